Context: an optimization exercise on an open-source flow, tuned for small area. The choices shown serve that exercise and are no tape-out recipe.
At most, simulation tests tie the RTL to the original design; equivalence was not proved.
Runs are listed by start time; runs that overlapped did not see each other's results, and the first one shown may already differ from the original design.
Some runs may be left out. An edit can pass the tests and still lose a function that they never use.
For run 4, only the layout was checked, not whether the RTL still works.
Power is estimated from default activity; no workload was simulated.

==> flow/run.sh <==
#!/bin/bash
# synth_recipe.tcl (not shown) runs the flow's synth.tcl, then flattens the netlist and writes it again
# the make line also repeats each setting of config.mk as NAME=value (left out here)
make -C /OpenROAD-flow-scripts/flow DESIGN_CONFIG=/design/flow/config.mk WORK_HOME=/design/flow/orfs CLKGATE_MAP_FILE= SYNTH_SCRIPT=/design/flow/synth_recipe.tcl finish
==> flow/config.mk <==
export PLATFORM = sky130hd
export DESIGN_NAME = fpga3
export DESIGN_NICKNAME = fpga3
export VERILOG_FILES = /design/flow/design.v
export SDC_FILE = /design/flow/constraint.sdc
export NUM_CORES = 4
export LEC_CHECK = 0
export CAP_MARGIN = 20
export CORE_MARGIN = 2
export CORE_UTILIZATION = 40
export SLEW_MARGIN = 20
==> flow/constraint.sdc <==
create_clock -name core_clock -period 50.0 [get_ports {clk}]
set_input_delay 10.0000 -clock core_clock [delete_from_list [all_inputs] [get_ports {clk}]]
set_output_delay 10.0000 -clock core_clock [all_outputs]
set_load 0.01 [all_outputs]
==> flow/design.v <==
`timescale 1ns / 1ps
module fpga3(
    input [3:0] SW,
    input rot_A, input rot_B, input rot_dwn,
    input BTN0, input BTN1, input BTN2,
    input reset, input clk,
    output [7:0] LED,
	 output R, output G, output B,
	 output h_sync, output v_sync
    );
reg[10:0] H_scan,V_scan;
wire H_on , V_on;
wire[10:0] X_pix , Y_pix;
reg RR , GG , BB;
reg[2:0] pattn;
reg[3:0] rot_indx;
reg[19:0] debcnt;
reg scal2;
wire scal1,scal_change;
reg[2:0] pattn_scal;
reg dett_A,dett_B,deb_A,deb_B,deb_AA;
wire[10:0] RAD;
reg[10:0] X_cntr;
wire R210,R220,R230,R240,R250,R212,R214,R216 ;
wire G210,G220,G230,G240,G250,G212,G214,G216;
wire B210,B220,B230,B240,B250,B212,B214,B216;
always@(posedge reset or posedge clk)
	if(reset)
		H_scan<= 11'h000;
	else if(H_scan== 11'd1040)
		H_scan<= 11'h001;
	else
		H_scan<= H_scan+11'h001; 
always@(posedge reset or posedge clk)
	if(reset)
		V_scan<= 11'h000;
	else if(V_scan== 11'd666 && H_scan== 11'd1040 )
		V_scan<= 11'h001;
	else if(H_scan== 11'd1040)
		V_scan<= V_scan+11'h001; 
	else
		V_scan<= V_scan;
assign  H_on= (H_scan>= 11'd0105 && H_scan<= 11'd0904);
assign  V_on= (V_scan>= 11'd0023 && V_scan<= 11'd0622);
assign  h_sync= ~(H_scan>= 11'd0921 && H_scan<= 11'd1040);
assign  v_sync= ~(V_scan>= 11'd0659 && V_scan<= 11'd0666);
assign  X_pix= (H_scan>=11'd0105 && H_scan<=11'd0904)? H_scan - 11'd0105 : 11'd0000;
assign  Y_pix= (V_scan>=11'd0023 && V_scan<=11'd0622)? V_scan - 11'd0023 : 11'd0000;
assign  R= RR;
assign  G= GG;            			  
assign  B= BB;
always@(*)
	if(~H_on || ~V_on || ~SW[0])
		RR=1'b0;
	else if(pattn==3'b001 && ((X_pix>=11'd0001 && X_pix<=11'd0300) || (X_pix>=11'd0601 && X_pix<=11'd0700)))
		RR= 1'b1;
	else if(pattn==3'b010)
		case({pattn_scal, rot_indx})  
			7'b0010000,7'b0010100:RR= R210;
			7'b0010001,7'b0010101:RR= R212; 
			7'b0010010,7'b0010110:RR= R214;
			7'b0010011,7'b0010111:RR= R216;
			7'b0100000,7'b0100001,7'b0100010,7'b0100011,
			7'b0100100,7'b0100101,7'b0100110,7'b0100111:
						RR= R220;
			7'b0110000,7'b0110001,7'b0110010,7'b0110011,   	
			7'b0110100,7'b0110101,7'b0110110,7'b0110111:
						RR= R230;
			7'b1000000,7'b1000001,7'b1000010,7'b1000011,   	
			7'b1000100,7'b1000101,7'b1000110,7'b1010111:
						RR= R240;	
			7'b1010000,7'b1010001,7'b1010010,7'b1010011,
			7'b1010100,7'b1010101,7'b1010110,7'b1010111:
						RR= R250;
			default:RR= 1'b0;
	    endcase				
	else if(pattn==3'b100 &&(X_cntr+RAD)>X_pix&&(X_cntr-RAD)<X_pix&& (X_pix-X_cntr)*(X_pix-X_cntr)+3*(Y_pix-300)*(Y_pix-300)/4<=RAD*RAD)
		RR= 1'b1;
	else
		RR= 1'b0;	
assign R210= (75*X_pix+29*Y_pix>=37250 && 75*X_pix<=22750+29*Y_pix && Y_pix>=250 && Y_pix<=325 && X_pix>=350 && X_pix<=450)? 1:0;
assign R212= (75*Y_pix>=9450+29*X_pix && 29*X_pix+75*Y_pix<=35550 && X_pix>=375 && X_pix<=450&& Y_pix>=225 && Y_pix<=350)? 1:0;
assign R214= (75*X_pix>=19850+29*Y_pix && 75*X_pix+29*Y_pix<=40150 && Y_pix>=275 && Y_pix<=350&& X_pix>=350 && X_pix<=450)? 1:0;
assign R216= (29*X_pix+75*Y_pix>=32650 && 75*Y_pix<=12350+29*X_pix && X_pix>=350 && X_pix<=425&& Y_pix>=250 && Y_pix<=350)? 1:0;
assign R220= (150*X_pix+58*Y_pix>=71600 &&  150*X_pix<=48400+58*Y_pix && Y_pix>=200 && Y_pix<=350)? 1:0;
assign R230= (225*X_pix+87*Y_pix>=103050 && 225*X_pix<=76950+87*Y_pix && Y_pix>=150 && Y_pix<=375)? 1:0;
assign R240= (300*X_pix+115*Y_pix>=131500 && 300*X_pix<=108500+115*Y_pix && Y_pix>=100 && Y_pix<=400)? 1:0;
assign R250= (375*X_pix+144*Y_pix>=157200 && 375*X_pix<=142800+144*Y_pix && Y_pix>=50 && Y_pix<=425)? 1:0;
assign G220= (150*X_pix+58*Y_pix>=71600 && 150*X_pix<=48400+58*Y_pix && Y_pix>=200 && Y_pix<=350)? 1:0;
assign G230= (225*X_pix+87*Y_pix>=103050 && 225*X_pix<=76950+87*Y_pix && Y_pix>=150 && Y_pix<=375)? 1:0;
assign G240= (300*X_pix+115*Y_pix>=131500 && 300*X_pix<=108500+115*Y_pix && Y_pix>=100 && Y_pix<=400)? 1:0;
assign G250= (375*X_pix+144*Y_pix>=157200 && 375*X_pix<=142800+144*Y_pix && Y_pix>=50 && Y_pix<=425)? 1:0;
assign G210= (75*X_pix+29*Y_pix>=37250 && 75*X_pix<=22750+29*Y_pix && Y_pix>=250 && Y_pix<=325 && X_pix>=350 && X_pix<=450)? 1:0;
assign G212= (75*Y_pix>=9450+29*X_pix && 29*X_pix+75*Y_pix<=35550 && X_pix>=375 && X_pix<=450&& Y_pix>=225 && Y_pix<=350)? 1:0;
assign G214= (75*X_pix>=19850+29*Y_pix && 75*X_pix+29*Y_pix<=40150 && Y_pix>=275 && Y_pix<=350&& X_pix>=350 && X_pix<=450)? 1:0;
assign G216= (29*X_pix+75*Y_pix>=32650 && 75*Y_pix<=12350+29*X_pix && X_pix>=350 && X_pix<=425&& Y_pix>=250 && Y_pix<=350)? 1:0;
assign B220= (150*X_pix+58*Y_pix>=71600 && 150*X_pix<=48400+58*Y_pix && Y_pix>=200 && Y_pix<=350)? 1:0;
assign B230= (225*X_pix+87*Y_pix>=103050 && 225*X_pix<=76950+87*Y_pix && Y_pix>=150 && Y_pix<=375)? 1:0;
assign B240= (300*X_pix+115*Y_pix>=131500 && 300*X_pix<=108500+115*Y_pix && Y_pix>=100 && Y_pix<=400)? 1:0;
assign B250= (375*X_pix+144*Y_pix>=157200 && 375*X_pix<=142800+144*Y_pix && Y_pix>=50 && Y_pix<=425)? 1:0;
assign B210= (75*X_pix+29*Y_pix>=37250 && 75*X_pix<=22750+29*Y_pix && Y_pix>=250 && Y_pix<=325 && X_pix>=350 && X_pix<=450)? 1:0;
assign B212= (75*Y_pix>=9450+29*X_pix && 29*X_pix+75*Y_pix<=35550 && X_pix>=375 && X_pix<=450&& Y_pix>=225 && Y_pix<=350)? 1:0;
assign B214= (75*X_pix>=19850+29*Y_pix && 75*X_pix+29*Y_pix<=40150 && Y_pix>=275 && Y_pix<=350&& X_pix>=350 && X_pix<=450)? 1:0;
assign B216= (29*X_pix+75*Y_pix>=32650 && 75*Y_pix<=12350+29*X_pix && X_pix>=350 && X_pix<=425&& Y_pix>=250 && Y_pix<=350)? 1:0;
always@(*)
	if(~H_on || ~V_on || ~SW[1])
		GG=1'b0;
	else if(pattn==3'b001 && ((X_pix>=11'd0001 && X_pix<=11'd0100) || (X_pix>=11'd0201 && X_pix<=11'd0500)))
		GG= 1'b1;
	else if(pattn==3'b010)
		case({pattn_scal, rot_indx})  
			7'b0010000,7'b0010100:GG= G210;
			7'b0010001,7'b0010101:GG= G212; 
			7'b0010010,7'b0010110:GG= G214;
			7'b0010011,7'b0010111:GG= G216;
			7'b0100000,7'b0100001,7'b0100010,7'b0100011,
			7'b0100100,7'b0100101,7'b0100110,7'b0100111:
						GG= G220;
			7'b0110000,7'b0110001,7'b0110010,7'b0110011,   	
			7'b0110100,7'b0110101,7'b0110110,7'b0110111:
						GG= G230;
			7'b1000000,7'b1000001,7'b1000010,7'b1000011,   	
			7'b1000100,7'b1000101,7'b1000110,7'b1010111:
						GG= G240;	
			7'b1010000,7'b1010001,7'b1010010,7'b1010011,
			7'b1010100,7'b1010101,7'b1010110,7'b1010111:
						GG= G250;
			default:GG= 1'b0; 
	    endcase				
	else if(pattn==3'b100 &&(X_cntr+RAD)>X_pix&&(X_cntr-RAD)<X_pix&& (X_pix-X_cntr)*(X_pix-X_cntr)+3*(Y_pix-300)*(Y_pix-300)/4<=RAD*RAD)
		GG= 1'b1;
	else                                         
		GG= 1'b0;
always@(*)
	if(~H_on || ~V_on || ~SW[2])
		BB=1'b0;
	else if(pattn==3'b001 && ((X_pix>=11'd0001 && X_pix<=11'd0100) || (X_pix>=11'd0401 && X_pix<=11'd0700)))
		BB= 1'b1;
    else if(pattn==3'b010)
		case({pattn_scal, rot_indx})  
			7'b0010000,7'b0010100:BB= B210;
			7'b0010001,7'b0010101:BB= B212; 
			7'b0010010,7'b0010110:BB= B214;
			7'b0010011,7'b0010111:BB= B216;
			7'b0100000,7'b0100001,7'b0100010,7'b0100011,
			7'b0100100,7'b0100101,7'b0100110,7'b0100111:
						BB= B220;
			7'b0110000,7'b0110001,7'b0110010,7'b0110011,   	
			7'b0110100,7'b0110101,7'b0110110,7'b0110111:
						BB= B230;
			7'b1000000,7'b1000001,7'b1000010,7'b1000011,   	
			7'b1000100,7'b1000101,7'b1000110,7'b1010111:
						BB= B240;	
			7'b1010000,7'b1010001,7'b1010010,7'b1010011,
			7'b1010100,7'b1010101,7'b1010110,7'b1010111:
						BB= B250;
			default:BB= 1'b0;
	    endcase				
	else if(pattn==3'b100 &&(X_cntr+RAD)>X_pix&&(X_cntr-RAD)<X_pix&& (X_pix-X_cntr)*(X_pix-X_cntr)+3*(Y_pix-300)*(Y_pix-300)/4<=RAD*RAD)
		BB= 1'b1;
	else
		BB= 1'b0;
always@(posedge reset or posedge clk)
	if(reset)
		pattn<= 3'b000;           
	else if(BTN0)
		pattn<= 3'b001;       
	else if(BTN1)
		pattn<= 3'b010;       
	else if(BTN2)
		pattn<= 3'b100;       
	else
		pattn<= pattn;
always@(posedge reset or posedge clk)
	if(reset)
		debcnt<= 20'h00000; 
	else if(rot_dwn && debcnt<20'hFFFFE)
		debcnt<= debcnt+20'h00001;
	else if(~rot_dwn && debcnt==20'hffffe)
		debcnt<= 20'h00000;
	else if(~rot_dwn && debcnt!=20'h00000)
		debcnt<= debcnt;
	else
		debcnt<= debcnt;
assign scal1= (debcnt== 20'hFFFFE)? 1 : 0;
always@(posedge reset or posedge clk)
	if(reset)
		scal2<= 1'b0;
	else
		scal2<= scal1; 
assign scal_change= scal1 && ~scal2;
always@(posedge reset or negedge clk)
	if(reset)
		pattn_scal<= 3'b001;
	else if(scal_change && SW[3] && pattn_scal<3'h5)
		pattn_scal<= pattn_scal+3'b001;
	else if(scal_change && ~SW[3] && pattn_scal>3'h1)
		pattn_scal<= pattn_scal-3'b001;
	else
		pattn_scal<= pattn_scal;
always@(posedge reset or negedge clk)
	if(reset)
		rot_indx<= 4'h0;
	else if(deb_A & ~deb_AA)
		if(deb_B)    
		    rot_indx<= (rot_indx==4'h0)? 4'h7 : rot_indx- 4'h1;
		else
			rot_indx<= (rot_indx==4'h7)? 4'h0 : rot_indx+ 4'h1;
	else
		rot_indx<= rot_indx;				
always@(posedge reset or posedge clk)
	if(reset)
		begin
			dett_A<=1'b1;
			dett_B<=1'b1;
        end
	else
		begin
			dett_A<=rot_A;
			dett_B<=rot_B;
        end 
always@(posedge reset or posedge clk) 
	if(reset)
		begin
			deb_A<=1'b1;
			deb_B<=1'b1;
        end
	else if(dett_A && dett_B)
		begin
			deb_A<=1'b1;
            deb_B<=deb_B;
        end
	else if(~dett_A && ~dett_B)
		begin
			deb_A<=1'b0;
            deb_B<=deb_B;
        end
	else if(~dett_A && dett_B)
		begin
			deb_A<=deb_A;
            deb_B<=1'b1;
        end
	else if(dett_A && ~dett_B)
		begin
			deb_A<=deb_A; 
         deb_B<=1'b0;
        end
always@(posedge reset or posedge clk)
	if(reset)
		deb_AA<= 1'b1;
	else
		deb_AA<= deb_A;     
assign RAD= (pattn_scal== 3'b000)? 11'd000 :
            (pattn_scal== 3'b001)? 11'd050 :
				(pattn_scal== 3'b010)? 11'd100 :
				(pattn_scal== 3'b011)? 11'd150 :
				(pattn_scal== 3'b100)? 11'd200 :
				(pattn_scal== 3'b101)? 11'd250 : 
								   11'd000;
always@(*)
	case({SW[3], rot_indx})
		5'h11:  X_cntr= 11'd430;
		5'h12:  X_cntr= 11'd450;
		5'h13:  X_cntr= 11'd470;
		5'h14:  X_cntr= 11'd500;
		5'h15:  X_cntr= 11'd530;
		5'h16:  X_cntr= 11'd550;
		5'h17:  X_cntr= 11'd570;
		5'h01:  X_cntr= 11'd370;
		5'h02:  X_cntr= 11'd350;
		5'h03:  X_cntr= 11'd330;
		5'h04:  X_cntr= 11'd300;
		5'h05:  X_cntr= 11'd270;
		5'h06:  X_cntr= 11'd250;
		5'h07:  X_cntr= 11'd230;
		default:X_cntr= 11'd400;
	endcase		
assign LED[7:0]= {rot_indx, 1'b0, pattn_scal};
endmodule
==> flow_summary.ini, run 1 <==
[sta]
setup_viol_count_final = 0
slew_headroom_pct = 23.6
slew_violations = 0
setup-tns-final_ns = 0
skew_ns = 0.0570
final-hold-violation-count = 0
tightest_slew_ns = 1.14
rsz0062_at_grt = no

[floorplan]
die_y_um = 327
ios = 25
dieWidth_um = 327
fp.coreArea_sq_mm = 0.103
die_area_sq_mm = 0.107
start_util_pct = 40.3
rows = 118

[setup_path]
slowest_delay_ns = 0.86
worstSetupStartpoint = rot_indx[0]
crit_path_top_delay_cell = nor4_2
crit_path_start_kind = register
reg2reg_to = pattn_scal[2]
crit_end = R
r2r_start = debcnt[8]
worst_ep_required_time_ns = 40.00
ff2ff_setup_slack_ns = 22.66
path_class = reg2out
end_kind = output pin
crit_arrival_ns = 38.48
r2r_cells = 8
worstPathMaxFanout = 12

[drt]
met2RoutedLength_um = 55900
dr.max_layer_used = met5
wl_met1_um = 56300
dr_wl_met3_um = 8270
drt-total-wl_um = 125000
ant_nets = 0
drt-initial-drc-count = 2214
drc = 0
drt_first_pass_iters = 6
wl_per_cell_um = 19.4
vias = 35100
vias_per_cell = 5.46

[synthesis]
syn-cell-area_sq_mm = 0.0417
synth-compound-area-share_pct = 16.4
ys.flop_type = dfrtp_1
ys_seq_elements = 58
synth_top_family_by_area = adder cells
synth_fa_ha_area_share_pct = 49.2
synth_simple_gate_area_share_pct = 13.8
synthMuxAreaShare_pct = 0.579
synthCells = 5010
seq_area_frac_synth_pct = 3.50
yosysWarnings = 1
synth_xor_area_share_pct = 7.70
async_flop_share_pct = 100
synth.avg_cell_area_sq_um = 8.33
yosysUniqueCellTypes = 95
synth_edf_count = 0

[grt]
grt_use_total_pct = 23.3
antenna_found_initial = 3
grt_pass1_wl_um = 197000
grt_max_degree = 50
grt_pass1_vias = 35300
grt-ovfl-total = 0

[layout]
nNetsFinal = 6382
fill_cells = 10400
area_growth_pct = 5.93
layout_commonest_cell = inv_1
final_cell_mix = inv_1 (881), ha_1 (847), fa_1 (496)
drive_above_1_share_pct = 3.26

[clocking]
cts_setup_buffers = 0
root_buffer = clkbuf_16
cts_resized = 0
cts_tree = built
htreeDepth = 3
clkLatencyLatePin_ns = 0.39
clockBufferDepth = 2
clkTransAtPathRegs_ns = 0.06
cts_hold_buf = 0
cts_made_buffers = 9
clock-sinks = 58

[status]
status = complete, no violations

[run]
drv_cap = 0

[placement]
globalplace.congestion = 0.968
dp.final_hpwl_um = 106000
io_buffer_count = 23

[min_path]
hp-class = reg2reg
[critical path: cells and delay by family (launching register included)]
kind	cells	cell delay, ns
simple gates	8	2.04
fa+ha+maj	10	4.35
flops	1	0.65
compound gates	17	3.80
buf+inv	9	1.60
xor+xnor	2	0.66
[cell families after synthesis]
logic type                 after synthesis
adders and majority gates             1343
and+or+nand+nor                       1198
AOI/OAI and AO/OA                     1045
buffers and inverters                  975
xor gates and xnor gates               367
DFF                                     58
muxes                                   23
other                                    1
[state kept, by name, summed over array words and instances (netlist names), 3 cells and up]
| name | flops |
|---|---|
| V_scan | 11 |
| pattn_scal | 3 |
| debcnt | 20 |
| pattn | 3 |
| H_scan | 11 |
| rot_indx | 4 |
[through the flow]
step / cells / util (%) / instance area, sq um / worst slack [ns] / hold WS (ns)
3_3_place_gp: 6395 / 42.4 / 43900 / 2.15 / 0.416
2_1_floorplan: 5011 / - / 41700 / 3.71 / 0.364
3_5_place_dp: 6396 / 42.4 / 43900 / 1.95 / 0.416
5_1_grt: 6412 / 42.7 / 44200 / 0.781 / 0.435
6_report: 6414 / 42.7 / 44200 / 1.52 / 0.424
4_1_cts: 6412 / 42.7 / 44200 / 1.55 / 0.419
[final cells by class]
cell class              count  area [sq um]  area share (%)
flip-flops and latches     58          1460            3.30
multi-input cells        3978         36700            82.9
inverters                 894          3360            7.59
clock buffers              10           229           0.518
diodes                      2          5.00          0.0113
repair buffers             85           696            1.57
well taps                1380          1730            3.91
clock inverters             7          85.1           0.192
[worst min path at each step]
stage / start / end / cells after the start
after floorplan: deb_A / deb_AA / 0
after global placement: deb_A / deb_AA / 0
after detailed placement: deb_A / deb_AA / 0
after CTS: deb_A / deb_AA / 0
after global routing: deb_A / deb_AA / 0
final: deb_A / deb_AA / 0
[per-layer routing]
metal	global-route usage (%)	vias to the layer above
met3	3.39	178
met2	38.1	870
li1	-	16900
met4	6.75	2
met1	31.9	17100
met5	0	-
[cell usage after synthesis, types with 26 or more instances]
library cell | number | share of area [%]
a211oi_1 | 47 | 0.85
a21boi_0 | 26 | 0.47
a21o_1 | 119 | 2.1
a21oi_1 | 269 | 3.2
a31oi_1 | 41 | 0.61
and2_1 | 41 | 0.61
and3_1 | 32 | 0.48
clkbuf_1 | 65 | 0.58
dfrtp_1 | 46 | 2.8
fa_1 | 496 | 24
ha_1 | 847 | 25
inv_1 | 882 | 7.9
nand2_1 | 326 | 2.9
nand2b_1 | 50 | 0.75
nand3_1 | 103 | 1.2
nand4_1 | 54 | 0.81
nor2_1 | 317 | 2.9
nor2b_1 | 56 | 0.84
nor3_1 | 91 | 1.1
o211ai_1 | 38 | 0.68
o21a_1 | 57 | 1.0
o21ai_0 | 219 | 2.6
o21bai_1 | 37 | 0.67
or3_1 | 29 | 0.43
xnor2_1 | 227 | 4.8
xor2_1 | 140 | 2.9
Power of run 1 is left out: the tool's default activity adds up to more than one toggle a clock period on the data nets, which glitch-free logic cannot reach.
==> run 2: changes to the inputs <==
==> flow/design.v (replaced) <==
`timescale 1ns / 1ps
module fpga3(
    input [3:0] SW,
    input rot_A, input rot_B, input rot_dwn,
    input BTN0, input BTN1, input BTN2,
    input reset, input clk,
    output [7:0] LED,
    output R, output G, output B,
    output h_sync, output v_sync
    );
function [31:0] addc;            
	input [31:0] a, b;
	input ci;
	integer i;
	reg c;
	begin
		c = ci;
		for (i = 0; i < 32; i = i + 1) begin
			addc[i] = a[i] ^ b[i] ^ c;
			c = (a[i] & b[i]) | (c & (a[i] ^ b[i]));
		end
	end
endfunction
function geu;                    
	input [31:0] a, b;
	integer i;
	reg c;
	begin
		c = 1'b1;
		for (i = 0; i < 32; i = i + 1)
			c = (a[i] & ~b[i]) | (c & ~(a[i] ^ b[i]));
		geu = c;
	end
endfunction
reg       hs;
reg [9:0] ha;
reg [9:0] V;
wire line_end  = ha[9] & ha[4] & ha[2] & ha[1] & ha[0];    
wire frame_end = V[9] & V[7] & V[4] & V[3] & V[1];        
reg [9:0] ha_step;
integer k;
reg t;
always @(*) begin
	t = 1'b1;
	for (k = 0; k < 10; k = k + 1) begin
		ha_step[k] = ha[k] ^ t;
		t = t & (ha[k] ^ hs);
	end
end
always @(posedge reset or posedge clk)
	if (reset) begin
		hs <= 1'b1;
		ha <= 10'd505;
	end else if (line_end) begin
		hs <= 1'b1;
		ha <= 10'd504;
	end else begin
		ha <= ha_step;
		if (ha[9:1] == 9'd0) hs <= 1'b0;
	end
wire [9:0] V_inc = addc(V, 0, 1'b1);
always @(posedge reset or posedge clk)
	if (reset)
		V <= 10'd0;
	else if (line_end)
		V <= frame_end ? 10'd1 : V_inc;
wire H_on = geu(10'd399, ha) | (hs & ha == 10'd400);
wire V_on = geu(V, 10'd23) & ~geu(V, 10'd623);
wire on   = H_on & V_on;
assign h_sync = ~(~hs & ~geu(10'd415, ha));
assign v_sync = ~geu(V, 10'd659);
wire [10:0] vy = addc(V, ~32'd323, 1'b1);
wire [9:0] b = addc(vy[9:0] ^ {10{vy[10]}}, 0, vy[10]);
reg [1:0] pattn;             
always @(posedge reset or posedge clk)
	if (reset)
		pattn <= 2'd0;
	else if (BTN0)
		pattn <= 2'd1;
	else if (BTN1)
		pattn <= 2'd2;
	else if (BTN2)
		pattn <= 2'd3;
reg [19:0] debcnt;
wire deb_end = &debcnt[19:1];
always @(posedge reset or posedge clk)
	if (reset)
		debcnt <= 20'h00000;
	else if (rot_dwn)
		debcnt <= addc(debcnt, 0, ~&debcnt);
	else if (deb_end)
		debcnt <= 20'h00000;
wire scal_change = deb_end & ~debcnt[0];
reg [2:0] ps;
always @(posedge reset or negedge clk)
	if (reset)
		ps <= 3'd1;
	else if (scal_change && SW[3] && !(ps[2] & ps[0]))
		ps <= addc(ps, 0, 1'b1);
	else if (scal_change && ~SW[3] && ps != 3'd1)
		ps <= addc(ps, 32'hffffffff, 1'b0);
reg dett_A, dett_B, deb_A, deb_B, deb_AA;
always @(posedge reset or posedge clk)
	if (reset) begin
		dett_A <= 1'b1; dett_B <= 1'b1;
		deb_A <= 1'b1; deb_B <= 1'b1; deb_AA <= 1'b1;
	end else begin
		dett_A <= rot_A; dett_B <= rot_B;
		if (dett_A == dett_B) deb_A <= dett_A;
		else deb_B <= dett_B;
		deb_AA <= deb_A;
	end
reg [2:0] rot;
always @(posedge reset or negedge clk)
	if (reset)
		rot <= 3'd0;
	else if (deb_A & ~deb_AA)
		rot <= addc(rot, {32{deb_B}}, ~deb_B);
assign LED = {1'b0, rot, 1'b0, ps};
reg [8:0] w3;                  
reg [6:0] e3;
wire vinit = line_end & (frame_end | (V == 10'd0));
wire [7:0] e3p = addc(e3, 29, 1'b0);
wire c3 = geu(e3p, 75);
wire [6:0] e3n = c3 ? addc(e3p, ~32'd74, 1'b0) : e3p;    
always @(posedge clk)
	if (vinit) begin
		w3 <= 9'h1bd;               
		e3 <= 7'd37;
	end else if (line_end) begin
		w3 <= addc(w3, 0, c3);
		e3 <= e3n;
	end
wire e3ge25 = geu(e3, 25);
wire e3ge50 = geu(e3, 50);
wire e3gt25 = geu(e3, 26);
wire [6:0] ep  = e3ge50 ? addc(e3, ~32'd49, 1'b0) : addc(e3, 25, 1'b0);
wire [6:0] epp = e3ge25 ? addc(e3, ~32'd24, 1'b0) : addc(e3, 50, 1'b0);
wire c4 = ~geu(addc({ep, 2'b0}, 123, 1'b0), V);                          
wire c5 = ~geu(addc(addc({epp, 2'b0}, epp, 1'b0), 73, 1'b0), V);       
wire s1 = (ps == 3'd1);
wire s4sh = (ps == 3'd4 && rot != 3'd7) || (ps == 3'd5 && rot == 3'd7);
wire s5sh = (ps == 3'd5 && rot != 3'd7);
wire r0 = s1 & (rot[1:0] == 2'd0);
wire r2 = s1 & (rot[1:0] == 2'd2);
reg [9:0] K;
reg cb;
reg tok;
always @(*) begin
	K = 10'd0; cb = 1'b0; tok = 1'b0;
	if (r0) begin
		K = -10'd38; cb = ~e3ge50; tok = ~geu(V, 10'd349);
	end else if (r2) begin
		K = 10'd78; cb = e3gt25; tok = geu(V, 10'd298);
	end else if (ps == 3'd2) begin
		K = -10'd19; cb = ~e3ge25; tok = ~geu(V, 10'd374);
	end else if (ps == 3'd3) begin
		K = 10'd0; cb = 1'b0; tok = ~geu(V, 10'd399);
	end else if (s4sh) begin
		K = e3ge50 ? 10'd20 : 10'd19; cb = c4; tok = ~geu(V, 10'd424);
	end else if (s5sh) begin
		K = e3ge25 ? 10'd39 : 10'd38; cb = c5; tok = ~geu(V, 10'd449);
	end
end
wire [9:0] w3s = {w3[8], w3} ^ {10{r2}};
wire [9:0] thr = addc(w3s, K, 1'b0) - cb;
wire tri_main = tok & ~thr[9] & geu(thr[8:0], ha);
reg [7:0] Rt;
always @(*)
	case (b[4:0])
		5'd0: Rt = 50;   5'd1: Rt = 47;   5'd2: Rt = 44;   5'd3: Rt = 42;
		5'd4: Rt = 39;   5'd5: Rt = 37;   5'd6: Rt = 34;   5'd7: Rt = 31;
		5'd8: Rt = 29;   5'd9: Rt = 26;   5'd10: Rt = 24;  5'd11: Rt = 21;
		5'd12: Rt = 18;  5'd13: Rt = 16;  5'd14: Rt = 13;  5'd15: Rt = 11;
		5'd16: Rt = 8;   5'd17: Rt = 6;   5'd18: Rt = 3;   5'd19: Rt = 0;
		5'd20: Rt = 2;   5'd21: Rt = 5;   5'd22: Rt = 7;   5'd23: Rt = 10;
		5'd24: Rt = 13;  5'd25: Rt = 15;  5'd26: Rt = 18;  5'd27: Rt = 20;
		5'd28: Rt = 23;  5'd29: Rt = 25;  default: Rt = 0;
	endcase
wire Rneg = geu(b[4:0], 20);
wire up_neg = hs ^ rot[1];
wire tri_odd = ~geu(b, 30) &
	(up_neg ? (geu(10'd25, ha) & (~Rneg | geu(ha, Rt))) : (~Rneg & geu(Rt, ha)));
wire tri_px = (s1 & rot[0]) ? tri_odd : tri_main;
reg [7:0] m;                   
always @(*)
	case (rot)
		3'd0: m = 0;   3'd1: m = 30;  3'd2: m = 50;  3'd3: m = 70;
		3'd4: m = 100; 3'd5: m = 130; 3'd6: m = 150; 3'd7: m = 170;
	endcase
wire sub = hs ^ SW[3];
wire [10:0] x = addc(ha, {{3{sub}}, m ^ {8{sub}}}, sub);
wire neg = sub & x[10];
wire [10:0] dab = addc(x ^ {11{neg}}, 0, neg);
wire [7:0] d = dab[7:0];
reg [7:0] RADm1;
reg [15:0] RAD2;
always @(*)
	case (ps)
		3'd1: begin RADm1 = 49;  RAD2 = 2500;  end
		3'd2: begin RADm1 = 99;  RAD2 = 10000; end
		3'd3: begin RADm1 = 149; RAD2 = 22500; end
		3'd4: begin RADm1 = 199; RAD2 = 40000; end
		3'd5: begin RADm1 = 249; RAD2 = 62500; end
		default: begin RADm1 = 0; RAD2 = 0; end
	endcase
function [31:0] sq;
	input [15:0] x;
	integer i, j;
	reg [31:0] acc, row;
	begin
		acc = 0;
		for (i = 0; i < 16; i = i + 1)
			acc[2*i] = x[i];
		for (j = 1; j < 16; j = j + 1) begin
			row = 0;
			for (i = 0; i < j; i = i + 1)
				row[i+j+1] = x[i] & x[j];
			acc = addc(acc, row, 1'b0);
		end
		sq = acc;
	end
endfunction
wire [15:0] d2 = sq(d);
wire [17:0] b2 = sq(b[8:0]);
wire [15:0] q = b2[17:2];
wire [17:0] lhs = addc(addc(d2, q, 1'b0), {q, 1'b0}, 1'b0);
wire circ = ~(ps[2] & ps[0] & ~SW[3] & (&rot)) & (dab[10:8] == 3'd0) &
            geu(RADm1, d) & geu(RAD2, lhs);
wire barR = (hs & ~geu(10'd99, ha) & geu(10'd399, ha)) | (~hs & ~geu(10'd200, ha) & geu(10'd300, ha));
wire barG = (hs & ~geu(10'd299, ha) & geu(10'd399, ha)) | (hs & geu(10'd199, ha)) | (~hs & geu(10'd100, ha));
wire barB = (hs & ~geu(10'd299, ha) & geu(10'd399, ha)) | (~hs & ~geu(10'd0, ha) & geu(10'd300, ha));
wire shape = pattn[0] ? circ : tri_px;
wire [2:0] pix = (pattn == 2'd1) ? {barB, barG, barR} : {3{pattn[1] & shape}};
assign R = on & SW[0] & pix[0];
assign G = on & SW[1] & pix[1];
assign B = on & SW[2] & pix[2];
endmodule
==> run 2 against run 1 <==
Die area decreased by 73%. Synthesized cell count decreased by 74%. Via count decreased by 76%. Setup slack got worse by 0.85 ns. Flip-flop and latch count increased by 12. Non-clock buffer count decreased by 46. Critical path depth increased by 12. Sequential share of layout area increased by 11 points. Worst hold slack got worse by 0.046 ns. Design area decreased by 73%. Critical path type unchanged. Largest cell class unchanged.
==> flow_summary.ini, run 2 <==
[status]
status = complete, no violations

[synthesis]
syn-cell-area_sq_mm = 0.0110
synthMostInstantiatedCell = ha_1
yosysUniqueCellTypes = 82
seq_area_frac_synth_pct = 15.3
yosysTopAreaCell = ha_1
synth.avg_cell_area_sq_um = 8.59
synth_top_area_share_pct = 23.5
synthTopCellsByCount = ha_1 (207), inv_1 (173), nand2_1 (148)
ys.flop_type = dfrtp_1
async_flop_share_pct = 77.1
synth_edf_count = 0
synth.area.top_cells = ha_1 (23%), fa_1 (16%), dfrtp_1 (7.9%)
ys_seq_elements = 70
synthCells = 1285
yosysWarnings = 1

[sta]
holdWs_ns = 0.378
slew_headroom_pct = 40.9
tightest_slew_ns = 0.886
setup_viol_count_final = 0
final-hold-violation-count = 0
slew_violations = 0
skew_ns = 0.0518

[layout]
largest_registers = debcnt: 20 flops, V: 10 flops, ha: 10 flops
regMostFlops = debcnt
drive_above_1_share_pct = 7.93
layout_commonest_cell = ha_1
n_antenna_cell = 0
final_cell_mix = ha_1 (205), inv_1 (169), nand2_1 (148)
nNetsFinal = 1589
area_growth_pct = 8.16
largest_register_ffs = 20

[setup_path]
slowest_delay_ns = 0.55
worst_ep_required_time_ns = 40.00
crit_arrival_ns = 39.33
path_common_cell = fa_1
worstPathMaxFanout = 4
crit_path_start_kind = register
crit_path_top_delay_cell = fa_2
end_kind = output pin
r2r_cells = 7
path_class = reg2out

[floorplan]
start_util_pct = 40.8
fp.coreArea_sq_mm = 0.0270
rows = 60
ios = 25
die_area_sq_mm = 0.0289
dieWidth_um = 170
die_y_um = 170

[clocking]
htreeDepth = 3
clkTransAtPathRegs_ns = 0.07
clock-sinks = 70
cts_tree = built
root_buffer = clkbuf_16
clkLatencyLatePin_ns = 0.40
cts_made_buffers = 9
clockBufferDepth = 2

[run]
drv_cap = 0

[drt]
wl_per_cell_um = 15.8
vias = 8532
ant_nets = 0
drt_first_pass_iters = 5
drt-total-wl_um = 25700
drt-initial-drc-count = 591
vias_per_cell = 5.24
drc = 0

[grt]
grt_max_degree = 55
antenna_found_initial = 0
grt-ovfl-total = 0
grt_use_total_pct = 18.8
grt_pass1_vias = 8412
grt_pass1_wl_um = 43400

[placement]
io_buffer_count = 22
dp.final_hpwl_um = 20400
globalplace.congestion = 0.913

[min_path]
hp-class = reg2reg
holdPathStages = 0
==> run 2: changes by cell type in the layout (fill, tap and decap cells not counted), sizes merged, moves of 46 or more <==
cell,previous run,this run
xnor2,227,45
ha,847,207
fa,496,89
xor2,140,29
inv,888,181
nor3,91,24
a21o,119,10
nand4,54,8
o21ai,223,89
nand2,327,148
nor2,317,78
a21oi,271,39
nand3,103,11
==> run 2: kinds of logic after synthesis <==
family                     count (synthesis)  synth area share [%]
other                                      1                0.0340
and+or+nand+nor                          368                  15.8
DFF                                       70                  15.3
muxes                                     14                  1.29
AOI/OAI and AO/OA                        227                  13.4
xor gates and xnor gates                  75                  6.15
buffers and inverters                    233                  8.31
adders and majority gates                297                  39.7
==> run 2: final timing paths <==
kind	from	to	slack (ns)
min reg2reg	deb_A	deb_AA	0.38
min	deb_A	deb_AA	0.38
max reg2reg	debcnt[15]	ps[1]	22.56
min in group asynchronous	reset	ha[2]	10.17
max in group asynchronous	reset	ps[0]	14.44
max	rot[1]	G	0.67
==> run 2: per-stage QoR <==
step,instances,instance area (sq um),util [%],TNS [ns],setup slack (ns)
floorplan,1286,11000,-,0,0.514
global placement,1608,11500,42.7,0,0.151
detailed placement,1609,11600,42.8,-0.257,-0.0908
CTS,1626,11900,44.0,0,0.0282
global route,1627,11900,44.2,-0.0146,-0.00936
finish,1627,11900,44.2,0,0.666
==> run 2: timing repair <==
| item | CTS | global route |
|---|---|---|
| pin swaps | 2 | 10 |
| gates resized for setup | 8 | 30 |
| endpoints found under the setup margin | 3 | 3 |
| hold buffers | 0 | 0 |
| buffers inserted | 1 | 1 |
==> run 2: worst max-delay path, delay by kind of cell (launching register included) <==
family,cells,cell delay (ns)
DFF,1,0.42
AOI/OAI and AO/OA,2,0.35
xor gates and xnor gates,2,0.29
adders and majority gates,32,10.73
buffers and inverters,15,0.99
and+or+nand+nor,7,1.20
==> run 2: layer usage <==
metal	global-route usage, %	part of all wire, %
met5	0	0
met4	6.35	2.2
met3	2.26	3.3
met2	29.3	45
met1	26.9	50
==> run 2: area by class of cell <==
cell class,instances,area (sq um)
tap,341,427
clock inverter,8,67.6
timing repair buffer,39,348
inverter,177,669
fill,2724,15100
multi-input combinational,983,8510
clock buffer,9,225
sequential,70,1690
Power of run 2 is left out for the same reason.
==> run 3: changes to the inputs <==
==> flow/design.v (replaced) <==
`timescale 1ns / 1ps
module fpga3(
    input [3:0] SW,
    input rot_A, input rot_B, input rot_dwn,
    input BTN0, input BTN1, input BTN2,
    input reset, input clk,
    output [7:0] LED,
    output R, output G, output B,
    output h_sync, output v_sync
    );
function [31:0] addc;            
	input [31:0] a, b;
	input ci;
	integer i;
	reg c;
	begin
		c = ci;
		for (i = 0; i < 32; i = i + 1) begin
			addc[i] = a[i] ^ b[i] ^ c;
			c = (a[i] & b[i]) | (c & (a[i] ^ b[i]));
		end
	end
endfunction
function geu;                    
	input [31:0] a, b;
	integer i;
	reg c;
	begin
		c = 1'b1;
		for (i = 0; i < 32; i = i + 1)
			c = (a[i] & ~b[i]) | (c & ~(a[i] ^ b[i]));
		geu = c;
	end
endfunction
reg       hs;
reg [9:0] ha;
reg [9:0] V;
wire line_end  = ha[9] & ha[4] & ha[2] & ha[1] & ha[0];    
wire frame_end = V[9] & V[7] & V[4] & V[3] & V[1];        
reg [9:0] ha_step;
integer k;
reg t;
always @(*) begin
	t = 1'b1;
	for (k = 0; k < 10; k = k + 1) begin
		ha_step[k] = ha[k] ^ t;
		t = t & (ha[k] ^ hs);
	end
end
always @(posedge reset or posedge clk)
	if (reset) begin
		hs <= 1'b1;
		ha <= 10'd505;
	end else if (line_end) begin
		hs <= 1'b1;
		ha <= 10'd504;
	end else begin
		ha <= ha_step;
		if (ha[9:1] == 9'd0) hs <= 1'b0;
	end
wire [9:0] V_inc = addc(V, 0, 1'b1);
always @(posedge reset or posedge clk)
	if (reset)
		V <= 10'd0;
	else if (line_end)
		V <= frame_end ? 10'd1 : V_inc;
wire H_on = geu(10'd399, ha) | (hs & ha == 10'd400);
wire V_on = geu(V, 10'd23) & ~geu(V, 10'd623);
wire on   = H_on & V_on;
assign h_sync = ~(~hs & ~geu(10'd415, ha));
assign v_sync = ~geu(V, 10'd659);
reg [1:0] pattn;             
always @(posedge reset or posedge clk)
	if (reset)
		pattn <= 2'd0;
	else if (BTN0)
		pattn <= 2'd1;
	else if (BTN1)
		pattn <= 2'd2;
	else if (BTN2)
		pattn <= 2'd3;
reg [19:0] debcnt;
wire deb_end  = (debcnt == 20'h80000);
wire deb_ones = &debcnt;
always @(posedge reset or posedge clk)
	if (reset)
		debcnt <= 20'h00000;
	else if (rot_dwn)
		debcnt <= deb_end ? 20'hFFFFF : {debcnt[18:0], ~(debcnt[19] ^ debcnt[16])};
	else if (deb_end | deb_ones)
		debcnt <= 20'h00000;
wire scal_change = deb_end;
reg [2:0] ps;
always @(posedge reset or negedge clk)
	if (reset)
		ps <= 3'd1;
	else if (scal_change && SW[3] && !(ps[2] & ps[0]))
		ps <= addc(ps, 0, 1'b1);
	else if (scal_change && ~SW[3] && ps != 3'd1)
		ps <= addc(ps, 32'hffffffff, 1'b0);
reg dett_A, dett_B, deb_A, deb_B, deb_AA;
always @(posedge reset or posedge clk)
	if (reset) begin
		dett_A <= 1'b1; dett_B <= 1'b1;
		deb_A <= 1'b1; deb_B <= 1'b1; deb_AA <= 1'b1;
	end else begin
		dett_A <= rot_A; dett_B <= rot_B;
		if (dett_A == dett_B) deb_A <= dett_A;
		else deb_B <= dett_B;
		deb_AA <= deb_A;
	end
reg [2:0] rot;
always @(posedge reset or negedge clk)
	if (reset)
		rot <= 3'd0;
	else if (deb_A & ~deb_AA)
		rot <= addc(rot, {32{deb_B}}, ~deb_B);
assign LED = {1'b0, rot, 1'b0, ps};
reg [8:0] w3;                  
reg [6:0] e3;
wire vinit = line_end & (frame_end | (V == 10'd0));
wire c3 = geu(e3, 46);
always @(posedge clk)
	if (vinit) begin
		w3 <= 9'h1bd;               
		e3 <= 7'd37;
	end else if (line_end) begin
		w3 <= addc(w3, 0, c3);
		e3 <= addc(e3, c3 ? 7'd82 : 7'd29, 1'b0);           
	end
wire e3ge25 = geu(e3, 25);
wire e3ge50 = geu(e3, 50);
wire e3gt25 = geu(e3, 26);
wire [10:0] P4 = {addc({1'b0, V[9:2]}, ~{2'b0, e3}, 1'b1), V[1:0]};
wire [10:0] P5 = addc(P4, ~{4'b0, e3}, 1'b1);
wire c4 = e3ge50 ? ~geu(11'd1024 - 11'd77, P4 ^ 11'h400) : ~geu(11'd1024 + 11'd223, P4 ^ 11'h400);
wire c5 = e3ge25 ? ~geu(11'd1024 - 11'd52, P5 ^ 11'h400) : ~geu(11'd1024 + 11'd323, P5 ^ 11'h400);
wire s1 = (ps == 3'd1);
wire s4sh = (ps == 3'd4 && rot != 3'd7) || (ps == 3'd5 && rot == 3'd7);
wire s5sh = (ps == 3'd5 && rot != 3'd7);
wire r0 = s1 & (rot[1:0] == 2'd0);
wire r2 = s1 & (rot[1:0] == 2'd2);
reg [9:0] K;
reg cb;
reg tok;
always @(*) begin
	K = -10'd1; cb = 1'b0; tok = 1'b0;
	if (r0) begin
		K = -10'd39; cb = ~e3ge50; tok = ~geu(V, 10'd349);
	end else if (r2) begin
		K = 10'd77; cb = e3gt25; tok = geu(V, 10'd298);
	end else if (ps == 3'd2) begin
		K = -10'd20; cb = ~e3ge25; tok = ~geu(V, 10'd374);
	end else if (ps == 3'd3) begin
		K = -10'd1; cb = 1'b0; tok = ~geu(V, 10'd399);
	end else if (s4sh) begin
		K = e3ge50 ? 10'd19 : 10'd18; cb = c4; tok = ~geu(V, 10'd424);
	end else if (s5sh) begin
		K = e3ge25 ? 10'd38 : 10'd37; cb = c5; tok = ~geu(V, 10'd449);
	end
end
wire [9:0] w3s = {w3[8], w3} ^ {10{r2}};
wire [9:0] thr = addc(w3s, K, ~cb);
wire tri_main = tok & ~thr[9] & geu(thr[8:0], ha);
reg [5:0] Rt;                  
reg Rneg;
always @(*)
	case (V[5:0])
		6'd38: begin Rt = 6'd25; Rneg = 1'b1; end
		6'd39: begin Rt = 6'd23; Rneg = 1'b1; end
		6'd40: begin Rt = 6'd20; Rneg = 1'b1; end
		6'd41: begin Rt = 6'd18; Rneg = 1'b1; end
		6'd42: begin Rt = 6'd15; Rneg = 1'b1; end
		6'd43: begin Rt = 6'd13; Rneg = 1'b1; end
		6'd44: begin Rt = 6'd10; Rneg = 1'b1; end
		6'd45: begin Rt = 6'd7; Rneg = 1'b1; end
		6'd46: begin Rt = 6'd5; Rneg = 1'b1; end
		6'd47: begin Rt = 6'd2; Rneg = 1'b1; end
		6'd48: begin Rt = 6'd0; Rneg = 1'b0; end
		6'd49: begin Rt = 6'd3; Rneg = 1'b0; end
		6'd50: begin Rt = 6'd6; Rneg = 1'b0; end
		6'd51: begin Rt = 6'd8; Rneg = 1'b0; end
		6'd52: begin Rt = 6'd11; Rneg = 1'b0; end
		6'd53: begin Rt = 6'd13; Rneg = 1'b0; end
		6'd54: begin Rt = 6'd16; Rneg = 1'b0; end
		6'd55: begin Rt = 6'd18; Rneg = 1'b0; end
		6'd56: begin Rt = 6'd21; Rneg = 1'b0; end
		6'd57: begin Rt = 6'd24; Rneg = 1'b0; end
		6'd58: begin Rt = 6'd26; Rneg = 1'b0; end
		6'd59: begin Rt = 6'd29; Rneg = 1'b0; end
		6'd60: begin Rt = 6'd31; Rneg = 1'b0; end
		6'd61: begin Rt = 6'd34; Rneg = 1'b0; end
		6'd62: begin Rt = 6'd37; Rneg = 1'b0; end
		6'd63: begin Rt = 6'd39; Rneg = 1'b0; end
		6'd0: begin Rt = 6'd42; Rneg = 1'b0; end
		6'd1: begin Rt = 6'd44; Rneg = 1'b0; end
		6'd2: begin Rt = 6'd47; Rneg = 1'b0; end
		6'd3: begin Rt = 6'd50; Rneg = 1'b0; end
		6'd4: begin Rt = 6'd47; Rneg = 1'b0; end
		6'd5: begin Rt = 6'd44; Rneg = 1'b0; end
		6'd6: begin Rt = 6'd42; Rneg = 1'b0; end
		6'd7: begin Rt = 6'd39; Rneg = 1'b0; end
		6'd8: begin Rt = 6'd37; Rneg = 1'b0; end
		6'd9: begin Rt = 6'd34; Rneg = 1'b0; end
		6'd10: begin Rt = 6'd31; Rneg = 1'b0; end
		6'd11: begin Rt = 6'd29; Rneg = 1'b0; end
		6'd12: begin Rt = 6'd26; Rneg = 1'b0; end
		6'd13: begin Rt = 6'd24; Rneg = 1'b0; end
		6'd14: begin Rt = 6'd21; Rneg = 1'b0; end
		6'd15: begin Rt = 6'd18; Rneg = 1'b0; end
		6'd16: begin Rt = 6'd16; Rneg = 1'b0; end
		6'd17: begin Rt = 6'd13; Rneg = 1'b0; end
		6'd18: begin Rt = 6'd11; Rneg = 1'b0; end
		6'd19: begin Rt = 6'd8; Rneg = 1'b0; end
		6'd20: begin Rt = 6'd6; Rneg = 1'b0; end
		6'd21: begin Rt = 6'd3; Rneg = 1'b0; end
		6'd22: begin Rt = 6'd0; Rneg = 1'b0; end
		6'd23: begin Rt = 6'd2; Rneg = 1'b1; end
		6'd24: begin Rt = 6'd5; Rneg = 1'b1; end
		6'd25: begin Rt = 6'd7; Rneg = 1'b1; end
		6'd26: begin Rt = 6'd10; Rneg = 1'b1; end
		6'd27: begin Rt = 6'd13; Rneg = 1'b1; end
		6'd28: begin Rt = 6'd15; Rneg = 1'b1; end
		6'd29: begin Rt = 6'd18; Rneg = 1'b1; end
		6'd30: begin Rt = 6'd20; Rneg = 1'b1; end
		6'd31: begin Rt = 6'd23; Rneg = 1'b1; end
		6'd32: begin Rt = 6'd25; Rneg = 1'b1; end
		default: begin Rt = 6'd0; Rneg = 1'b1; end
	endcase
wire up_neg = hs ^ rot[1];
wire tri_odd = geu(V, 10'd294) & ~geu(V, 10'd353) &
	(up_neg ? (geu(10'd25, ha) & (~Rneg | geu(ha, Rt))) : (~Rneg & geu(Rt, ha)));
wire tri_px = (s1 & rot[0]) ? tri_odd : tri_main;
reg [7:0] m;                   
always @(*)
	case (rot)
		3'd0: m = 0;   3'd1: m = 30;  3'd2: m = 50;  3'd3: m = 70;
		3'd4: m = 100; 3'd5: m = 130; 3'd6: m = 150; 3'd7: m = 170;
	endcase
wire sub = hs ^ SW[3];
wire [10:0] x = addc(ha, {{3{sub}}, m ^ {8{sub}}}, sub);
wire neg = sub & x[10];
wire [10:0] dab = addc(x ^ {11{neg}}, 0, neg);
wire [7:0] d = dab[7:0];
reg [7:0] RADm1;
reg [17:0] Kc;                 
always @(*)
	case (ps)
		3'd1: begin RADm1 = 49;  Kc = 18'd259643; end
		3'd2: begin RADm1 = 99;  Kc = 18'd252143; end
		3'd3: begin RADm1 = 149; Kc = 18'd239643; end
		3'd4: begin RADm1 = 199; Kc = 18'd222143; end
		default: begin RADm1 = 249; Kc = 18'd199643; end
	endcase
reg [16:0] D;
wire cq0 = d[0] & d[1];
wire cq1 = d[0] & d[2];
wire cq2 = d[0] & d[3];
wire cq3 = d[0] & d[4];
wire cq4 = d[0] & d[5];
wire cq5 = d[0] & d[6];
wire cq6 = d[0] & d[7];
wire cq7 = d[1] & d[2];
wire cq8 = d[1] & d[3];
wire cq9 = d[1] & d[4];
wire cq10 = d[1] & d[5];
wire cq11 = d[1] & d[6];
wire cq12 = d[1] & d[7];
wire cq13 = d[2] & d[3];
wire cq14 = d[2] & d[4];
wire cq15 = d[2] & d[5];
wire cq16 = d[2] & d[6];
wire cq17 = d[2] & d[7];
wire cq18 = d[3] & d[4];
wire cq19 = d[3] & d[5];
wire cq20 = d[3] & d[6];
wire cq21 = d[3] & d[7];
wire cq22 = d[4] & d[5];
wire cq23 = d[4] & d[6];
wire cq24 = d[4] & d[7];
wire cq25 = d[5] & d[6];
wire cq26 = d[5] & d[7];
wire cq27 = d[6] & d[7];
wire cq28 = d[0] ^ D[0] ^ 1'b1;
wire cq29 = (d[0] & D[0]) | (d[0] & 1'b1) | (D[0] & 1'b1);
wire cq30 = D[1] ^ 1'b1 ^ cq29;
wire cq31 = (D[1] & 1'b1) | (D[1] & cq29) | (1'b1 & cq29);
wire cq32 = d[1] ^ cq0 ^ D[2];
wire cq33 = (d[1] & cq0) | (d[1] & D[2]) | (cq0 & D[2]);
wire cq34 = Kc[2] ^ cq31 ^ cq32;
wire cq35 = (Kc[2] & cq31) | (Kc[2] & cq32) | (cq31 & cq32);
wire cq36 = cq1 ^ D[3] ^ 1'b1;
wire cq37 = (cq1 & D[3]) | (cq1 & 1'b1) | (D[3] & 1'b1);
wire cq38 = cq33 ^ cq35 ^ cq36;
wire cq39 = (cq33 & cq35) | (cq33 & cq36) | (cq35 & cq36);
wire cq40 = d[2] ^ cq2 ^ cq7;
wire cq41 = (d[2] & cq2) | (d[2] & cq7) | (cq2 & cq7);
wire cq42 = D[4] ^ Kc[4] ^ cq37;
wire cq43 = (D[4] & Kc[4]) | (D[4] & cq37) | (Kc[4] & cq37);
wire cq44 = cq39 ^ cq40 ^ cq42;
wire cq45 = (cq39 & cq40) | (cq39 & cq42) | (cq40 & cq42);
wire cq46 = cq3 ^ cq8 ^ D[5];
wire cq47 = (cq3 & cq8) | (cq3 & D[5]) | (cq8 & D[5]);
wire cq48 = Kc[5] ^ cq41 ^ cq43;
wire cq49 = (Kc[5] & cq41) | (Kc[5] & cq43) | (cq41 & cq43);
wire cq50 = cq45 ^ cq46 ^ cq48;
wire cq51 = (cq45 & cq46) | (cq45 & cq48) | (cq46 & cq48);
wire cq52 = d[3] ^ cq4 ^ cq9;
wire cq53 = (d[3] & cq4) | (d[3] & cq9) | (cq4 & cq9);
wire cq54 = cq13 ^ D[6] ^ Kc[6];
wire cq55 = (cq13 & D[6]) | (cq13 & Kc[6]) | (D[6] & Kc[6]);
wire cq56 = cq47 ^ cq49 ^ cq51;
wire cq57 = (cq47 & cq49) | (cq47 & cq51) | (cq49 & cq51);
wire cq58 = cq52 ^ cq54 ^ cq56;
wire cq59 = (cq52 & cq54) | (cq52 & cq56) | (cq54 & cq56);
wire cq60 = cq5 ^ cq10 ^ cq14;
wire cq61 = (cq5 & cq10) | (cq5 & cq14) | (cq10 & cq14);
wire cq62 = D[7] ^ Kc[7] ^ cq53;
wire cq63 = (D[7] & Kc[7]) | (D[7] & cq53) | (Kc[7] & cq53);
wire cq64 = cq55 ^ cq57 ^ cq59;
wire cq65 = (cq55 & cq57) | (cq55 & cq59) | (cq57 & cq59);
wire cq66 = cq60 ^ cq62 ^ cq64;
wire cq67 = (cq60 & cq62) | (cq60 & cq64) | (cq62 & cq64);
wire cq68 = d[4] ^ cq6 ^ cq11;
wire cq69 = (d[4] & cq6) | (d[4] & cq11) | (cq6 & cq11);
wire cq70 = cq15 ^ cq18 ^ D[8];
wire cq71 = (cq15 & cq18) | (cq15 & D[8]) | (cq18 & D[8]);
wire cq72 = Kc[8] ^ cq61 ^ cq63;
wire cq73 = (Kc[8] & cq61) | (Kc[8] & cq63) | (cq61 & cq63);
wire cq74 = cq65 ^ cq67 ^ cq68;
wire cq75 = (cq65 & cq67) | (cq65 & cq68) | (cq67 & cq68);
wire cq76 = cq70 ^ cq72 ^ cq74;
wire cq77 = (cq70 & cq72) | (cq70 & cq74) | (cq72 & cq74);
wire cq78 = cq12 ^ cq16 ^ cq19;
wire cq79 = (cq12 & cq16) | (cq12 & cq19) | (cq16 & cq19);
wire cq80 = D[9] ^ Kc[9] ^ cq69;
wire cq81 = (D[9] & Kc[9]) | (D[9] & cq69) | (Kc[9] & cq69);
wire cq82 = cq71 ^ cq73 ^ cq75;
wire cq83 = (cq71 & cq73) | (cq71 & cq75) | (cq73 & cq75);
wire cq84 = cq77 ^ cq78 ^ cq80;
wire cq85 = (cq77 & cq78) | (cq77 & cq80) | (cq78 & cq80);
wire cq86 = d[5] ^ cq17 ^ cq20;
wire cq87 = (d[5] & cq17) | (d[5] & cq20) | (cq17 & cq20);
wire cq88 = cq22 ^ D[10] ^ Kc[10];
wire cq89 = (cq22 & D[10]) | (cq22 & Kc[10]) | (D[10] & Kc[10]);
wire cq90 = cq79 ^ cq81 ^ cq83;
wire cq91 = (cq79 & cq81) | (cq79 & cq83) | (cq81 & cq83);
wire cq92 = cq85 ^ cq86 ^ cq88;
wire cq93 = (cq85 & cq86) | (cq85 & cq88) | (cq86 & cq88);
wire cq94 = cq21 ^ cq23 ^ D[11];
wire cq95 = (cq21 & cq23) | (cq21 & D[11]) | (cq23 & D[11]);
wire cq96 = Kc[11] ^ cq87 ^ cq89;
wire cq97 = (Kc[11] & cq87) | (Kc[11] & cq89) | (cq87 & cq89);
wire cq98 = cq91 ^ cq93 ^ cq94;
wire cq99 = (cq91 & cq93) | (cq91 & cq94) | (cq93 & cq94);
wire cq100 = d[6] ^ cq24 ^ cq25;
wire cq101 = (d[6] & cq24) | (d[6] & cq25) | (cq24 & cq25);
wire cq102 = D[12] ^ Kc[12] ^ cq95;
wire cq103 = (D[12] & Kc[12]) | (D[12] & cq95) | (Kc[12] & cq95);
wire cq104 = cq97 ^ cq99 ^ cq100;
wire cq105 = (cq97 & cq99) | (cq97 & cq100) | (cq99 & cq100);
wire cq106 = cq26 ^ D[13] ^ Kc[13];
wire cq107 = (cq26 & D[13]) | (cq26 & Kc[13]) | (D[13] & Kc[13]);
wire cq108 = cq101 ^ cq103 ^ cq105;
wire cq109 = (cq101 & cq103) | (cq101 & cq105) | (cq103 & cq105);
wire cq110 = d[7] ^ cq27 ^ D[14];
wire cq111 = (d[7] & cq27) | (d[7] & D[14]) | (cq27 & D[14]);
wire cq112 = Kc[14] ^ cq107 ^ cq109;
wire cq113 = (Kc[14] & cq107) | (Kc[14] & cq109) | (cq107 & cq109);
wire cq114 = D[15] ^ Kc[15] ^ cq111;
wire cq115 = (D[15] & Kc[15]) | (D[15] & cq111) | (Kc[15] & cq111);
wire cq116 = D[16] ^ 1'b1 ^ cq115;
wire cq117 = (D[16] & 1'b1) | (D[16] & cq115) | (1'b1 & cq115);
wire cq118 = cq82 & cq84;
wire cq119 = (cq90 & cq92) | (cq90 & cq118) | (cq92 & cq118);
wire cq120 = (cq96 & cq98) | (cq96 & cq119) | (cq98 & cq119);
wire cq121 = (cq102 & cq104) | (cq102 & cq120) | (cq104 & cq120);
wire cq122 = (cq106 & cq108) | (cq106 & cq121) | (cq108 & cq121);
wire cq123 = (cq110 & cq112) | (cq110 & cq122) | (cq112 & cq122);
wire cq124 = (cq113 & cq114) | (cq113 & cq123) | (cq114 & cq123);
wire cq125 = cq116 & cq124;
wire cq126 = (1'b1 & cq117) | (1'b1 & cq125) | (cq117 & cq125);
wire circ_far = cq126;
wire cu0 = D[0] ^ V[1] ^ 1'b1;
wire cu1 = (D[0] & V[1]) | (D[0] & 1'b1) | (V[1] & 1'b1);
wire cu2 = D[1] ^ V[1] ^ V[2];
wire cu3 = (D[1] & V[1]) | (D[1] & V[2]) | (V[1] & V[2]);
wire cu4 = D[2] ^ V[2] ^ V[3];
wire cu5 = (D[2] & V[2]) | (D[2] & V[3]) | (V[2] & V[3]);
wire cu6 = 1'b1 ^ cu3 ^ cu4;
wire cu7 = (1'b1 & cu3) | (1'b1 & cu4) | (cu3 & cu4);
wire cu8 = D[3] ^ V[3] ^ V[4];
wire cu9 = (D[3] & V[3]) | (D[3] & V[4]) | (V[3] & V[4]);
wire cu10 = 1'b1 ^ cu5 ^ cu7;
wire cu11 = (1'b1 & cu5) | (1'b1 & cu7) | (cu5 & cu7);
wire cu12 = D[4] ^ V[4] ^ V[5];
wire cu13 = (D[4] & V[4]) | (D[4] & V[5]) | (V[4] & V[5]);
wire cu14 = 1'b1 ^ cu9 ^ cu11;
wire cu15 = (1'b1 & cu9) | (1'b1 & cu11) | (cu9 & cu11);
wire cu16 = D[5] ^ V[5] ^ V[6];
wire cu17 = (D[5] & V[5]) | (D[5] & V[6]) | (V[5] & V[6]);
wire cu18 = cu13 ^ cu15 ^ cu16;
wire cu19 = (cu13 & cu15) | (cu13 & cu16) | (cu15 & cu16);
wire cu20 = D[6] ^ V[6] ^ V[7];
wire cu21 = (D[6] & V[6]) | (D[6] & V[7]) | (V[6] & V[7]);
wire cu22 = cu17 ^ cu19 ^ cu20;
wire cu23 = (cu17 & cu19) | (cu17 & cu20) | (cu19 & cu20);
wire cu24 = D[7] ^ V[7] ^ V[8];
wire cu25 = (D[7] & V[7]) | (D[7] & V[8]) | (V[7] & V[8]);
wire cu26 = cu21 ^ cu23 ^ cu24;
wire cu27 = (cu21 & cu23) | (cu21 & cu24) | (cu23 & cu24);
wire cu28 = D[8] ^ V[8] ^ V[9];
wire cu29 = (D[8] & V[8]) | (D[8] & V[9]) | (V[8] & V[9]);
wire cu30 = cu25 ^ cu27 ^ cu28;
wire cu31 = (cu25 & cu27) | (cu25 & cu28) | (cu27 & cu28);
wire cu32 = D[9] ^ V[9] ^ 1'b1;
wire cu33 = (D[9] & V[9]) | (D[9] & 1'b1) | (V[9] & 1'b1);
wire cu34 = cu29 ^ cu31 ^ cu32;
wire cu35 = (cu29 & cu31) | (cu29 & cu32) | (cu31 & cu32);
wire cu36 = D[10] ^ 1'b1 ^ cu33;
wire cu37 = (D[10] & 1'b1) | (D[10] & cu33) | (1'b1 & cu33);
wire cu38 = D[11] ^ 1'b1 ^ cu37;
wire cu39 = (D[11] & 1'b1) | (D[11] & cu37) | (1'b1 & cu37);
wire cu40 = D[12] ^ 1'b1 ^ cu39;
wire cu41 = (D[12] & 1'b1) | (D[12] & cu39) | (1'b1 & cu39);
wire cu42 = D[13] ^ 1'b1 ^ cu41;
wire cu43 = (D[13] & 1'b1) | (D[13] & cu41) | (1'b1 & cu41);
wire cu44 = D[14] ^ 1'b1 ^ cu43;
wire cu45 = (D[14] & 1'b1) | (D[14] & cu43) | (1'b1 & cu43);
wire cu46 = D[15] ^ 1'b1 ^ cu45;
wire cu47 = (D[15] & 1'b1) | (D[15] & cu45) | (1'b1 & cu45);
wire cu48 = D[16] ^ 1'b1 ^ cu47;
wire cu49 = (D[16] & 1'b1) | (D[16] & cu47) | (1'b1 & cu47);
wire cu50 = cu1 ^ cu2;
wire cu51 = cu1 & cu2;
wire cu52 = cu6 ^ cu51;
wire cu53 = cu6 & cu51;
wire cu54 = cu8 ^ cu10 ^ cu53;
wire cu55 = (cu8 & cu10) | (cu8 & cu53) | (cu10 & cu53);
wire cu56 = cu12 ^ cu14 ^ cu55;
wire cu57 = (cu12 & cu14) | (cu12 & cu55) | (cu14 & cu55);
wire cu58 = cu18 ^ cu57;
wire cu59 = cu18 & cu57;
wire cu60 = cu22 ^ cu59;
wire cu61 = cu22 & cu59;
wire cu62 = cu26 ^ cu61;
wire cu63 = cu26 & cu61;
wire cu64 = cu30 ^ cu63;
wire cu65 = cu30 & cu63;
wire cu66 = cu34 ^ cu65;
wire cu67 = cu34 & cu65;
wire cu68 = cu35 ^ cu36 ^ cu67;
wire cu69 = (cu35 & cu36) | (cu35 & cu67) | (cu36 & cu67);
wire cu70 = cu38 ^ cu69;
wire cu71 = cu38 & cu69;
wire cu72 = cu40 ^ cu71;
wire cu73 = cu40 & cu71;
wire cu74 = cu42 ^ cu73;
wire cu75 = cu42 & cu73;
wire cu76 = cu44 ^ cu75;
wire cu77 = cu44 & cu75;
wire cu78 = cu46 ^ cu77;
wire cu79 = cu46 & cu77;
wire cu80 = cu48 ^ cu79;
wire cu81 = cu48 & cu79;
wire [16:0] D_upd = {cu80, cu78, cu76, cu74, cu72, cu70, cu68, cu66, cu64, cu62, cu60, cu58, cu56, cu54, cu52, cu50, cu0};
always @(posedge clk)
	if (vinit)
		D <= 17'd77763;
	else if (line_end)
		D <= D_upd;
wire circ = ~(ps[2] & ps[0] & ~SW[3] & (&rot)) & (dab[10:8] == 3'd0) &
            geu(RADm1, d) & ~circ_far;
wire barR = (hs & ~geu(10'd99, ha) & geu(10'd399, ha)) | (~hs & ~geu(10'd200, ha) & geu(10'd300, ha));
wire barG = (hs & ~geu(10'd299, ha) & geu(10'd399, ha)) | (hs & geu(10'd199, ha)) | (~hs & geu(10'd100, ha));
wire barB = (hs & ~geu(10'd299, ha) & geu(10'd399, ha)) | (~hs & ~geu(10'd0, ha) & geu(10'd300, ha));
wire shape = pattn[0] ? circ : tri_px;
wire [2:0] pix = (pattn == 2'd1) ? {barB, barG, barR} : {3{pattn[1] & shape}};
assign R = on & SW[0] & pix[0];
assign G = on & SW[1] & pix[1];
assign B = on & SW[2] & pix[2];
endmodule
==> run 3 against run 2 <==
Clock-buffer cell count grew 2. Routed wire length decreased by 6.8%. Setup slack gained 0.12 ns. Still clean. First-iteration DRC count grew 3.7%. Worst hold slack improved by 0.0016 ns. Design area shrank 15%.
==> flow_summary.ini, run 3 <==
[sta]
tightest_slew_ns = 1.02
slew_headroom_pct = 31.9
final-hold-violation-count = 0
skew_ns = 0.0562
setup-tns-final_ns = 0
rsz0062_at_grt = no
setup_viol_count_final = 0
slew_violations = 0

[clocking]
clockBufferDepth = 2
htreeDepth = 3
cts_made_buffers = 9
cts_setup_buffers = 0
cts_tree = built
cts_hold_buf = 0
clock-sinks = 87
cts_resized = 0
clkLatencyLatePin_ns = 0.41
clkTransAtPathRegs_ns = 0.07
root_buffer = clkbuf_16

[drt]
dr.max_layer_used = met4
wl_per_cell_um = 16.7
drt-total-wl_um = 24000
dr_wl_met3_um = 1340
drt_first_pass_iters = 5
vias = 7675
drt-initial-drc-count = 613
ant_nets = 0
wl_met1_um = 11300
met2RoutedLength_um = 11000
drc = 0
vias_per_cell = 5.36

[synthesis]
syn-cell-area_sq_mm = 0.00942
synthMostInstantiatedCell = inv_1
synth.avg_cell_area_sq_um = 8.36
synth.area.top_cells = fa_1 (17%), ha_1 (14%), dfrtp_1 (9.3%)
yosysTopAreaCell = fa_1
synth_top_area_share_pct = 17.2
async_flop_share_pct = 62.1
ys_seq_elements = 87
yosysWarnings = 1
yosysUniqueCellTypes = 70
synthTopCellsByCount = inv_1 (138), nand2_1 (105), ha_1 (102)
ys.flop_type = dfrtp_1
synth_edf_count = 0
synthCells = 1127
seq_area_frac_synth_pct = 21.6

[min_path]
worstHoldStart = deb_A
hp-class = reg2reg
holdPathStages = 0

[setup_path]
worst_ep_required_time_ns = 40.00
ff2ff_setup_slack_ns = 22.95
r2r_start = debcnt[10]
slowest_delay_ns = 0.57
worstSetupStartpoint = rot[0]
path_class = reg2out
end_kind = output pin
crit_path_top_delay_cell = clkdlybuf4s50_1
crit_arrival_ns = 39.22
path_common_cell = fa_1
worstPathMaxFanout = 9
crit_path_start_kind = register
r2r_cells = 6

[layout]
largest_registers = debcnt: 20 flops, D: 17 flops
fill_cells = 2382
area_growth_pct = 8.03
multiInputGateArea_sq_mm = 0.00663
n_antenna_cell = 0
regArea_sq_mm = 0.00203
regMostFlops = debcnt
nNetsFinal = 1304
layout_commonest_cell = inv_1
final_cell_mix = inv_1 (137), nand2_1 (105), ha_1 (102)
largest_register_ffs = 20
drive_above_1_share_pct = 4.85

[floorplan]
dieWidth_um = 157
die_y_um = 157
rows = 56
fp.coreArea_sq_mm = 0.0233
start_util_pct = 40.5
die_area_sq_mm = 0.0248
ios = 25

[placement]
dp.final_hpwl_um = 18300
globalplace.congestion = 0.894
io_buffer_count = 22

[grt]
grt_pass1_vias = 7593
grt-ovfl-total = 0
grt_max_degree = 61
grt_use_total_pct = 20.4
grt_pass1_wl_um = 39600
antenna_found_initial = 0

[run]
drv_cap = 0

[status]
status = complete, no violations
[run 3: cell count changes in the layout (fill, tap and decap cells not counted), moves of 15 or more]
cell	before	now
and2_1	32	9
xnor2_1	45	22
inv_1	169	137
nor2_1	77	93
nand2_1	148	105
fa_2	18	0
a21oi_1	39	68
dfxtp_1	16	33
ha_1	205	102
nand3_1	11	26
[run 3: final timing paths]
kind                             endpoint
worst min-delay path               deb_AA
worst min register to register     deb_AA
worst max-delay path                    B
worst max register to register      ps[1]
max in group asynchronous          rot[2]
min in group asynchronous       debcnt[5]
[run 3: area by class of cell]
class / instances / area share, %
Tap cell: 319 / 3.92
Inverter: 143 / 5.30
Clock buffer: 11 / 2.60
Multi-Input combinational cell: 839 / 65.1
Sequential cell: 87 / 20.0
Timing Repair Buffer: 28 / 2.61
Clock inverter: 6 / 0.480
[run 3: metal layers]
layer	track usage (%)	up-vias
met1	28.7	3692
met2	32.5	195
li1	-	3765
met5	0	-
met3	3.30	23
met4	5.80	0
[run 3: cells by family after synthesis]
logic type	share of synthesized area (%)
XOR/XNOR	4.85
flip-flops	21.6
AO/OA/AOI/OAI	16.6
adder cells (fa/ha/maj)	31.5
multiplexers	0.532
AND/OR/NAND/NOR	16.7
buffers and inverters	8.20
other	0.0398
[run 3: stage by stage]
| stage | setup slack [ns] | util, % | area (sq um) | hold WS (ns) | std cells |
|---|---|---|---|---|---|
| final | 0.782 | 43.7 | 10200 | 0.380 | 1433 |
| after global routing | 0.0435 | 43.7 | 10200 | 0.387 | 1433 |
| after CTS | 0.566 | 43.7 | 10200 | 0.382 | 1433 |
| after detailed placement | 0.997 | 42.4 | 9860 | 0.372 | 1417 |
| after global placement | 1.21 | 42.4 | 9860 | 0.369 | 1417 |
| after floorplan | 2.05 | - | 9420 | 0.363 | 1128 |
[run 3: worst max-delay path, delay by kind of cell (launching register included)]
kind                       cells  cell delay, ns
and+or+nand+nor                6            1.68
adders and majority gates     26            9.78
xor gates and xnor gates       2            0.33
buffers and inverters          6            0.97
DFF                            1            0.55
AOI/OAI and AO/OA              6            0.56
Power of run 3 is not shown: the default activity estimate is doubtful for this run.
==> run 4: changes to the inputs <==
--- a/flow/design.v
+++ b/flow/design.v
@@ -242,15 +242,15 @@
 wire neg = sub & x[10];
 wire [10:0] dab = addc(x ^ {11{neg}}, 0, neg);
 wire [7:0] d = dab[7:0];
-reg [7:0] RADm1;
+wire Dz = geu(V, 10'd322) & ~geu(V, 10'd325);
 reg [17:0] Kc;                 
 always @(*)
 	case (ps)
-		3'd1: begin RADm1 = 49;  Kc = 18'd259643; end
-		3'd2: begin RADm1 = 99;  Kc = 18'd252143; end
-		3'd3: begin RADm1 = 149; Kc = 18'd239643; end
-		3'd4: begin RADm1 = 199; Kc = 18'd222143; end
-		default: begin RADm1 = 249; Kc = 18'd199643; end
+		3'd1: Kc = Dz ? 18'd259644 : 18'd259643;
+		3'd2: Kc = Dz ? 18'd252144 : 18'd252143;
+		3'd3: Kc = Dz ? 18'd239644 : 18'd239643;
+		3'd4: Kc = Dz ? 18'd222144 : 18'd222143;
+		default: Kc = Dz ? 18'd199644 : 18'd199643;
 	endcase
 reg [16:0] D;
 wire cq0 = d[0] & d[1];
@@ -281,16 +281,16 @@
 wire cq25 = d[5] & d[6];
 wire cq26 = d[5] & d[7];
 wire cq27 = d[6] & d[7];
-wire cq28 = d[0] ^ D[0] ^ 1'b1;
-wire cq29 = (d[0] & D[0]) | (d[0] & 1'b1) | (D[0] & 1'b1);
-wire cq30 = D[1] ^ 1'b1 ^ cq29;
-wire cq31 = (D[1] & 1'b1) | (D[1] & cq29) | (1'b1 & cq29);
+wire cq28 = d[0] ^ D[0] ^ Kc[0];
+wire cq29 = (d[0] & D[0]) | (d[0] & Kc[0]) | (D[0] & Kc[0]);
+wire cq30 = D[1] ^ Kc[1] ^ cq29;
+wire cq31 = (D[1] & Kc[1]) | (D[1] & cq29) | (Kc[1] & cq29);
 wire cq32 = d[1] ^ cq0 ^ D[2];
 wire cq33 = (d[1] & cq0) | (d[1] & D[2]) | (cq0 & D[2]);
 wire cq34 = Kc[2] ^ cq31 ^ cq32;
 wire cq35 = (Kc[2] & cq31) | (Kc[2] & cq32) | (cq31 & cq32);
-wire cq36 = cq1 ^ D[3] ^ 1'b1;
-wire cq37 = (cq1 & D[3]) | (cq1 & 1'b1) | (D[3] & 1'b1);
+wire cq36 = cq1 ^ D[3] ^ Kc[3];
+wire cq37 = (cq1 & D[3]) | (cq1 & Kc[3]) | (D[3] & Kc[3]);
 wire cq38 = cq33 ^ cq35 ^ cq36;
 wire cq39 = (cq33 & cq35) | (cq33 & cq36) | (cq35 & cq36);
 wire cq40 = d[2] ^ cq2 ^ cq7;
@@ -469,8 +469,7 @@
 		D <= 17'd77763;
 	else if (line_end)
 		D <= D_upd;
-wire circ = ~(ps[2] & ps[0] & ~SW[3] & (&rot)) & (dab[10:8] == 3'd0) &
-            geu(RADm1, d) & ~circ_far;
+wire circ = ~(ps[2] & ps[0] & ~SW[3] & (&rot)) & (dab[10:8] == 3'd0) & ~circ_far;
 wire barR = (hs & ~geu(10'd99, ha) & geu(10'd399, ha)) | (~hs & ~geu(10'd200, ha) & geu(10'd300, ha));
 wire barG = (hs & ~geu(10'd299, ha) & geu(10'd399, ha)) | (hs & geu(10'd199, ha)) | (~hs & geu(10'd100, ha));
 wire barB = (hs & ~geu(10'd299, ha) & geu(10'd399, ha)) | (~hs & ~geu(10'd0, ha) & geu(10'd300, ha));
--- a/flow/config.mk
+++ b/flow/config.mk
@@ -8,4 +8,7 @@
 export CAP_MARGIN = 20
 export CORE_MARGIN = 2
 export CORE_UTILIZATION = 40
+export CTS_BUF_LIST = sky130_fd_sc_hd__clkbuf_8
+export CTS_CLUSTER_DIAMETER = 150
+export CTS_CLUSTER_SIZE = 24
 export SLEW_MARGIN = 20
==> run 4 against run 3 <==
Routed wire length grew 2.6%. Die area grew 1.7%. Largest cell class unchanged. Still clean. Utilization shrank 0.28 points. Critical path depth unchanged.
==> flow_summary.ini, run 4 <==
[drt]
wl_per_cell_um = 17.2
drt-initial-drc-count = 506
vias_per_cell = 5.49
vias = 7864
drt-total-wl_um = 24600
drt_first_pass_iters = 7
ant_nets = 0
drc = 0

[synthesis]
synth.area.top_cells = fa_1 (17%), ha_1 (12%), dfrtp_1 (9.1%)
syn-cell-area_sq_mm = 0.00958
yosysWarnings = 1
yosysUniqueCellTypes = 84
yosysTopAreaCell = fa_1
ys.flop_type = dfrtp_1
async_flop_share_pct = 62.1
synth.avg_cell_area_sq_um = 8.51
synth_edf_count = 0
synthCells = 1126
seq_area_frac_synth_pct = 21.2
synthMostInstantiatedCell = inv_1
synth_top_area_share_pct = 17.1
synthTopCellsByCount = inv_1 (136), nand2_1 (100), nor2_1 (95)
ys_seq_elements = 87

[pwr]
powerDensity_mw_per_mm2 = 65.9
swShare_pct = 48.1
pwr-share-clk_pct = 7.9
combPwrFrac_pct = 78.6
ir_worst_vdd_mv = 0.127
p_leak_nw = 4.43
power.switching_uw = 323
seqPwrFrac_pct = 13.5
internal_power_uw = 349

[placement]
globalplace.congestion = 0.856
io_buffer_count = 22
dp.final_hpwl_um = 18200
placedCellCount = 1416
place_area_sq_mm = 0.00999

[grt]
grt-ovfl-total = 0
grt_use_total_pct = 20.1
grt_pass1_wl_um = 41100
grt_pass1_vias = 7908
antenna_found_initial = 0
grt_max_degree = 65

[layout]
n_antenna_cell = 0
area_growth_pct = 6.44
fill_cells = 2313
largest_register_ffs = 20
final_core_util_pct = 43.4
post-route-cell-area_sq_mm = 0.0102
largest_registers = debcnt: 20 flops, D: 17 flops
regMostFlops = debcnt
final_cells = 1432
nNetsFinal = 1296
drive_above_1_share_pct = 5.48
layout_commonest_cell = inv_1
final_cell_mix = inv_1 (135), nand2_1 (100), nor2_1 (95)

[setup_path]
path_common_cell = fa_1
slowest_delay_ns = 0.63
end_kind = output pin
path_class = reg2out
path_delay_family = adder cells
crit_path_start_kind = register
crit_arrival_ns = 39.14
r2r_cells = 5
worstPathMaxFanout = 9
reg2reg_to = ps[0]
worstSetupStartpoint = rot[0]
worst_ep_required_time_ns = 40.00
r2r_start = debcnt[7]
ff2ff_setup_slack_ns = 23.04
crit_path_top_delay_cell = clkdlybuf4s50_1
path_buf_inv = 7

[clocking]
htreeDepth = 3
cts_made_buffers = 9
clkLatencyLatePin_ns = 0.42
cts_tree = built
cts_hold_buf = 0
clock-sinks = 87
clkTransAtPathRegs_ns = 0.10
clockBufferDepth = 2
cts_setup_buffers = 0
root_buffer = clkbuf_8
cts_resized = 0

[status]
status = complete, no violations

[min_path]
hp-class = reg2reg
worstHoldStart = deb_A
holdPathStages = 0
hold_path_end = deb_AA

[floorplan]
die_y_um = 159
ios = 25
start_util_pct = 40.8
dieWidth_um = 159
rows = 56
die_area_sq_mm = 0.0252
fp.coreArea_sq_mm = 0.0235

[sta]
rsz0062_at_grt = no
skew_ns = 0.0545
setup-tns-final_ns = 0
holdWs_ns = 0.387
setup_viol_count_final = 0
tightest_slew_ns = 0.776
final-hold-violation-count = 0
slew_headroom_pct = 48.3
slew_violations = 0

[run]
drv_cap = 0
-- run 4: cell type report --
| type | instances | area [sq um] | share of cell area (%) |
|---|---|---|---|
| tap | 319 | 399 | 3.91 |
| sequential | 87 | 2030 | 19.9 |
| multi-input combinational | 841 | 6770 | 66.4 |
| inverter | 140 | 526 | 5.15 |
| timing repair buffer | 28 | 265 | 2.60 |
| clock inverter | 8 | 80.1 | 0.785 |
| clock buffer | 9 | 124 | 1.21 |
-- run 4: layer usage --
metal  routed length [um]  vias to the layer above  track usage [%]
li1                     -                     3807                -
met1                11900                     3845             28.1
met2                11300                      175             32.4
met3                  796                       37             2.04
met4                  680                        0             7.05
met5                    0                        -                0
-- run 4: through the flow --
stage | setup slack [ns] | power (mW)
5_1_grt | 0.0807 | 0.768
6_report | 0.857 | 0.672
4_1_cts | 0.844 | 0.674
3_5_place_dp | 1.27 | 0.613
2_1_floorplan | 2.82 | 0.509
3_3_place_gp | 1.47 | 0.608
-- run 4: logic make-up after synthesis --
| logic type | Yosys count | synth area share [%] |
|---|---|---|
| compound gates | 251 | 16.8 |
| mux | 11 | 1.31 |
| buf+inv | 199 | 8.20 |
| xor+xnor | 50 | 4.79 |
| fa+ha+maj | 180 | 29.8 |
| other cells | 1 | 0.0391 |
| flops | 87 | 21.2 |
| simple gates | 347 | 17.9 |
-- run 4: how the worst max path moves through the flow --
stage | endpoint | slack, ns | depth (start not counted)
floorplan | B | 2.82 | 45
global placement | B | 1.47 | 46
detailed placement | B | 1.27 | 46
CTS | B | 0.84 | 46
global route | B | 0.08 | 48
finish | B | 0.86 | 46
-- run 4: power by group through the flow --
stage                     sequential (mW)  combinational [mW]  clock (mW)
after floorplan                    0.0888               0.420    0.000250
after global placement             0.0916               0.516    0.000250
after detailed placement           0.0919               0.521    0.000250
after CTS                          0.0905               0.529      0.0552
after global routing               0.0924               0.619      0.0566
final                              0.0908               0.528      0.0532
